Background: an optimization exercise with open tools, aiming at small area. Do not read the settings as production practice.
At most, simulation tests tie the RTL to the original design; equivalence was not proved.
Runs are listed by start time; runs that overlapped did not see each other's results, and the first one shown may already differ from the original design.
The series may have gaps, and a smaller design here may also do less where the tests do not look.
No functional check of the RTL was part of runs 1 to 4.
The clock cells of runs 6 to 9 come from the design's own scripts or RTL, not from TritonCTS.
The clock port is modelled as an ideal driver, which makes a skipped or thinned clock tree look cheaper than it is; a real chip needs a root buffer or a tree.
Power is estimated from default activity; no workload was simulated.

## flow/config.mk

```make
export PLATFORM = sky130hd
export DESIGN_NAME = protein_kontrol
export DESIGN_NICKNAME = protein_kontrol
export VERILOG_FILES = /design/flow/design.v
export SDC_FILE = /design/flow/constraint.sdc
export NUM_CORES = 8
export LEC_CHECK = 0
export CAP_MARGIN = 20
export CORE_MARGIN = 2
export CORE_UTILIZATION = 40
export SLEW_MARGIN = 20
```

## flow/design.v

```verilog
`timescale 1ns / 1ps
module nukleotid_kontrol(
input clk,
input [1:0] nukleotid1,
input [1:0] nukleotid2,
output reg cikis
    );
    always@(posedge clk)
    begin
    if(nukleotid1==nukleotid2)
        cikis <= 1'b1;
    else
        cikis <= 1'b0;
    end
endmodule
`timescale 1ns / 1ps
module kodon_kontrol(
input clk,
input [5:0] kodon1,
input [5:0] kodon2,
output reg [1:0] skor
    );
    wire  cikis1,cikis2,cikis3;
    nukleotid_kontrol u0 (clk,kodon1[5:4],kodon2[5:4],cikis1);
    nukleotid_kontrol u1 (clk,kodon1[3:2],kodon2[3:2],cikis2);
    nukleotid_kontrol u2 (clk,kodon1[1:0],kodon2[1:0],cikis3);
    always@(posedge clk)  
    begin
    if(cikis1==1'b0&&cikis2==1'b0&&cikis3==1'b0)
     skor <= 2'b00;
    else if (cikis1==1'b1&&cikis2==1'b1&&cikis3==1'b1)  
     skor <= 2'b11;
     else if (cikis1==1'b0&&cikis2==1'b0&&cikis3==1'b1)
     skor <= 2'b01;
     else if (cikis1==1'b0&&cikis2==1'b1&&cikis3==1'b0)
     skor <= 2'b01;
     else if (cikis1==1'b1&&cikis2==1'b0&&cikis3==1'b0)
     skor <= 2'b01;
     else
     skor <= 2'b10;
    end
endmodule
`timescale 1ns / 1ps
module protein_kontrol(
input clk,
input rst,  
input [5:0] kodon1,
input [5:0] kodon2,
output reg [63:0] puan,
output reg [9:0] uzunluk,
output reg bitti_mi
    );
    wire [1:0] cikis;  
    kodon_kontrol u0 (clk,kodon1,kodon2,cikis);
    reg [9:0] uzunluk_next;
    reg [63:0] puan_next;
    reg bitti_mi_next;
    reg basla,basla_next;  
    always@* begin
    uzunluk_next = uzunluk;
    puan_next = puan;
    bitti_mi_next = bitti_mi;
    basla_next = basla;
    if(kodon1==6'b000110)
        basla_next = 1'b1;
    if(uzunluk > 1000)
        bitti_mi_next = 1'b1;
    if(kodon1 == 6'b011000 || kodon1 == 6'b010000 || kodon1 == 6'b010010)  
        bitti_mi_next = 1'b1;
    if(basla && !bitti_mi)
    begin
        uzunluk_next = uzunluk + 1;
        puan_next = puan + cikis;
        basla_next = 1'b1;  
    end
    if(bitti_mi)
    begin
        uzunluk_next =0;
        puan_next = 0;
        bitti_mi_next = 0;  
        basla_next = 0;  
    end
    end
    always@(posedge clk)
    begin
    if(rst)
    begin
    basla <= 1'b0;
    bitti_mi <= 1'b0;
    uzunluk <= 10'd0;
    puan <= 64'd0;
    end
    else
    begin
    basla <= basla_next;
    bitti_mi <= bitti_mi_next;
    uzunluk <= uzunluk_next;
    puan <= puan_next;
    end
    end
endmodule
```

## flow/run.sh

```bash
#!/bin/bash
# synth_recipe.tcl (not shown) runs the flow's synth.tcl, then flattens the netlist and writes it again
# the make line also repeats each setting of config.mk as NAME=value (left out here)
make -C /OpenROAD-flow-scripts/flow DESIGN_CONFIG=/design/flow/config.mk WORK_HOME=/design/flow/orfs CLKGATE_MAP_FILE= SYNTH_SCRIPT=/design/flow/synth_recipe.tcl finish
```

## flow/constraint.sdc

```tcl
create_clock -name core_clock -period 5.0 [get_ports {clk}]
set_input_delay 1.0000 -clock core_clock [delete_from_list [all_inputs] [get_ports {clk}]]
set_output_delay 1.0000 -clock core_clock [all_outputs]
set_load 0.01 [all_outputs]
```

==> results of run 1 <==
[final timing paths]
path,start,to,slack (ps)
min,u0.u1.cikis,u0.skor[0],470
min reg2reg,u0.u1.cikis,u0.skor[0],470
max,puan[0],puan[50],1660
max reg2reg,puan[0],puan[50],1660
[metal layers]
| layer | GRT usage | part of all wire |
|---|---|---|
| met5 | 0 | 0 |
| met4 | 0.0644 | 0.0062 |
| met3 | 0.0304 | 0.051 |
| met2 | 0.302 | 0.46 |
| met1 | 0.260 | 0.48 |
[cell families (layout without fill, tap and decap cells)]
group / count (synthesis) / after routing
DFF: 81 / 81
buffers and inverters: 27 / 116
muxes: 2 / 2
AOI/OAI and AO/OA: 63 / 63
xor gates and xnor gates: 50 / 50
adders and majority gates: 6 / 6
and+or+nand+nor: 213 / 213
[layout by cell type, fill, tap and decap left out, types with 2 or more instances in the layout]
master           netlist  layout
mux2i_1                2       2
nor2b_1                2       2
or2_2                  2       2
clkinv_2               0       3
and2_1                 2       2
a21oi_1               32      32
nand3_1               20      20
nand4_2                2       2
nand2_1               26      26
o31ai_1                7       7
dfxtp_1               81      81
xnor2_1               18      18
or4_1                  7       7
nor4_4                 2       3
nand4b_1               3       3
or3_2                  3       3
xor2_1                32      32
or3_1                 20      20
nand4_1               30      30
bufinv_16              0       2
nor2_1                66      66
nor3_2                 2       2
inv_1                 12      12
nor4_1                 4       3
and4_1                 3       3
clkdlybuf4s50_1        0      88
and3_1                 4       4
clkbuf_8               0       9
ha_1                   4       4
o21ai_0               22      22
nor3_1                 5       5
[worst max-delay path: cells and delay by family, from the launching register on]
family                   cells  cell delay, ps
AO/OA/AOI/OAI                1             150
adder cells (fa/ha/maj)      2             570
buffers and inverters        1              50
AND/OR/NAND/NOR              4            2130
flip-flops                   1             360
[flip-flops by register name, summed over array words and instances, names as in the netlist]
name and flops:
u0.u2.cikis 1, u0.u1.cikis 1, u0.u0.cikis 1, puan 64, u0.skor 2, basla 1, bitti_mi 1, uzunluk 10
[report_power, final]
part           internal (mW)  leakage [nW]  total (mW)  switching, mW
clock                  0.277         0.109       0.510          0.233
sequential             0.651         0.654       0.655        0.00410
combinational         0.0191         0.842      0.0404         0.0213
total                  0.947          1.60        1.21          0.259
[area by class of cell]
| cell class | count | area [um2] |
|---|---|---|
| Inverter | 12 | 45.0 |
| Timing Repair Buffer | 89 | 888 |
| Clock inverter | 6 | 83.8 |
| Sequential cell | 81 | 1620 |
| Clock buffer | 9 | 124 |
| Multi-Input combinational cell | 334 | 2080 |
| Fill cell | 871 | 4240 |
| Tap cell | 129 | 161 |
[metrics by stage]
| stage | utilization | worst slack (ps) | instances | total power, mW |
|---|---|---|---|---|
| finish | 0.541 | 1660 | 660 | 1.21 |
| global route | 0.541 | 1390 | 660 | 1.26 |
| CTS | 0.541 | 1650 | 660 | 1.22 |
| detailed placement | 0.519 | 1680 | 645 | 0.712 |
| global placement | 0.517 | 1810 | 645 | 0.710 |
| floorplan | - | 2450 | 442 | 0.692 |
==> results.txt, run 1 <==
Status -> finished clean
Power per cell area -> 241 nW/um2
Worst EP required -> 5280 ps
Final Hold Fails -> 0
Slowest-stage cell, CP -> nor3_2
Antenna Violating Nets Remaining -> 0
Largest stage delay on the critical path -> 730 ps
Combinational family with the most area after synthesis -> simple AND/OR/NAND/NOR gates
RSZ-0062 raised after global routing -> false
Worst path cell trace -> ha_1 > inv_1 > fa_1 > nand4bb_1 > nor3_2 > nand4_1 > or3_1 > a21oi_1
Pins Over Slew Limit -> 0
First-pass GRT wire length -> 15700 um
I/O Buffers -> 88
Htree depth -> 3
Post-Place Cell Area -> 4790 um2
Commonest cells in the netlist -> 81 x dfxtp_1, 66 x nor2_1, 32 x a21oi_1, 32 x xor2_1, 30 x nand4_1
Post-Syn Area per Cell -> 8.58 um2
Synth Area in Adders -> 0.0211
Arr. time, crit path -> 3620 ps
Most frequent cell after synthesis -> dfxtp_1
DR vias/cell -> 5.26
Sink Count -> 81
Dominant synthesized flop cell -> dfxtp_1
Worst clock skew -> 9.79 ps
Post-synthesis mux area share -> 0.00528
Post-Route WL -> 9420 um
Nets -> 546
Core Area -> 9240 um2
Critical path endpoint category -> flip-flop
Share of cells above drive strength 1 -> 0.0640
Max Fanout on Critical Path -> 15
LEAKAGE -> 1.60 nW
Vias -> 3474
Netlist cell types -> 45
Share of synthesized registers carrying an async set or reset -> 0
XOR/XNOR Fraction of Synth Area -> 0.115
Synth Instances -> 442
Share of the synthesized area in the top cell type -> 0.428
Worst vdd ir -> 137 uV
Grt total ovfl -> 0
Final setup vio count -> 0
Postcts setup bufs -> 0
Post-Syn Nets -> 461
Period utilisation layout -> 0.668
Io pins -> 89
Synth Warn # -> 3
Largest net degree at the start of global routing -> 48
Top cells by area, synth -> dfxtp_1 43%, xor2_1 7.4%, nor2_1 6.5%, nand4_1 4.9%, a21oi_1 4.2%
Drt wl/cell -> 14.3 um
Worst setup SP type -> flip-flop
GP Congestion -> 0.820
FMAX -> 0.299 GHz
Initial drt markers -> 171
Fin area -> 5000 um2
Cell taking the most area after synthesis -> dfxtp_1
# rows -> 35
Critical path type -> flip-flop to flip-flop
Total GRT Usage -> 0.189
Worst Max-Slew Pin Slew -> 945 ps
Hold slack -> 473 ps
DIE WIDTH -> 101 um
Worst-path clk slew -> 80 ps
Hold WC Path Type -> flip-flop to flip-flop
Post-synthesis simple-gate area fraction -> 0.312
Post-synthesis sequential area ratio -> 0.428
Layout area overhead -> 31.9%
Compound-Gate Fraction of Synth Area -> 0.0894
Number of flops mapped to enable cells by yosys -> 0
Synthesized flop and latch total -> 81
Clock root buffer -> clkbuf_8
Relative slew slack -> 0.370
Max cap viols -> 0
Ant. Diodes -> 0
DIE AREA -> 10300 um2
Vias in the first global route -> 3197
Clock latency (worst-skew pair) -> 350 ps
Cts repair resizes -> 0
TritonRoute pass-1 iters -> 4
CTS tree -> yes
Hold depth -> 1
Crit path time final -> 3340 ps
DRC viols -> 0
Post-DP HPWL -> 6660 um
Post-Syn Area -> 3790 um2
Cts bufs inserted -> 9
CTS Buffer Depth -> 2
Final setup TNS -> 0 ps
Cts hold-fix bufs -> 0
Antenna violations before repair -> 0
Initial Utilization -> 0.410
Die Height -> 101 um
Worst R2R Path Depth -> 8
==> inputs of run 2 (changes only) <==
==> flow/design.v (replaced) <==
module protein_kontrol(
input clk,
input rst,
input [5:0] kodon1,
input [5:0] kodon2,
output [63:0] puan,
output reg [9:0] uzunluk,
output reg bitti_mi
    );
    wire e0 = kodon1[1:0] == kodon2[1:0];
    wire e1 = kodon1[3:2] == kodon2[3:2];
    wire e2 = kodon1[5:4] == kodon2[5:4];
    reg [1:0] c1, c2;
    reg [11:0] p;
    reg basla;
    wire start = kodon1 == 6'b000110;
    wire stop  = kodon1 == 6'b011000 || kodon1 == 6'b010000 || kodon1 == 6'b010010;
    wire uzun = &{uzunluk[9:5], uzunluk[3], uzunluk[0]};
    always @(posedge clk) begin
        c1 <= e0 + e1 + e2;
        c2 <= c1;
        if (rst || bitti_mi) begin
            basla <= 1'b0;
            bitti_mi <= 1'b0;
            uzunluk <= 10'd0;
            p <= 12'd0;
        end else begin
            basla <= basla | start;
            bitti_mi <= uzun | stop;
            uzunluk <= uzunluk + {9'd0, basla};
            p <= p + (basla ? {10'd0, c2} : 12'd0);
        end
    end
    assign puan = {52'd0, p};
endmodule
==> flow/flow/run.sh (new file) <==
#!/bin/bash
# Own layout flow: the standard synthesis unchanged, then the standard ORFS
# layout with two changes:
#  - the constant-0 outputs share the one tie cell synthesis makes (no per-port
#    tie cells, SKIP_REPAIR_TIE_FANOUT);
#  - port buffers use the smallest buffer, buf_1, instead of clkdlybuf4s50_1.
set -euo pipefail
bash standard.sh synth > synth.log 2>&1
bash standard.sh SKIP_REPAIR_TIE_FANOUT=1 \
  "BUFFER_PORTS_ARGS=-buffer_cell sky130_fd_sc_hd__buf_1" finish > layout.log 2>&1
==> flow/standard.sh (new file) <==
#!/bin/bash
# synth_recipe.tcl (not shown) runs the flow's synth.tcl, then flattens the netlist and writes it again
# the make line also repeats each setting of config.mk as NAME=value (left out here)
make -C /OpenROAD-flow-scripts/flow DESIGN_CONFIG=/design/flow/config.mk WORK_HOME=/design/flow/orfs CLKGATE_MAP_FILE= SYNTH_SCRIPT=/design/flow/synth_recipe.tcl "${@:-finish}"
removed: flow/run.sh
==> run 2 against run 1 <==
  * Clock power is 73% lower
  * Worst setup slack improved by 1200 ps
  * Critical path depth fell by 1
  * Critical endpoint is now p[10]
  * Final cell count fell by 66%
  * First-iteration DRC count shrank 67%
  * Hold slack got worse by 140 ps
  * Still clean on timing, DRC and antenna
  * Critical path type unchanged
==> results.txt, run 2 <==
Worst R2R Path Depth -> 7 (-1)
Die Height -> 68.1 um (-33%)
Most frequent cells in the layout -> 36 x buf_1, 28 x dfxtp_1, 13 x a21oi_1
Hold depth -> 0 (-1)
Dominant synthesized flop cell -> dfxtp_1
Drt wl/cell -> 11.0 um (-23%)
RSZ-0062 raised after global routing -> false
Most common cell after layout, fill and taps aside -> buf_1
Post-DP HPWL -> 1860 um (-72%)
Cts bufs inserted -> 3 (-6)
Synth Warn # -> 1 (-2)
Worst Max-Slew Pin Slew -> 565 ps (-380 ps)
Ant. Diodes -> 0 (unchanged)
Critical path endpoint category -> flip-flop
Hold Startpoint -> c1[1]
Clock latency (worst-skew pair) -> 270 ps (-80 ps)
GP Congestion -> 0.737 (-10%)
Worst clock skew -> 3.17 ps (-6.62 ps)
Met2 wire len -> 1040 um (-76%)
Final setup TNS -> 0 ps (unchanged)
Gate power share -> 0.089 (+0.056)
Pins Over Slew Limit -> 0 (unchanged)
CTS Buffer Depth -> 2 (unchanged)
Most frequent cell after synthesis -> buf_4
Netlist cell types -> 29 (-36%)
Layout area overhead -> -8.84%
Io pins -> 89 (unchanged)
Critical path type -> flip-flop to flip-flop
Relative slew slack -> 0.623 (+0.254)
Number of flops mapped to enable cells by yosys -> 0 (unchanged)
Worst setup SP type -> flip-flop
Synthesized flop and latch total -> 28 (-65%)
Sink Count -> 28 (-65%)
Commonest cells in the netlist -> 52 x buf_4, 28 x dfxtp_1, 13 x a21oi_1
Uppermost routed layer -> met4
Vias in the first global route -> 889 (-72%)
Power per cell area -> 271 nW/um2 (+12%)
Grt total ovfl -> 0 (unchanged)
CTS tree -> yes
Clock network fraction of total power -> 0.338 (-0.085)
Largest net degree at the start of global routing -> 53 (+10%)
Crit path time final -> 2140 ps (-1200 ps)
Clock root buffer -> clkbuf_8
Vias -> 1087 (-69%)
Post-Route WL -> 2480 um (-74%)
R2r setup slk -> 2860 ps (+1200 ps)
Cell taking the most area after synthesis -> dfxtp_1
Met3 wire len -> 193 um (-60%)
Top cells by area, synth -> dfxtp_1 34%, buf_4 24%, xor2_1 5.3%, a21oi_1 4.0%, ha_1 3.0%
Switch share -> 0.239 (+0.0241)
Share of cells above drive strength 1 -> 0.0284 (-0.0356)
Max reg flops -> 12 (-81%)
Final setup vio count -> 0 (unchanged)
Max Fanout on Critical Path -> 6 (-9)
Cell-internal power -> 308 uW (-67%)
Worst-path clk slew -> 90 ps (about the same)
Antenna violations before repair -> 0 (unchanged)
Share of synthesized registers carrying an async set or reset -> 0 (unchanged)
DIE AREA -> 4630 um2 (-55%)
Share of the synthesized area in the top cell type -> 0.341 (-0.0861)
DRC viols -> 0 (unchanged)
Htree depth -> 1 (-2)
Nets -> 197 (-64%)
Post-Syn Nets -> 210 (-54%)
FMAX -> 0.466 GHz (+56%)
Worst path cell trace -> and2_1 > ha_1 > inv_1 > fa_1 > nand4b_1 > or4_1 > a21oi_1
Post-synthesis sequential area ratio -> 0.341 (-0.0861)
Largest regs -> p (12), uzunluk (10)
Core Area -> 3970 um2 (-57%)
LEAKAGE -> 0.521 nW (-68%)
Period utilisation layout -> 0.429 (-0.240)
Post-Route M1 WL -> 1210 um (-73%)
Postcts setup bufs -> 0 (unchanged)
FF/Latch Area -> 561 um2 (-65%)
Post-Syn Area -> 1640 um2 (-57%)
Post-Syn Area per Cell -> 8.64 um2 (+0.70%)
Synth Instances -> 190 (-57%)
# rows -> 23 (-34%)
Largest stage delay on the critical path -> 520 ps (-210 ps)
DIE WIDTH -> 68.1 um (-33%)
Reg2reg end -> p[10]
Initial drt markers -> 56 (-67%)
Worst EP required -> 5210 ps (-70 ps)
Cts repair resizes -> 0 (unchanged)
RR Startpoint -> basla
Cts hold-fix bufs -> 0 (unchanged)
DR vias/cell -> 4.81 (-8.6%)
Place WS -> 2880 ps (+1200 ps)
First-pass GRT wire length -> 4000 um (-75%)
Final Hold Fails -> 0 (unchanged)
Worst vdd ir -> 221 uV (+61%)
Biggest register -> p
Antenna Violating Nets Remaining -> 0 (unchanged)
Hold WC Path Type -> flip-flop to flip-flop
TritonRoute pass-1 iters -> 4 (unchanged)
Area of the multi-input gates -> 657 um2 (-68%)
Hold EP -> c2[1]
FILL cells -> 432 (-50%)
Net Sw Power -> 96.6 uW (-63%)
Slowest-stage cell, CP -> or4_1
Status -> finished clean
Initial Utilization -> 0.413 (+0.00293)
Register share of total power -> 0.573 (+0.029)
Worst setup slack after layout -> 2860 ps (+1200 ps)
Arr. time, crit path -> 2350 ps (-1270 ps)
Total GRT Usage -> 0.113 (-0.0760)
I/O Buffers -> 36 (-59%)
Max cap viols -> 0 (unchanged)
==> run 2: cell types whose count changed after synthesis, sizes merged, moves of 19 or more <==
cell   delta
a21oi    -19
buf      +47
dfxtp    -53
nand2    -19
nand4    -30
nor2     -54
xor2     -22
==> run 2: worst max path at each step <==
stage,startpoint,to,slack (ps),cells after the start
6_report,basla,p[10],2860,7
5_1_grt,basla,p[10],2720,7
2_1_floorplan,basla,p[10],3030,7
4_1_cts,basla,p[10],2840,7
3_3_place_gp,basla,p[10],2940,7
3_5_place_dp,basla,p[10],2880,7
==> run 2: critical path: cells and delay by family, from the launching register on <==
family / cells / cell delay (ps)
buffers and inverters: 1 / 50
DFF: 1 / 380
and+or+nand+nor: 3 / 950
AOI/OAI and AO/OA: 1 / 140
adders and majority gates: 2 / 560
==> run 2: final cells by class <==
class                           count  area share
Sequential cell                    28       0.375
Tap cell                           50      0.0418
Clock buffer                        4      0.0368
Multi-Input combinational cell    101       0.439
Timing Repair Buffer               36      0.0903
Inverter                            7      0.0176
==> run 2: power by group through the flow <==
stage	Combinational, mW	Clock, mW	Sequential, mW
finish	0.0360	0.137	0.232
global route	0.0419	0.154	0.233
CTS	0.0359	0.145	0.232
detailed placement	0.0359	0	0.237
global placement	0.0357	0	0.237
floorplan	0.0581	0	0.237
==> run 2: cell families after synthesis <==
group	count (synthesis)	synth area share
buffers and inverters	61	0.258
AND/OR/NAND/NOR	56	0.187
flip-flops	28	0.341
AO/OA/AOI/OAI	25	0.0854
XOR/XNOR	11	0.0587
adder cells (fa/ha/maj)	6	0.0549
multiplexers	2	0.0122
other	1	0.00228
==> run 2: metrics by stage <==
stage               hold WS (ps)  std cells  utilization  total power [mW]  instance area (um2)
floorplan                    310        190            -             0.295                 1640
global route                 342        226        0.377             0.429                 1500
global placement             310        222        0.363             0.273                 1440
finish                       332        226        0.377             0.405                 1500
detailed placement           314        222        0.363             0.273                 1440
CTS                          336        226        0.377             0.413                 1500
==> run 2: layer usage <==
| layer | up-vias | global-route usage |
|---|---|---|
| met5 | - | 0 |
| met4 | 0 | 0.0325 |
| met3 | 4 | 0.0395 |
| met2 | 32 | 0.161 |
| met1 | 488 | 0.160 |
| li1 | 563 | - |
==> inputs of run 3 (changes only) <==
==> flow/flow/run.sh (replaced) <==
#!/bin/bash
set -euo pipefail
bash standard.sh synth > synth.log 2>&1
bash standard.sh SKIP_REPAIR_TIE_FANOUT=1 \
  "BUFFER_PORTS_ARGS=-buffer_cell sky130_fd_sc_hd__buf_1" \
  "CTS_ARGS=-buf_list sky130_fd_sc_hd__clkbuf_8 -root_buf sky130_fd_sc_hd__clkbuf_8 -dont_use_dummy_load" \
  finish > layout.log 2>&1
==> run 3 against run 2 <==
  * Highest routed layer unchanged
  * Critical path type unchanged
  * Critical path depth did not move
  * Sequential share of layout area rose by 0.35 points
  * Still clean
  * Largest power group unchanged
  * Global-route usage fell by 0.34 points
==> results.txt, run 3 <==
TritonRoute pass-1 iters -> 4 (unchanged)
Largest net degree at the start of global routing -> 53 (unchanged)
First-pass GRT wire length -> 3950 um (-1.1%)
Htree depth -> 1 (unchanged)
FILL cells -> 434 (+0.46%)
Post-Route WL -> 2470 um (-0.28%)
I/O Buffers -> 36 (unchanged)
Clock latency (worst-skew pair) -> 270 ps (about the same)
Relative slew slack -> 0.616 (-0.00711)
Total GRT Usage -> 0.110 (-0.00345)
Clock root buffer -> clkbuf_8
Slowest-stage cell, CP -> or4_1
Core Area -> 3970 um2 (unchanged)
Final Hold Fails -> 0 (unchanged)
Post-synthesis simple-gate area fraction -> 0.187 (unchanged)
DR vias/cell -> 4.82 (+0.17%)
Antenna violations before repair -> 0 (unchanged)
Area of the multi-input gates -> 657 um2 (unchanged)
Worst clock skew -> 3.29 ps (+0.117 ps)
Crit path time final -> 2150 ps (+1.51 ps)
Hold WC Path Type -> flip-flop to flip-flop
Nets -> 197 (unchanged)
Max cap viols -> 0 (unchanged)
Cts repair resizes -> 0 (unchanged)
Initial drt markers -> 52 (-7.1%)
Power per cell area -> 260 nW/um2 (-4.0%)
Compound-Gate Fraction of Synth Area -> 0.0854 (unchanged)
Final setup vio count -> 0 (unchanged)
Post-Syn Area per Cell -> 8.64 um2 (unchanged)
Worst-path clk slew -> 90 ps (about the same)
Worst path cell trace -> and2_1 > ha_1 > inv_1 > fa_1 > nand4b_1 > or4_1 > a21oi_1
Share of cells above drive strength 1 -> 0.0229 (-0.00555)
FF/Latch Area -> 561 um2 (unchanged)
Worst vdd ir -> 236 uV (+6.8%)
DRC viols -> 0 (unchanged)
Post-Route M1 WL -> 1220 um (+0.91%)
Cts hold-fix bufs -> 0 (unchanged)
Place WS -> 2880 ps (unchanged)
DIE WIDTH -> 68.1 um (unchanged)
Vias in the first global route -> 884 (-0.56%)
Max reg flops -> 12 (unchanged)
# rows -> 23 (unchanged)
Worst setup SP type -> flip-flop
Largest stage delay on the critical path -> 510 ps (about the same)
Cell taking the most area after synthesis -> dfxtp_1
Status -> finished clean
Antenna Violating Nets Remaining -> 0 (unchanged)
Uppermost routed layer -> met4
Max Fanout on Critical Path -> 6 (unchanged)
Share of synthesized registers carrying an async set or reset -> 0 (unchanged)
XOR/XNOR Fraction of Synth Area -> 0.0587 (unchanged)
Post-Syn Nets -> 210 (unchanged)
Synth Instances -> 190 (unchanged)
LEAKAGE -> 0.514 nW (-1.4%)
Hold slack -> 332 ps (+0.00100 ps)
Ant. Diodes -> 0 (unchanged)
Met2 wire len -> 1030 um (-0.86%)
Grt total ovfl -> 0 (unchanged)
Synth Area in Adders -> 0.0549 (unchanged)
Most frequent cells in the layout -> 36 x buf_1, 28 x dfxtp_1, 13 x a21oi_1
Post-DP HPWL -> 1860 um (unchanged)
Initial Utilization -> 0.413 (unchanged)
GP Congestion -> 0.737 (unchanged)
Postcts setup bufs -> 0 (unchanged)
Most common cell after layout, fill and taps aside -> buf_1
Synthesized flop and latch total -> 28 (unchanged)
Io pins -> 89 (unchanged)
RSZ-0062 raised after global routing -> false
FMAX -> 0.466 GHz (about the same)
Top cells by area, synth -> dfxtp_1 34%, buf_4 24%, xor2_1 5.3%, a21oi_1 4.0%, ha_1 3.0%
Post-synthesis sequential area ratio -> 0.341 (unchanged)
Worst EP required -> 5200 ps (about the same)
Critical path endpoint category -> flip-flop
Met3 wire len -> 192 um (-0.52%)
Most frequent cell after synthesis -> buf_4
Pins Over Slew Limit -> 0 (unchanged)
Biggest register -> p
Post-Syn Area -> 1640 um2 (unchanged)
Number of flops mapped to enable cells by yosys -> 0 (unchanged)
Arr. time, crit path -> 2340 ps (about the same)
Cts bufs inserted -> 3 (unchanged)
Worst Max-Slew Pin Slew -> 576 ps (+10.7 ps)
Largest regs -> p (12), uzunluk (10)
Layout area overhead -> -9.68%
Post-synthesis mux area share -> 0.0122 (unchanged)
DIE AREA -> 4630 um2 (unchanged)
Sink Count -> 28 (unchanged)
Share of the synthesized area in the top cell type -> 0.341 (unchanged)
Critical path type -> flip-flop to flip-flop
Crit path buffers/inverters -> 1 (unchanged)
Synth Warn # -> 1 (unchanged)
CTS Buffer Depth -> 2 (unchanged)
Final setup TNS -> 0 ps (unchanged)
Period utilisation layout -> 0.429 (about the same)
Netlist cell types -> 29 (unchanged)
Dominant synthesized flop cell -> dfxtp_1
Worst setup slack after layout -> 2850 ps (-1.51 ps)
Vias -> 1084 (-0.28%)
Drt wl/cell -> 11.0 um (+0.16%)
CTS tree -> yes
Combinational family with the most area after synthesis -> buffers and inverters
Commonest cells in the netlist -> 52 x buf_4, 28 x dfxtp_1, 13 x a21oi_1
Die Height -> 68.1 um (unchanged)
Crit path max-delay family -> simple AND/OR/NAND/NOR gates
run 3: cell counts after synthesis:
No cell type changed its count.
run 3: area by class of cell:
class,instances,area share
clock buffers,3,0.0278
well taps,50,0.0422
multi-input cells,101,0.443
flip-flops and latches,28,0.378
repair buffers,36,0.0911
inverters,7,0.0177
run 3: cell families (layout without fill, tap and decap cells):
kind of cell	Yosys count	in the layout
muxes	2	2
DFF	28	28
AOI/OAI and AO/OA	25	25
buffers and inverters	61	46
xor gates and xnor gates	11	11
and+or+nand+nor	56	56
adders and majority gates	6	6
other	1	1
run 3: metal layers:
| metal | up-vias | track usage |
|---|---|---|
| li1 | 562 | - |
| met1 | 489 | 0.159 |
| met2 | 31 | 0.161 |
| met3 | 2 | 0.0345 |
| met4 | 0 | 0.0175 |
| met5 | - | 0 |
run 3: worst paths after layout:
| path | to | depth (start not counted) | from | slack, ps |
|---|---|---|---|---|
| min | c2[1] | 0 | c1[1] | 330 |
| min reg2reg | c2[1] | 0 | c1[1] | 330 |
| max reg2reg | p[10] | 7 | basla | 2850 |
| max | p[10] | 7 | basla | 2850 |
run 3: metrics by stage:
stage               instance area [um2]  power (mW)   util  instances
finish                             1480       0.385  0.373        225
global route                       1480       0.406  0.373        225
CTS                                1480       0.392  0.373        225
detailed placement                 1440       0.273  0.363        222
global placement                   1440       0.273  0.363        222
floorplan                          1640       0.295      -        190
run 3: report_power, final:
part	total [mW]	switching (mW)	internal [mW]
clock network	0.117	0.0633	0.0539
logic	0.0360	0.0283	0.00763
registers	0.232	0.00175	0.230
total	0.385	0.0934	0.292
==> inputs of run 4 (changes only) <==
==> flow/flow/run.sh (replaced) <==
#!/bin/bash
set -euo pipefail
bash standard.sh synth > synth.log 2>&1
bash standard.sh SKIP_REPAIR_TIE_FANOUT=1 \
  "BUFFER_PORTS_ARGS=-buffer_cell sky130_fd_sc_hd__buf_1" \
  "CTS_ARGS=-sink_clustering_enable -sink_clustering_size 30 -sink_clustering_max_diameter 500 -buf_list sky130_fd_sc_hd__clkbuf_8 -root_buf sky130_fd_sc_hd__clkbuf_8 -dont_use_dummy_load" \
  finish > layout.log 2>&1
==> run 4 against run 3 <==
  * Hold slack unchanged
  * Critical endpoint unchanged
  * Synthesized cell count unchanged
  * Clock power barely moved
  * Critical path type unchanged
  * Synthesized area unchanged
  * Sequential power about the same
  * Clock-buffer cell count stayed put
  * Power is the same
  * Combinational power barely moved
==> results.txt, run 4 <==
Period utilisation layout -> 0.429 (unchanged)
Netlist cell types -> 29 (unchanged)
Total power -> 385 uW (unchanged)
Register share of total power -> 0.602 (about the same)
Nets -> 197 (unchanged)
# rows -> 23 (unchanged)
Cts repair resizes -> 0 (unchanged)
Final setup vio count -> 0 (unchanged)
Post-synthesis sequential area ratio -> 0.341 (unchanged)
Clock root buffer -> clkbuf_8
DR vias/cell -> 4.82 (unchanged)
Crit path max-delay family -> simple AND/OR/NAND/NOR gates
Worst-path clk slew -> 90 ps (about the same)
Post-Syn Nets -> 210 (unchanged)
Die Height -> 68.1 um (unchanged)
Vias -> 1084 (unchanged)
Hold WC Path Type -> flip-flop to flip-flop
Vias in the first global route -> 884 (unchanged)
Io pins -> 89 (unchanged)
Worst setup SP type -> flip-flop
Core Area -> 3970 um2 (unchanged)
Max reg flops -> 12 (unchanged)
Top cells by area, synth -> dfxtp_1 34%, buf_4 24%, xor2_1 5.3%, a21oi_1 4.0%, ha_1 3.0%
Power per cell area -> 260 nW/um2 (unchanged)
Relative slew slack -> 0.616 (unchanged)
Share of cells above drive strength 1 -> 0.0229 (unchanged)
Number of flops mapped to enable cells by yosys -> 0 (unchanged)
Crit path buffers/inverters -> 1 (unchanged)
Synthesized flop and latch total -> 28 (unchanged)
Initial Utilization -> 0.413 (unchanged)
Cell-internal power -> 292 uW (unchanged)
Gate power share -> 0.093 (about the same)
Drt wl/cell -> 11.0 um (unchanged)
DRC viols -> 0 (unchanged)
CTS tree -> yes
Post-Route WL -> 2470 um (unchanged)
Antenna Violating Nets Remaining -> 0 (unchanged)
Post-DP HPWL -> 1860 um (unchanged)
Sink Count -> 28 (unchanged)
Share of synthesized registers carrying an async set or reset -> 0 (unchanged)
Worst path cell trace -> and2_1 > ha_1 > inv_1 > fa_1 > nand4b_1 > or4_1 > a21oi_1
DIE WIDTH -> 68.1 um (unchanged)
Initial drt markers -> 52 (unchanged)
Post-Syn Area per Cell -> 8.64 um2 (unchanged)
Clock latency (worst-skew pair) -> 270 ps (about the same)
Area of the multi-input gates -> 657 um2 (unchanged)
Largest regs -> p (12), uzunluk (10)
FMAX -> 0.466 GHz (unchanged)
Critical path endpoint category -> flip-flop
Htree depth -> 1 (unchanged)
Most frequent cell after synthesis -> buf_4
Hold slack -> 332 ps (unchanged)
Clock network fraction of total power -> 0.304 (about the same)
Most common cell after layout, fill and taps aside -> buf_1
Post-Syn Area -> 1640 um2 (unchanged)
Pins Over Slew Limit -> 0 (unchanged)
Switch share -> 0.242 (unchanged)
Share of the synthesized area in the top cell type -> 0.341 (unchanged)
Grt total ovfl -> 0 (unchanged)
Critical path type -> flip-flop to flip-flop
Postcts setup bufs -> 0 (unchanged)
I/O Buffers -> 36 (unchanged)
Max Fanout on Critical Path -> 6 (unchanged)
Ant. Diodes -> 0 (unchanged)
Antenna violations before repair -> 0 (unchanged)
First-pass GRT wire length -> 3950 um (unchanged)
Dominant synthesized flop cell -> dfxtp_1
Arr. time, crit path -> 2340 ps (about the same)
Worst vdd ir -> 236 uV (unchanged)
Final setup TNS -> 0 ps (unchanged)
Synth Instances -> 190 (unchanged)
TritonRoute pass-1 iters -> 4 (unchanged)
Status -> finished clean
GP Congestion -> 0.737 (unchanged)
Cell taking the most area after synthesis -> dfxtp_1
Worst clock skew -> 3.29 ps (unchanged)
Net Sw Power -> 93.4 uW (unchanged)
Worst EP required -> 5200 ps (about the same)
Commonest cells in the netlist -> 52 x buf_4, 28 x dfxtp_1, 13 x a21oi_1
Layout area overhead -> -9.68% (unchanged)
Largest net degree at the start of global routing -> 53 (unchanged)
RSZ-0062 raised after global routing -> false
Largest stage delay on the critical path -> 510 ps (about the same)
Slowest-stage cell, CP -> or4_1
Crit path time final -> 2150 ps (unchanged)
Worst Max-Slew Pin Slew -> 576 ps (unchanged)
FILL cells -> 434 (unchanged)
Max cap viols -> 0 (unchanged)
Synth Warn # -> 1 (unchanged)
DIE AREA -> 4630 um2 (unchanged)
Cts hold-fix bufs -> 0 (unchanged)
CTS Buffer Depth -> 2 (unchanged)
Total GRT Usage -> 0.110 (unchanged)
Final Hold Fails -> 0 (unchanged)
Biggest register -> p
FF/Latch Area -> 561 um2 (unchanged)
LEAKAGE -> 0.514 nW (unchanged)
Most frequent cells in the layout -> 36 x buf_1, 28 x dfxtp_1, 13 x a21oi_1
Cts bufs inserted -> 3 (unchanged)
==> run 4: cell type report <==
class,count,share of cell area
multi-input cells,101,0.443
flip-flops and latches,28,0.378
repair buffers,36,0.0911
well taps,50,0.0422
clock buffers,3,0.0278
inverters,7,0.0177
==> run 4: logic make-up after synthesis <==
family,synth area share
multiplexers,0.0122
adder cells (fa/ha/maj),0.0549
buffers and inverters,0.258
AO/OA/AOI/OAI,0.0854
XOR/XNOR,0.0587
other,0.00228
flip-flops,0.341
AND/OR/NAND/NOR,0.187
==> run 4: worst register-to-register path, cell delays in order (launching register included) <==
cell	delay, ps
dfxtp_1	380
and2_1	140
ha_1	150
inv_1	50
fa_1	410
nand4b_1	290
or4_1	510
a21oi_1	140
==> run 4: power by group through the flow <==
stage                     clock [mW]  sequential, mW  combinational (mW)
after CTS                      0.124           0.232              0.0359
after floorplan                    0           0.237              0.0581
after global placement             0           0.237              0.0357
after global routing           0.131           0.233              0.0419
final                          0.117           0.232              0.0360
after detailed placement           0           0.237              0.0359
==> run 4: layer usage <==
layer  routed length [um]  vias to the layer above  part of all wire  GRT usage
li1                     -                      562                 -          -
met1                 1220                      489              0.50      0.159
met2                 1030                       31              0.42      0.161
met3                  192                        2             0.078     0.0345
met4                   19                        0            0.0077     0.0175
met5                    0                        -                 0          0
==> run 4: metrics by stage <==
stage,instance area [um2],std cells,utilization,setup WS [ps]
floorplan,1640,190,-,3030
global placement,1440,222,0.363,2940
detailed placement,1440,222,0.363,2880
CTS,1480,225,0.373,2830
global route,1480,225,0.373,2710
finish,1480,225,0.373,2850
==> run 4: worst paths after layout <==
path | cells past startpoint | slack, ps | from | to
worst max-delay path | 7 | 2850 | basla | p[10]
worst min-delay path | 0 | 330 | c1[1] | c2[1]
worst max register to register | 7 | 2850 | basla | p[10]
worst min register to register | 0 | 330 | c1[1] | c2[1]
==> inputs of run 5 (changes only) <==
==> flow/design.v (replaced) <==
module protein_kontrol(
input clk,
input rst,
input [5:0] kodon1,
input [5:0] kodon2,
output [63:0] puan,
output reg [9:0] uzunluk,
output reg bitti_mi
    );
    wire [5:0] x = kodon1 ^ kodon2;
    wire d0 = x[1] | x[0];
    wire d1 = x[3] | x[2];
    wire d2 = x[5] | x[4];
    reg [1:0] m1, m2;
    reg [11:0] p;
    reg basla;
    wire start = kodon1 == 6'b000110;
    wire stop  = ~kodon1[5] & kodon1[4] & ~kodon1[2] & ~kodon1[0] & ~(kodon1[3] & kodon1[1]);
    wire uzun = &{uzunluk[9:5], uzunluk[3], uzunluk[0]};
    wire clr = rst | bitti_mi;
    wire [1:0] a = ~m2 & {2{basla}};
    wire [12:0] pc;
    wire [11:0] ps;
    assign ps[0] = p[0] ^ a[0];
    assign pc[1] = p[0] & a[0];
    assign ps[1] = p[1] ^ a[1] ^ pc[1];
    assign pc[2] = (p[1] & a[1]) | (pc[1] & (p[1] ^ a[1]));
    genvar i;
    generate for (i = 2; i < 12; i = i + 1) begin : pinc
        assign ps[i] = p[i] ^ pc[i];
        assign pc[i+1] = p[i] & pc[i];
    end endgenerate
    wire [10:0] lc;
    wire [9:0] ls;
    assign lc[0] = basla;
    generate for (i = 0; i < 10; i = i + 1) begin : linc
        assign ls[i] = uzunluk[i] ^ lc[i];
        assign lc[i+1] = uzunluk[i] & lc[i];
    end endgenerate
    always @(posedge clk) begin
        m1 <= {(d0 & d1) | (d0 & d2) | (d1 & d2), d0 ^ d1 ^ d2};
        m2 <= m1;
        basla <= ~clr & (basla | start);
        bitti_mi <= ~clr & (uzun | stop);
        uzunluk <= ls & {10{~clr}};
        p <= ps & {12{~clr}};
    end
    assign puan = {52'd0, p};
endmodule
==> flow/flow/run.sh (replaced) <==
#!/bin/bash
set -euo pipefail
bash standard.sh synth > synth.log 2>&1
bash standard.sh SKIP_REPAIR_TIE_FANOUT=1 \
  "BUFFER_PORTS_ARGS=-buffer_cell sky130_fd_sc_hd__buf_1" \
  "CTS_ARGS=-buf_list sky130_fd_sc_hd__clkbuf_8 -root_buf sky130_fd_sc_hd__clkbuf_8 -dont_use_dummy_load" \
  finish > layout.log 2>&1
==> run 5 against run 4 <==
  * Sequential cell count did not move
  * Worst setup slack worse by 820 ps
  * Register-to-register slack got worse by 820 ps
  * Utilization decreased by 0.12 points
==> results.txt, run 5 <==
Area of the multi-input gates -> 576 um2 (-12%)
TritonRoute pass-1 iters -> 4 (unchanged)
Worst setup SP type -> flip-flop
# rows -> 22 (-4.3%)
Status -> finished clean
CTS Buffer Depth -> 2 (unchanged)
Synth Warn # -> 1 (unchanged)
Postcts setup bufs -> 0 (unchanged)
Worst clock skew -> 12.2 ps (+8.90 ps)
Critical path type -> flip-flop to flip-flop
FILL cells -> 400 (-7.8%)
Sink Count -> 28 (unchanged)
I/O Buffers -> 36 (unchanged)
Largest net degree at the start of global routing -> 53 (unchanged)
RSZ-0062 raised after global routing -> false
Clock latency (worst-skew pair) -> 260 ps (about the same)
Cell taking the most area after synthesis -> dfxtp_1
Relative slew slack -> 0.398 (-0.219)
Share of the synthesized area in the top cell type -> 0.365 (+0.0234)
Drt wl/cell -> 10.3 um (-6.1%)
GP Congestion -> 0.696 (-5.6%)
Worst vdd ir -> 129 uV (-45%)
Worst-path clk slew -> 90 ps (about the same)
Antenna Violating Nets Remaining -> 0 (unchanged)
Max cap viols -> 0 (unchanged)
Gate power share -> 0.093 (about the same)
Post-Syn Nets -> 185 (-12%)
Register share of total power -> 0.610 (+0.008)
Top cells by area, synth -> dfxtp_1 36%, buf_4 25%, ha_1 15%, and2_1 8.1%, xnor2_1 4.6%
Most frequent cell after synthesis -> buf_4
Worst Max-Slew Pin Slew -> 900 ps (+325 ps)
Crit path time final -> 2970 ps (+820 ps)
Vias -> 764 (-30%)
Worst EP required -> 5170 ps (-30 ps)
Cts bufs inserted -> 3 (unchanged)
Initial Utilization -> 0.417 (+0.00320)
Most common cell after layout, fill and taps aside -> buf_1
Netlist cell types -> 17 (-41%)
Period utilisation layout -> 0.593 (+0.164)
Crit path max-delay family -> adder cells
Synth Instances -> 150 (-21%)
Vias in the first global route -> 748 (-15%)
DRC viols -> 0 (unchanged)
Post-Route WL -> 1880 um (-24%)
CTS tree -> yes
Final setup vio count -> 0 (unchanged)
Place WS -> 2040 ps (-834 ps)
Hold WC Path Type -> flip-flop to flip-flop
Number of flops mapped to enable cells by yosys -> 0 (unchanged)
Crit path buffers/inverters -> 0 (-1)
Ant. Diodes -> 0 (unchanged)
Commonest cells in the netlist -> 52 x buf_4, 28 x dfxtp_1, 20 x and2_1
Post-Syn Area -> 1540 um2 (-6.4%)
Critical path endpoint category -> flip-flop
DIE AREA -> 4350 um2 (-6.0%)
DIE WIDTH -> 66.0 um (-3.1%)
Share of cells above drive strength 1 -> 0.0370 (+0.0142)
Clock network fraction of total power -> 0.297 (-0.007)
Post-synthesis sequential area ratio -> 0.365 (+0.0234)
Post-Place Cell Area -> 1330 um2 (-7.6%)
Final Hold Fails -> 0 (unchanged)
Fin area -> 1370 um2 (-7.4%)
Post-Syn Area per Cell -> 10.2 um2 (+19%)
Most frequent cells in the layout -> 36 x buf_1, 28 x dfxtp_1, 20 x and2_1
Arr. time, crit path -> 3130 ps (+790 ps)
Switch share -> 0.232 (-0.0104)
DR vias/cell -> 4.17 (-13%)
Clock root buffer -> clkbuf_8
LEAKAGE -> 0.641 nW (+25%)
Layout area overhead -> -10.7%
FF/Latch Area -> 561 um2 (unchanged)
Largest stage delay on the critical path -> 360 ps (-150 ps)
Synthesized flop and latch total -> 28 (unchanged)
Total GRT Usage -> 0.0891 (-0.0205)
Final Core Density -> 0.372 (-0.00123)
Slowest-stage cell, CP -> fa_1
Nets -> 172 (-13%)
First-pass GRT wire length -> 3020 um (-24%)
Dominant synthesized flop cell -> dfxtp_1
Io pins -> 89 (unchanged)
Max Fanout on Critical Path -> 4 (-2)
Share of synthesized registers carrying an async set or reset -> 0 (unchanged)
Hold slack -> 318 ps (-14.6 ps)
Worst path cell trace -> nor2b_1 > ha_1 > fa_1 > ha_1 > ha_1 > ha_1 > ha_1 > ha_1 > ha_1 > ha_1 > ha_1 > ha_1 > xnor2_1 > nor2_1
Htree depth -> 1 (unchanged)
Biggest register -> p
Die Height -> 66.0 um (-3.1%)
Antenna violations before repair -> 0 (unchanged)
Max reg flops -> 12 (unchanged)
Largest regs -> p (12), uzunluk (10)
Crit-path most repeated cell -> ha_1
Initial drt markers -> 21 (-60%)
Cts hold-fix bufs -> 0 (unchanged)
Power per cell area -> 277 nW/um2 (+6.8%)
Net Sw Power -> 88.3 uW (-5.4%)
FMAX -> 0.337 GHz (-28%)
Pins Over Slew Limit -> 0 (unchanged)
Cell-internal power -> 292 uW (+0.19%)
Core Area -> 3690 um2 (-7.1%)
Grt total ovfl -> 0 (unchanged)
Cts repair resizes -> 0 (unchanged)
Final setup TNS -> 0 ps (unchanged)
Post-DP HPWL -> 1560 um (-16%)
Worst setup slack after layout -> 2030 ps (-820 ps)
-- run 5: cell count changes in the layout (fill, tap and decap cells not counted), moves of 8 or more --
cell / previous run / this run
and2_1: 5 / 20
ha_1: 4 / 19
a21oi_1: 13 / 2
xor2_1: 10 / 0
nand3_1: 8 / 0
-- run 5: path summary, 6_finish.rpt --
| path | from | end | slack (ps) | depth (start not counted) |
|---|---|---|---|---|
| max | basla | p[11] | 2030 | 14 |
| min | m1[0] | m2[0] | 320 | 0 |
| max reg2reg | basla | p[11] | 2030 | 14 |
| min reg2reg | m1[0] | m2[0] | 320 | 0 |
-- run 5: cell families (layout without fill, tap and decap cells) --
logic type               count (synthesis)  in the layout  synth area share
buffers and inverters                   54             39             0.261
AND/OR/NAND/NOR                         36             36             0.139
flip-flops                              28             28             0.365
adder cells (fa/ha/maj)                 21             21             0.181
XOR/XNOR                                 8              8            0.0456
AO/OA/AOI/OAI                            2              2           0.00651
other                                    1              1           0.00244
-- run 5: power by group through the flow --
stage	Clock (mW)	Sequential (mW)	Combinational, mW
floorplan	0	0.237	0.0583
detailed placement	0	0.237	0.0358
CTS	0.118	0.232	0.0358
global route	0.129	0.232	0.0405
finish	0.113	0.232	0.0356
global placement	0	0.237	0.0351
-- run 5: cell type report --
class	count	share of cell area
multi-input combinational	68	0.419
tap	48	0.0438
clock buffer	3	0.0301
timing repair buffer	36	0.0985
sequential	28	0.408
-- run 5: through the flow --
stage	total power, mW	cells
3_3_place_gp	0.272	180
6_report	0.381	183
2_1_floorplan	0.295	150
5_1_grt	0.402	183
4_1_cts	0.386	183
3_5_place_dp	0.273	180
-- run 5: routing by layer --
layer	vias to the layer above	GRT usage	wire, um
met2	44	0.152	855
li1	396	-	-
met1	324	0.0988	796
met3	0	0.0239	232
met4	0	0.0536	0
met5	-	0	0
==> inputs of run 6 (changes only) <==
--- a/flow/design.v
+++ b/flow/design.v
@@ -18,7 +18,7 @@
     wire stop  = ~kodon1[5] & kodon1[4] & ~kodon1[2] & ~kodon1[0] & ~(kodon1[3] & kodon1[1]);
     wire uzun = &{uzunluk[9:5], uzunluk[3], uzunluk[0]};
     wire clr = rst | bitti_mi;
-    wire [1:0] a = ~m2 & {2{basla}};
+    wire [1:0] a = m2;
     wire [12:0] pc;
     wire [11:0] ps;
     assign ps[0] = p[0] ^ a[0];
@@ -39,7 +39,7 @@
     end endgenerate
     always @(posedge clk) begin
         m1 <= {(d0 & d1) | (d0 & d2) | (d1 & d2), d0 ^ d1 ^ d2};
-        m2 <= m1;
+        m2 <= ~m1 & {2{~clr & (basla | start)}};
         basla <= ~clr & (basla | start);
         bitti_mi <= ~clr & (uzun | stop);
         uzunluk <= ls & {10{~clr}};
==> flow/flow/run.sh (replaced) <==
#!/bin/bash
# Own layout flow: the standard synthesis unchanged, then the standard ORFS
# layout with these changes:
#  - the constant-0 outputs share the one tie cell synthesis makes
#    (SKIP_REPAIR_TIE_FANOUT), instead of one tie cell per port;
#  - port buffers use buf_1 instead of clkdlybuf4s50_1;
#  - the clock tree is one buffer driving all flip-flops (cts_post.tcl).
set -euo pipefail
F=$PWD/flow
bash standard.sh synth > synth.log 2>&1
bash standard.sh SKIP_REPAIR_TIE_FANOUT=1 \
  "BUFFER_PORTS_ARGS=-buffer_cell sky130_fd_sc_hd__buf_1" \
  "CTS_ARGS=-buf_list sky130_fd_sc_hd__clkbuf_8 -root_buf sky130_fd_sc_hd__clkbuf_8 -dont_use_dummy_load" \
  POST_CTS_TCL=$F/cts_post.tcl CLK_LEAVES=${CLK_LEAVES:-2} CLK_LEAF_CELL=${CLK_LEAF_CELL:-sky130_fd_sc_hd__clkbuf_8} \
  finish > layout.log 2>&1
==> flow/flow/cts_post.tcl (new file) <==
# Replace the clock tree that CTS built with CLK_LEAVES buffers of cell
# CLK_LEAF_CELL, each driven by the clock port and driving an equal share of
# the flip-flops (split by position), placed at the centre of its share.
set block [ord::get_db_block]
set clk_net [$block findNet clk]
set nleaf $::env(CLK_LEAVES)
set cell $::env(CLK_LEAF_CELL)
set master [[ord::get_db] findMaster $cell]
# walk the tree: collect sinks (non-buffer loads) and the CTS buffers
set sinks {}
set bufs {}
set todo [list $clk_net]
while {[llength $todo]} {
  set net [lindex $todo 0]
  set todo [lrange $todo 1 end]
  foreach it [$net getITerms] {
    if {![$it isInputSignal]} { continue }
    set inst [$it getInst]
    if {[string match "sky130_fd_sc_hd__clkbuf_*" [[$inst getMaster] getName]]} {
      lappend bufs $inst
      lappend todo [[$inst findITerm X] getNet]
    } else {
      lappend sinks $it
    }
  }
}
foreach inst $bufs {
  set onet [[$inst findITerm X] getNet]
  foreach it [$inst getITerms] { if {[$it getNet] ne "NULL"} { $it disconnect } }
  odb::dbInst_destroy $inst
  if {$onet != $clk_net} { odb::dbNet_destroy $onet }
}
foreach it $sinks { $it disconnect }
# split sinks by position along the longer side
set keyed {}
foreach it $sinks {
  set bb [[$it getInst] getBBox]
  set x [expr {([$bb xMin] + [$bb xMax]) / 2}]
  set y [expr {([$bb yMin] + [$bb yMax]) / 2}]
  lappend keyed [list $x $y $it]
}
set xs [lsort -integer [lmap k $keyed {lindex $k 0}]]
set ys [lsort -integer [lmap k $keyed {lindex $k 1}]]
set axis [expr {([lindex $xs end] - [lindex $xs 0]) >= ([lindex $ys end] - [lindex $ys 0]) ? 0 : 1}]
set keyed [lsort -integer -index $axis $keyed]
set n [llength $keyed]
for {set g 0} {$g < $nleaf} {incr g} {
  set lo [expr {$g * $n / $nleaf}]
  set hi [expr {($g + 1) * $n / $nleaf - 1}]
  set inst [odb::dbInst_create $block $master "clkbuf_leaf_$g"]
  set net [odb::dbNet_create $block "clknet_leaf_$g"]
  $net setSigType CLOCK
  [$inst findITerm A] connect $clk_net
  [$inst findITerm X] connect $net
  set sx 0; set sy 0
  foreach k [lrange $keyed $lo $hi] {
    [lindex $k 2] connect $net
    set sx [expr {$sx + [lindex $k 0]}]
    set sy [expr {$sy + [lindex $k 1]}]
  }
  set m [expr {$hi - $lo + 1}]
  $inst setLocation [expr {$sx / $m}] [expr {$sy / $m}]
  $inst setPlacementStatus PLACED
  puts "clock leaf $g: $cell driving $m flip-flops"
}
detailed_placement
check_placement -verbose
estimate_parasitics -placement
report_check_types -max_slew -max_capacitance -violators
==> run 6 against run 5 <==
  * Global-route usage up 0.56 points
  * Sequential cell count stayed put
  * Clock skew decreased by 7.3 ps
  * Utilization fell by 0.44 points
  * Register-to-register slack better by 170 ps
  * Synthesized area about the same
  * Hold slack gained 77 ps
==> results.txt, run 6 <==
Status -> finished clean
GP Congestion -> 0.678 (-2.5%)
Worst Max-Slew Pin Slew -> 861 ps (-39.5 ps)
Hold WC Path Type -> flip-flop to flip-flop
Max cap viols -> 0 (unchanged)
Worst setup slack after layout -> 2210 ps (+173 ps)
Place WS -> 2200 ps (+160 ps)
Final setup vio count -> 0 (unchanged)
Io pins -> 89 (unchanged)
DR vias/cell -> 4.32 (+3.4%)
Dominant synthesized flop cell -> dfxtp_1
Vias in the first global route -> 748 (unchanged)
FMAX -> 0.358 GHz (+6.2%)
First-pass GRT wire length -> 3190 um (+5.9%)
Most frequent cells in the layout -> 36 x buf_1, 28 x dfxtp_1, 20 x and2_1
Grt total ovfl -> 0 (unchanged)
DIE AREA -> 4350 um2 (about the same)
Worst EP required -> 5040 ps (-130 ps)
Worst vdd ir -> 92.1 uV (-29%)
Worst-path clk slew -> 80 ps (about the same)
Post-synthesis sequential area ratio -> 0.365 (about the same)
Total power -> 352 uW (-7.5%)
Synthesized flop and latch total -> 28 (unchanged)
Power per cell area -> 260 nW/um2 (-6.4%)
RSZ-0062 raised after global routing -> false
Largest regs -> p (12), uzunluk (10)
Share of cells above drive strength 1 -> 0.0224 (-0.0146)
Initial Utilization -> 0.416 (about the same)
Reg2reg end -> p[11]
Max reg flops -> 12 (unchanged)
Critical path endpoint category -> flip-flop
# rows -> 22 (unchanged)
Hold Startpoint -> m1[0]
Synth Warn # -> 1 (unchanged)
Cell taking the most area after synthesis -> dfxtp_1
Relative slew slack -> 0.424 (+0.0265)
Most common cell after layout, fill and taps aside -> buf_1
Commonest cells in the netlist -> 52 x buf_4, 28 x dfxtp_1, 20 x and2_1
RR Startpoint -> p[0]
Period utilisation layout -> 0.558 (-0.0346)
Antenna violations before repair -> 0 (unchanged)
Clock latency (worst-skew pair) -> 140 ps (-120 ps)
Worst clock skew -> 4.85 ps (-7.33 ps)
Die Height -> 66.0 um (about the same)
Layout area overhead -> -11.7%
Final setup TNS -> 0 ps (unchanged)
Biggest register -> p
Critical path origin -> p[0]
Drt wl/cell -> 10.6 um (+2.6%)
R2r setup slk -> 2210 ps (+170 ps)
Share of synthesized registers carrying an async set or reset -> 0 (unchanged)
Core Area -> 3690 um2 (unchanged)
Sink Count -> 28 (unchanged)
Post-Syn Nets -> 186 (+0.54%)
Hold slack -> 395 ps (+76.8 ps)
Nets -> 171 (-0.58%)
Largest net degree at the start of global routing -> 53 (unchanged)
Post-Place Cell Area -> 1330 um2 (-0.19%)
Hold EP -> m2[0]
Worst R2R Path Depth -> 13 (-1)
Crit path time final -> 2790 ps (-173 ps)
Most frequent cell after synthesis -> buf_4
Synth Instances -> 151 (+0.67%)
TritonRoute pass-1 iters -> 2 (-2)
Initial drt markers -> 7 (-67%)
Post-Syn Area per Cell -> 10.2 um2 (-0.74%)
Post-DP HPWL -> 1630 um (+4.2%)
LEAKAGE -> 0.631 nW (-1.6%)
Final Hold Fails -> 0 (unchanged)
Antenna Violating Nets Remaining -> 0 (unchanged)
Ant. Diodes -> 0 (unchanged)
Pins Over Slew Limit -> 0 (unchanged)
Critical path type -> flip-flop to flip-flop
Top cells by area, synth -> dfxtp_1 37%, buf_4 25%, ha_1 15%, and2_1 8.1%, xnor2_1 4.6%
DIE WIDTH -> 66.0 um (about the same)
DRC viols -> 0 (unchanged)
Share of the synthesized area in the top cell type -> 0.365 (about the same)
Worst setup SP type -> flip-flop
I/O Buffers -> 36 (unchanged)
Vias -> 786 (+2.9%)
Number of flops mapped to enable cells by yosys -> 0 (unchanged)
Arr. time, crit path -> 2830 ps (-300 ps)
Total GRT Usage -> 0.0947 (+0.00559)
Max Fanout on Critical Path -> 2 (-2)
Post-Route WL -> 1920 um (+2.1%)
Netlist cell types -> 17 (unchanged)
Fin area -> 1360 um2 (-1.2%)
Hold depth -> 1 (+1)
Post-Syn Area -> 1540 um2 (about the same)
==> run 6: kinds of logic (layout without fill, tap and decap cells) <==
family / Yosys count / in the layout / share of synthesized area
buffers and inverters: 55 / 38 / 0.262
AND/OR/NAND/NOR: 36 / 36 / 0.138
flip-flops: 28 / 28 / 0.365
adder cells (fa/ha/maj): 21 / 21 / 0.181
XOR/XNOR: 8 / 8 / 0.0456
AO/OA/AOI/OAI: 2 / 2 / 0.00652
other: 1 / 1 / 0.00244
==> run 6: worst max-delay path by stage <==
stage	depth (start not counted)	slack [ps]	endpoint
floorplan	12	2260	p[10]
global placement	13	2230	p[11]
detailed placement	12	2200	p[10]
global route	13	2060	p[11]
finish	13	2210	p[11]
==> run 6: worst max-delay path, stage by stage, from the launching register on <==
cell	delay, ps
dfxtp_1	330
ha_1	190
fa_1	360
ha_1	190
ha_1	170
ha_1	180
ha_1	180
ha_1	170
ha_1	170
ha_1	180
ha_1	180
ha_1	190
xnor2_1	150
nor2_1	50
==> run 6: layout make-up <==
type / count / area [um2]
sequential: 28 / 561
timing repair buffer: 36 / 135
multi-input combinational: 68 / 573
tap: 48 / 60.1
fill: 383 / 2330
buffer: 2 / 27.5
==> run 6: power by group <==
group | total, mW | internal (mW) | switching [mW]
combinational | 0.0358 | 0.00816 | 0.0276
sequential | 0.228 | 0.227 | 0.00117
clock | 0.0883 | 0.0368 | 0.0515
total | 0.352 | 0.272 | 0.0803
==> run 6: per-layer routing <==
layer | vias to the layer above | part of all wire | track usage
met3 | 3 | 0.11 | 0.0221
met5 | - | 0 | 0
met4 | 0 | 0.020 | 0.0459
li1 | 397 | - | -
met2 | 39 | 0.47 | 0.172
met1 | 347 | 0.41 | 0.103
==> run 6: per-stage QoR <==
step           utilization  instances
2_1_floorplan            -        151
3_3_place_gp         0.360        180
3_5_place_dp         0.360        180
5_1_grt              0.368        182
6_report             0.368        182
==> inputs of run 7 (changes only) <==
--- a/flow/flow/run.sh
+++ b/flow/flow/run.sh
@@ -11,5 +11,5 @@
 bash standard.sh SKIP_REPAIR_TIE_FANOUT=1 \
   "BUFFER_PORTS_ARGS=-buffer_cell sky130_fd_sc_hd__buf_1" \
   "CTS_ARGS=-buf_list sky130_fd_sc_hd__clkbuf_8 -root_buf sky130_fd_sc_hd__clkbuf_8 -dont_use_dummy_load" \
-  POST_CTS_TCL=$F/cts_post.tcl CLK_LEAVES=${CLK_LEAVES:-2} CLK_LEAF_CELL=${CLK_LEAF_CELL:-sky130_fd_sc_hd__clkbuf_8} \
+  POST_CTS_TCL=$F/cts_post.tcl CLK_LEAVES=${CLK_LEAVES:-4} CLK_LEAF_CELL=${CLK_LEAF_CELL:-sky130_fd_sc_hd__clkbuf_2} \
   finish > layout.log 2>&1
==> run 7 against run 6 <==
  * Critical path type unchanged
  * Global-route usage is 0.46 points higher
  * Highest routed layer unchanged
  * Largest cell class unchanged
  * Wire length is 2.2% higher
  * First-iteration DRC count is 86% higher
  * Still clean on timing, DRC and antenna
==> results.txt, run 7 <==
Pins Over Slew Limit -> 0 (unchanged)
R2r setup slk -> 2200 ps (about the same)
Final setup TNS -> 0 ps (unchanged)
TritonRoute pass-1 iters -> 2 (unchanged)
Drt wl/cell -> 10.7 um (+1.1%)
Io pins -> 89 (unchanged)
Hold WC Path Type -> flip-flop to flip-flop
Initial drt markers -> 13 (+6)
Critical path origin -> p[0]
Worst clock skew -> 11.8 ps (+6.93 ps)
RR Startpoint -> p[0]
Post-synthesis sequential area ratio -> 0.365 (unchanged)
GP Congestion -> 0.678 (unchanged)
Number of flops mapped to enable cells by yosys -> 0 (unchanged)
Initial Utilization -> 0.416 (unchanged)
Biggest register -> p
Synthesized flop and latch total -> 28 (unchanged)
Synth Warn # -> 1 (unchanged)
Share of synthesized registers carrying an async set or reset -> 0 (unchanged)
Max cap viols -> 0 (unchanged)
Post-Syn Area -> 1540 um2 (unchanged)
Vias -> 800 (+1.8%)
Commonest cells in the netlist -> 52 x buf_4, 28 x dfxtp_1, 20 x and2_1
DIE AREA -> 4350 um2 (unchanged)
Power per cell area -> 251 nW/um2 (-3.4%)
Worst R2R Path Depth -> 13 (unchanged)
Crit path max-delay family -> adder cells
Worst setup SP type -> flip-flop
Worst setup slack after layout -> 2200 ps (-4.65 ps)
LEAKAGE -> 0.633 nW (+0.35%)
Largest regs -> p (12), uzunluk (10)
Core Area -> 3690 um2 (unchanged)
Critical path type -> flip-flop to flip-flop
Post-Syn Area per Cell -> 10.2 um2 (unchanged)
Relative slew slack -> 0.434 (+0.00946)
DIE WIDTH -> 66.0 um (unchanged)
Largest stage delay on the critical path -> 360 ps (about the same)
Final setup vio count -> 0 (unchanged)
Share of the synthesized area in the top cell type -> 0.365 (unchanged)
Place WS -> 2200 ps (unchanged)
Most frequent cells in the layout -> 36 x buf_1, 28 x dfxtp_1, 20 x and2_1
Largest net degree at the start of global routing -> 53 (unchanged)
Total GRT Usage -> 0.0994 (+0.00465)
Ant. Diodes -> 0 (unchanged)
Period utilisation layout -> 0.559 (+0.000930)
First-pass GRT wire length -> 3230 um (+1.1%)
Layout area overhead -> -12.1%
Post-Route WL -> 1970 um (+2.2%)
Synth Instances -> 151 (unchanged)
Worst-path clk slew -> 120 ps (+40 ps)
I/O Buffers -> 36 (unchanged)
RSZ-0062 raised after global routing -> false
Max Fanout on Critical Path -> 2 (unchanged)
Post-DP HPWL -> 1630 um (unchanged)
DR vias/cell -> 4.35 (+0.67%)
Worst Max-Slew Pin Slew -> 846 ps (-14.1 ps)
Grt total ovfl -> 0 (unchanged)
Crit path buffers/inverters -> 0 (unchanged)
Sink Count -> 28 (unchanged)
Post-Syn Nets -> 186 (unchanged)
Reg2reg end -> p[11]
DRC viols -> 0 (unchanged)
Worst vdd ir -> 104 uV (+13%)
Antenna violations before repair -> 0 (unchanged)
Critical path endpoint category -> flip-flop
Die Height -> 66.0 um (unchanged)
Dominant synthesized flop cell -> dfxtp_1
Share of cells above drive strength 1 -> 0.0368 (+0.0144)
Final Hold Fails -> 0 (unchanged)
Most frequent cell after synthesis -> buf_4
Vias in the first global route -> 764 (+2.1%)
Most common cell after layout, fill and taps aside -> buf_1
Netlist cell types -> 17 (unchanged)
Max reg flops -> 12 (unchanged)
Clock latency (worst-skew pair) -> 140 ps (about the same)
# rows -> 22 (unchanged)
Antenna Violating Nets Remaining -> 0 (unchanged)
Slowest-stage cell, CP -> fa_1
Crit path time final -> 2800 ps (+4.65 ps)
Nets -> 173 (+1.2%)
Top cells by area, synth -> dfxtp_1 37%, buf_4 25%, ha_1 15%, and2_1 8.1%, xnor2_1 4.6%
Crit path capture -> p[11]
Worst EP required -> 5040 ps (about the same)
Number of cells on the critical path -> 13 (unchanged)
Cell taking the most area after synthesis -> dfxtp_1
FMAX -> 0.358 GHz (-0.17%)
Arr. time, crit path -> 2840 ps (about the same)
Status -> finished clean
Crit-path most repeated cell -> ha_1
Worst path cell trace -> ha_1 > fa_1 > ha_1 > ha_1 > ha_1 > ha_1 > ha_1 > ha_1 > ha_1 > ha_1 > ha_1 > xnor2_1 > nor2_1
-- run 7: cell counts after synthesis --
Identical to the previous run, type by type.
-- run 7: how the worst min path moves through the flow --
stage               slack [ps]  depth (start not counted)    end  start
floorplan                  380                          1  m2[0]  m1[0]
global placement           380                          1  m2[1]  m1[1]
detailed placement         380                          1  m2[0]  m1[0]
global route               430                          1  m2[0]  m1[0]
finish                     400                          1  m2[0]  m1[0]
-- run 7: cell families after synthesis --
kind of cell	share of synthesized area
xor+xnor	0.0456
simple gates	0.138
buf+inv	0.262
compound gates	0.00652
flops	0.365
other cells	0.00244
fa+ha+maj	0.181
-- run 7: through the flow --
stage	cell area, um2	util	total power [mW]	hold WS (ps)	instances
global route	1350	0.366	0.359	428	184
finish	1350	0.366	0.338	399	184
detailed placement	1330	0.360	0.269	380	180
floorplan	1540	-	0.292	376	151
global placement	1330	0.360	0.268	382	180
-- run 7: layer usage --
metal,vias up,GRT usage,wire (um)
met2,41,0.169,910
met5,-,0,0
met4,0,0.0689,42
li1,401,-,-
met3,5,0.0273,215
met1,353,0.106,798
-- run 7: final cells by class --
class	count	area, um2
Buffer	4	20.0
Fill cell	385	2340
Multi-Input combinational cell	68	573
Sequential cell	28	561
Tap cell	48	60.1
Timing Repair Buffer	36	135
-- run 7: where the power goes --
part           leakage (nW)  total, mW  internal, mW  switching, mW
clock                0.0166     0.0742        0.0224         0.0518
combinational         0.390     0.0357       0.00816         0.0276
sequential            0.226      0.228         0.227        0.00117
-- run 7: worst reg2reg max path, delay by kind of cell, from the launching register on --
| kind | cells | cell delay [ps] |
|---|---|---|
| adder cells (fa/ha/maj) | 11 | 2160 |
| flip-flops | 1 | 340 |
| XOR/XNOR | 1 | 150 |
| AND/OR/NAND/NOR | 1 | 50 |
==> inputs of run 8 (changes only) <==
--- a/flow/flow/run.sh
+++ b/flow/flow/run.sh
@@ -11,5 +11,5 @@
 bash standard.sh SKIP_REPAIR_TIE_FANOUT=1 \
   "BUFFER_PORTS_ARGS=-buffer_cell sky130_fd_sc_hd__buf_1" \
   "CTS_ARGS=-buf_list sky130_fd_sc_hd__clkbuf_8 -root_buf sky130_fd_sc_hd__clkbuf_8 -dont_use_dummy_load" \
-  POST_CTS_TCL=$F/cts_post.tcl CLK_LEAVES=${CLK_LEAVES:-4} CLK_LEAF_CELL=${CLK_LEAF_CELL:-sky130_fd_sc_hd__clkbuf_2} \
+  POST_CTS_TCL=$F/cts_post.tcl CLK_LEAVES=${CLK_LEAVES:-1} CLK_LEAF_CELL=${CLK_LEAF_CELL:-sky130_fd_sc_hd__clkbuf_16} \
   finish > layout.log 2>&1
==> run 8 against run 7 <==
  * Final area increased by 0.37%
  * Still clean on timing, DRC and antenna
  * Critical path type unchanged
  * Synthesized area did not move
  * First-iteration DRC count shrank 38%
  * Global-route usage shrank 0.64 points
  * Sequential share of layout area fell by 0.15 points
  * Largest cell class unchanged
  * Via count shrank 1.8%
  * Hold slack got worse by 3.0 ps
  * Sequential power barely moved
  * Combinational power hardly changed
==> results.txt, run 8 <==
Status -> finished clean
Most common cell after layout, fill and taps aside -> buf_1
Worst-path clk slew -> 100 ps (-20 ps)
Initial drt markers -> 8 (-5)
Number of flops mapped to enable cells by yosys -> 0 (unchanged)
DR vias/cell -> 4.34 (-0.12%)
DIE AREA -> 4350 um2 (unchanged)
Biggest register -> p
Drt wl/cell -> 10.6 um (-0.77%)
Net Sw Power -> 79.6 uW (-1.1%)
Period utilisation layout -> 0.560 (+0.000754)
Cell-internal power -> 272 uW (+5.6%)
Max cap viols -> 0 (unchanged)
Clock network fraction of total power -> 0.250 (+0.031)
Worst EP required -> 5050 ps (about the same)
Gate power share -> 0.102 (-0.004)
Share of cells above drive strength 1 -> 0.0150 (-0.0217)
Relative slew slack -> 0.422 (-0.0115)
Post-synthesis mux area share -> 0 (unchanged)
Placed cell count -> 180 (unchanged)
Final setup TNS -> 0 ps (unchanged)
FMAX -> 0.357 GHz (-0.13%)
Synthesized flop and latch total -> 28 (unchanged)
Nets -> 170 (-1.7%)
Max reg flops -> 12 (unchanged)
Commonest cells in the netlist -> 52 x buf_4, 28 x dfxtp_1, 20 x and2_1
First-pass GRT wire length -> 3150 um (-2.6%)
RSZ-0062 raised after global routing -> false
Switch share -> 0.226 (-0.0117)
Vias in the first global route -> 744 (-2.6%)
Final std cells w/o fill -> 181 (-1.6%)
GP Congestion -> 0.678 (unchanged)
Initial Utilization -> 0.416 (unchanged)
Max Fanout on Critical Path -> 2 (unchanged)
Critical path type -> flip-flop to flip-flop
Area of the multi-input gates -> 573 um2 (unchanged)
Share of synthesized registers carrying an async set or reset -> 0 (unchanged)
Post-DP HPWL -> 1630 um (unchanged)
Dominant synthesized flop cell -> dfxtp_1
TritonRoute pass-1 iters -> 2 (unchanged)
Antenna violations before repair -> 0 (unchanged)
Largest net degree at the start of global routing -> 53 (unchanged)
Place WS -> 2200 ps (unchanged)
Worst clock skew -> 6.89 ps (-4.89 ps)
Die Height -> 66.0 um (unchanged)
Fin area -> 1350 um2 (+0.37%)
Final setup vio count -> 0 (unchanged)
Share of the synthesized area in the top cell type -> 0.365 (unchanged)
Most frequent cells in the layout -> 36 x buf_1, 28 x dfxtp_1, 20 x and2_1
Combinational family with the most area after synthesis -> buffers and inverters
Post-Route WL -> 1920 um (-2.4%)
Worst Max-Slew Pin Slew -> 864 ps (+17.2 ps)
Post-synthesis simple-gate area fraction -> 0.138 (unchanged)
Synth Instances -> 151 (unchanged)
Post-Syn Area per Cell -> 10.2 um2 (unchanged)
Netlist cell types -> 17 (unchanged)
XOR/XNOR Fraction of Synth Area -> 0.0456 (unchanged)
Total GRT Usage -> 0.0929 (-0.00643)
DRC viols -> 0 (unchanged)
Largest regs -> p (12), uzunluk (10)
LEAKAGE -> 0.628 nW (-0.68%)
Post-Syn Area -> 1540 um2 (unchanged)
Worst setup slack after layout -> 2200 ps (-3.77 ps)
FILL cells -> 382 (-0.78%)
Compound-Gate Fraction of Synth Area -> 0.00652 (unchanged)
Arr. time, crit path -> 2850 ps (about the same)
Post-Place Cell Area -> 1330 um2 (unchanged)
Total power -> 352 uW (+4.0%)
Cell taking the most area after synthesis -> dfxtp_1
Synth Warn # -> 1 (unchanged)
Crit path time final -> 2800 ps (+3.77 ps)
Worst setup SP type -> flip-flop
Pins Over Slew Limit -> 0 (unchanged)
Core Area -> 3690 um2 (unchanged)
Worst vdd ir -> 172 uV (+65%)
Clock latency (worst-skew pair) -> 160 ps (+20 ps)
Sink Count -> 28 (unchanged)
Ant. Diodes -> 0 (unchanged)
I/O Buffers -> 36 (unchanged)
Post-Syn Nets -> 186 (unchanged)
Register share of total power -> 0.649 (-0.026)
Hold WC Path Type -> flip-flop to flip-flop
Vias -> 786 (-1.8%)
Power per cell area -> 260 nW/um2 (+3.6%)
FF/Latch Area -> 561 um2 (unchanged)
Post-synthesis sequential area ratio -> 0.365 (unchanged)
Top cells by area, synth -> dfxtp_1 37%, buf_4 25%, ha_1 15%, and2_1 8.1%, xnor2_1 4.6%
DIE WIDTH -> 66.0 um (unchanged)
Io pins -> 89 (unchanged)
Antenna Violating Nets Remaining -> 0 (unchanged)
Most frequent cell after synthesis -> buf_4
Grt total ovfl -> 0 (unchanged)
Critical path endpoint category -> flip-flop
Synth Area in Adders -> 0.181 (unchanged)
# rows -> 22 (unchanged)
Layout area overhead -> -11.8%
Final Hold Fails -> 0 (unchanged)
-- run 8: cell counts after synthesis --
No cell type changed its count.
-- run 8: final timing paths --
| kind | startpoint | endpoint | slack [ps] | cells past startpoint |
|---|---|---|---|---|
| setup / recovery | p[0] | p[11] | 2200 | 13 |
| hold reg to reg | m1[0] | m2[0] | 400 | 1 |
| hold / removal | m1[0] | m2[0] | 400 | 1 |
| setup reg to reg | p[0] | p[11] | 2200 | 13 |
-- run 8: final cells by class --
type	count	area share
Buffer	1	0.0185
Multi-Input combinational cell	68	0.423
Sequential cell	28	0.414
Tap cell	48	0.0444
Timing Repair Buffer	36	0.0998
-- run 8: kinds of logic (layout without fill, tap and decap cells) --
family                   after synthesis  in the layout
flip-flops                            28             28
XOR/XNOR                               8              8
AND/OR/NAND/NOR                       36             36
adder cells (fa/ha/maj)               21             21
buffers and inverters                 55             37
AO/OA/AOI/OAI                          2              2
other                                  1              1
-- run 8: power groups by stage --
| stage | clock, mW | sequential [mW] | combinational (mW) |
|---|---|---|---|
| floorplan | 0 | 0.233 | 0.0584 |
| global placement | 0 | 0.233 | 0.0352 |
| detailed placement | 0 | 0.233 | 0.0359 |
| global route | 0.100 | 0.229 | 0.0409 |
| finish | 0.0877 | 0.228 | 0.0357 |
-- run 8: layer usage --
| layer | share of wire | track usage | up-vias |
|---|---|---|---|
| li1 | - | - | 393 |
| met3 | 0.10 | 0.0221 | 2 |
| met5 | 0 | 0 | - |
| met4 | 0.018 | 0.0383 | 0 |
| met1 | 0.39 | 0.0963 | 353 |
| met2 | 0.49 | 0.177 | 38 |
-- run 8: per-stage QoR --
step           utilization  hold slack [ps]
3_3_place_gp         0.360              382
5_1_grt              0.367              425
3_5_place_dp         0.360              380
2_1_floorplan            -              376
6_report             0.367              396
-- run 8: critical path, stage by stage, from the launching register on --
cell and delay, ps:
dfxtp_1 340, ha_1 190, fa_1 360, ha_1 190
ha_1 170, ha_1 180, ha_1 180, ha_1 180
ha_1 170, ha_1 180, ha_1 180, ha_1 190
xnor2_1 150, nor2_1 50
==> inputs of run 9 (changes only) <==
==> flow/flow/run.sh (replaced) <==
#!/bin/bash
# Own layout flow: the standard synthesis unchanged, then the standard ORFS
# layout with these changes:
#  - the constant-0 outputs share the one tie cell synthesis makes
#    (SKIP_REPAIR_TIE_FANOUT), instead of one tie cell per port;
#  - port buffers use buf_1 instead of clkdlybuf4s50_1;
#  - the clock tree is four clkbuf_2, each driven by the clock port and
#    driving a quarter of the flip-flops (cts_post.tcl).
set -euo pipefail
F=$PWD/flow
bash standard.sh synth > synth.log 2>&1
bash standard.sh SKIP_REPAIR_TIE_FANOUT=1 \
  "BUFFER_PORTS_ARGS=-buffer_cell sky130_fd_sc_hd__buf_1" \
  "CTS_ARGS=-buf_list sky130_fd_sc_hd__clkbuf_8 -root_buf sky130_fd_sc_hd__clkbuf_8 -dont_use_dummy_load" \
  POST_CTS_TCL=$F/cts_post.tcl CLK_LEAVES=${CLK_LEAVES:-4} CLK_LEAF_CELL=${CLK_LEAF_CELL:-sky130_fd_sc_hd__clkbuf_2} \
  finish > layout.log 2>&1
==> run 9 against run 8 <==
  * Critical endpoint unchanged
  * Global-route usage rose by 0.64 points
  * Synthesized area did not move
  * Synthesized cell count did not move
  * Wire length rose by 2.4%
  * Utilization fell by 0.14 points
  * Maximum frequency rose by 0.13%
  * Power fell by 3.8%
  * Register-to-register slack barely moved
==> results.txt, run 9 <==
Status -> finished clean
FF/Latch Area -> 561 um2 (unchanged)
Post-Syn Area per Cell -> 10.2 um2 (unchanged)
Drt wl/cell -> 10.7 um (+0.78%)
GP Congestion -> 0.678 (unchanged)
Top cells by area, synth -> dfxtp_1 37%, buf_4 25%, ha_1 15%, and2_1 8.1%, xnor2_1 4.6%
Final setup TNS -> 0 ps (unchanged)
Grt total ovfl -> 0 (unchanged)
Core Area -> 3690 um2 (unchanged)
Die Height -> 66.0 um (unchanged)
Dominant synthesized flop cell -> dfxtp_1
Vias -> 800 (+1.8%)
Share of cells above drive strength 1 -> 0.0368 (+0.0217)
DIE WIDTH -> 66.0 um (unchanged)
Number of flops mapped to enable cells by yosys -> 0 (unchanged)
Worst-path clk slew -> 120 ps (+20 ps)
Antenna violations before repair -> 0 (unchanged)
Max reg flops -> 12 (unchanged)
Ant. Diodes -> 0 (unchanged)
Sink Count -> 28 (unchanged)
Most frequent cell after synthesis -> buf_4
Arr. time, crit path -> 2840 ps (about the same)
Hold WC Path Type -> flip-flop to flip-flop
Net Sw Power -> 80.5 uW (+1.2%)
Post-synthesis simple-gate area fraction -> 0.138 (unchanged)
Commonest cells in the netlist -> 52 x buf_4, 28 x dfxtp_1, 20 x and2_1
Worst Max-Slew Pin Slew -> 846 ps (-17.2 ps)
Largest net degree at the start of global routing -> 53 (unchanged)
Switch share -> 0.238 (+0.0117)
Area of the multi-input gates -> 573 um2 (unchanged)
Pins Over Slew Limit -> 0 (unchanged)
Synth Warn # -> 1 (unchanged)
Period utilisation layout -> 0.559 (-0.000754)
Clock network fraction of total power -> 0.219 (-0.031)
Antenna Violating Nets Remaining -> 0 (unchanged)
Share of the synthesized area in the top cell type -> 0.365 (unchanged)
Initial Utilization -> 0.416 (unchanged)
Initial drt markers -> 13 (+5)
Gate power share -> 0.106 (+0.004)
Critical path type -> flip-flop to flip-flop
Combinational family with the most area after synthesis -> buffers and inverters
Most frequent cells in the layout -> 36 x buf_1, 28 x dfxtp_1, 20 x and2_1
Compound-Gate Fraction of Synth Area -> 0.00652 (unchanged)
Synthesized flop and latch total -> 28 (unchanged)
Max Fanout on Critical Path -> 2 (unchanged)
XOR/XNOR Fraction of Synth Area -> 0.0456 (unchanged)
DIE AREA -> 4350 um2 (unchanged)
First-pass GRT wire length -> 3230 um (+2.6%)
Final setup vio count -> 0 (unchanged)
Post-DP HPWL -> 1630 um (unchanged)
DRC viols -> 0 (unchanged)
DR vias/cell -> 4.35 (+0.12%)
FMAX -> 0.358 GHz (+0.13%)
Relative slew slack -> 0.434 (+0.0115)
Clock latency (worst-skew pair) -> 140 ps (-20 ps)
Register share of total power -> 0.675 (+0.026)
Worst clock skew -> 11.8 ps (+4.89 ps)
Nets -> 173 (+1.8%)
I/O Buffers -> 36 (unchanged)
Power per cell area -> 251 nW/um2 (-3.4%)
Most common cell after layout, fill and taps aside -> buf_1
Worst EP required -> 5040 ps (about the same)
# rows -> 22 (unchanged)
Final Hold Fails -> 0 (unchanged)
TritonRoute pass-1 iters -> 2 (unchanged)
Total GRT Usage -> 0.0994 (+0.00643)
Max cap viols -> 0 (unchanged)
Post-Syn Nets -> 186 (unchanged)
Crit path time final -> 2800 ps (-3.77 ps)
Total power -> 338 uW (-3.8%)
FILL cells -> 385 (+0.79%)
Critical path endpoint category -> flip-flop
Cell-internal power -> 258 uW (-5.3%)
Synth Instances -> 151 (unchanged)
Vias in the first global route -> 764 (+2.7%)
Netlist cell types -> 17 (unchanged)
Layout area overhead -> -12.1%
RSZ-0062 raised after global routing -> false
LEAKAGE -> 0.633 nW (+0.68%)
Worst setup SP type -> flip-flop
Post-Syn Area -> 1540 um2 (unchanged)
Cell taking the most area after synthesis -> dfxtp_1
Post-synthesis sequential area ratio -> 0.365 (unchanged)
Biggest register -> p
Synth Area in Adders -> 0.181 (unchanged)
Io pins -> 89 (unchanged)
Post-synthesis mux area share -> 0 (unchanged)
Worst vdd ir -> 104 uV (-39%)
Share of synthesized registers carrying an async set or reset -> 0 (unchanged)
Post-Route WL -> 1970 um (+2.4%)
Largest regs -> p (12), uzunluk (10)
run 9: path summary, 6_finish.rpt:
kind | startpoint | endpoint | slack [ps] | depth (start not counted)
max | p[0] | p[11] | 2200 | 13
min | m1[0] | m2[0] | 400 | 1
max reg2reg | p[0] | p[11] | 2200 | 13
min reg2reg | m1[0] | m2[0] | 400 | 1
run 9: metal layers:
metal  vias to the layer above  wire length (um)  track usage
met4                         0                42       0.0689
met5                         -                 0            0
met3                         5               215       0.0273
met2                        41               910        0.169
met1                       353               798        0.106
li1                        401                 -            -
run 9: kinds of logic (layout without fill, tap and decap cells):
kind of cell | after synthesis | in the layout
compound gates | 2 | 2
xor+xnor | 8 | 8
fa+ha+maj | 21 | 21
buf+inv | 55 | 40
flops | 28 | 28
other cells | 1 | 1
simple gates | 36 | 36
run 9: power groups by stage:
stage,clock [mW],combinational (mW),sequential [mW]
finish,0.0742,0.0357,0.228
global route,0.0888,0.0409,0.229
detailed placement,0,0.0359,0.233
global placement,0,0.0352,0.233
floorplan,0,0.0584,0.233
run 9: critical path, stage by stage (launching register included):
cell	delay, ps
dfxtp_1	340
ha_1	190
fa_1	360
ha_1	190
ha_1	170
ha_1	170
ha_1	180
ha_1	180
ha_1	170
ha_1	180
ha_1	180
ha_1	190
xnor2_1	150
nor2_1	50
run 9: cell type report:
| type | count | share of cell area |
|---|---|---|
| Timing Repair Buffer | 36 | 0.100 |
| Multi-Input combinational cell | 68 | 0.425 |
| Buffer | 4 | 0.0148 |
| Tap cell | 48 | 0.0445 |
| Sequential cell | 28 | 0.416 |
run 9: metrics by stage:
stage	utilization	hold WS, ps	instances	cell area, um2	setup slack (ps)
5_1_grt	0.366	428	184	1350	2060
3_5_place_dp	0.360	380	180	1330	2200
3_3_place_gp	0.360	382	180	1330	2230
6_report	0.366	399	184	1350	2200
2_1_floorplan	-	376	151	1540	2260

[static timing again, ports no longer ideal]
How much do the figures lean on ideal ports? The routed layouts below were timed once more, with nothing changed but the port constraints.
Step 1 sets driving cells, clkbuf_16 on the clock port and buf_2 on the other inputs (assumed; they add their load-dependent delay and slew).
Step 2 moves the port delays by t, midway between the first and last clock arrival at a register: inputs arrive t later, outputs are due t later. That takes back most of the time a late clock gives input paths.
Slacks: no drivers / after step 1 / after step 2; pairs: no drivers / after step 1.
| run | shift t [ns] | slack for setup (ns) | clock arrival spread, ns | slew at the worst register clock pin (ns) | worst data-port slew with drivers (ns) |
|---|---|---|---|---|---|
| run 1 | 0.378 | 1.659 / 1.659 / 1.659 | 0.009 / 0.010 | 0.08 / 0.08 | 0.04 |
| run 2 | 0.294 | 2.856 / 2.856 / 2.856 | 0.003 / 0.003 | 0.09 / 0.09 | 0.03 |
| run 3 | 0.290 | 2.855 / 2.855 / 2.855 | 0.004 / 0.004 | 0.09 / 0.09 | 0.03 |
| run 4 | 0.290 | 2.855 / 2.855 / 2.855 | 0.004 / 0.004 | 0.09 / 0.09 | 0.03 |
| run 5 | 0.279 | 2.035 / 2.035 / 2.035 | 0.013 / 0.012 | 0.09 / 0.09 | 0.03 |
| run 6 | 0.171 | 2.208 / 2.208 / 2.208 | 0.005 / 0.005 | 0.08 / 0.08 | 0.04 |
| run 7 | 0.176 | 2.203 / 2.203 / 2.203 | 0.012 / 0.012 | 0.12 / 0.12 | 0.04 |
| run 8 | 0.185 | 2.199 / 2.199 / 2.199 | 0.007 / 0.007 | 0.10 / 0.10 | 0.04 |
| run 9 | 0.176 | 2.203 / 2.203 / 2.203 | 0.012 / 0.012 | 0.12 / 0.12 | 0.04 |
After both steps setup and hold are still met in every run listed.
